What follows belongs to an exercise in optimizing a design on an open flow for small area; a production flow would make more cautious choices.
In this exercise RTL edits were held to simulation tests only and were not proved equivalent to the original.
Order is by start time. A run may have started before the one above it ended, and the first run may already hold edits.
The series may have gaps, and a smaller design here may also do less where the tests do not look.
No driver is modelled on the clock port, so clocking that relies on it looks cheaper here than on a real chip.

--- design/flow/config.mk ---
export PLATFORM = sky130hd
export DESIGN_NAME = MainClock
export DESIGN_NICKNAME = MainClock
export VERILOG_FILES = /design/flow/design.v
export SDC_FILE = /design/flow/constraint.sdc
export NUM_CORES = 4
export LEC_CHECK = 0
export CAP_MARGIN = 20
export CORE_MARGIN = 2
export CORE_UTILIZATION = 40
export SLEW_MARGIN = 20
--- design/flow/design.v ---
`timescale 1ns / 1ps
module Divider50MHz(
	input CLK_50M,
	input nCLR,
	output reg CLK_1HzOut,
	output Tick
    );
	 parameter N=25;
	 parameter CLK_Freq=50000000; 
	 parameter OUT_Freq=1;
	 reg [N-1:0] CountDiv;
	 assign Tick = ~(CountDiv<(CLK_Freq/(2*OUT_Freq)-1));
	 always@(posedge CLK_50M or negedge nCLR)begin
		if(~nCLR)begin
			CLK_1HzOut<=0;
			CountDiv<=0;
		end
		else begin
			if(CountDiv<(CLK_Freq/(2*OUT_Freq)-1))
				CountDiv<=CountDiv+1'b1;
			else begin
				CountDiv<=0;
				CLK_1HzOut<=~CLK_1HzOut;
			end
		 end
		end
endmodule
`timescale 1ns / 1ps
module Divider1000(
	input CLK_50M,
	input nCLR,
	output reg CLK_1HzOut,
	output Tick
    );
	 parameter N=25;
	 parameter CLK_Freq=50000000; 
	 parameter OUT_Freq=100;
	 reg [N-1:0] CountDiv;
	 assign Tick = ~(CountDiv<(CLK_Freq/(2*OUT_Freq)-1));
	 always@(posedge CLK_50M or negedge nCLR)begin
		if(~nCLR)begin
			CLK_1HzOut<=0;
			CountDiv<=0;
		end
		else begin
			if(CountDiv<(CLK_Freq/(2*OUT_Freq)-1))
				CountDiv<=CountDiv+1'b1;
			else begin
				CountDiv<=0;
				CLK_1HzOut<=~CLK_1HzOut;
			end
		 end
		end
endmodule
`timescale 1ns / 1ps
module Counter10(
	input CP,
	input nCR,
	input EN,
	output reg [3:0] Q
    );
	always@(posedge CP or negedge nCR)begin
		if(~nCR) Q<=4'b0000;
		else if(~EN) Q<=Q;
		else if(Q==4'b1001) Q<=4'b0000;
		else Q<=Q+1'b1;
	end
endmodule
`timescale 1ns / 1ps
module Counter6(
	input CP,
	input nCR,
	input EN,
	output reg [3:0] Q
    );
	always@(posedge CP or negedge nCR)begin
		if(~nCR) Q<=4'b0000;
		else if(~EN) Q<=Q;
		else if(Q==4'b0101) Q<=4'b0000;
		else Q<=Q+1'b1;
	end
endmodule
`timescale 1ns / 1ps
module Counter24(
   output reg [3:0] CntH,CntL,
	input CP,nCR,EN
    );
	always@(posedge CP or negedge nCR)begin
		if(~nCR) {CntH,CntL}<=8'h00;
		else if(~EN) {CntH,CntL}<={CntH,CntL};
		else if((CntH>2)||(CntL>9)||((CntH==2)&&(CntL>=3)))begin  
			{CntH,CntL}<=8'h00;
		end
		else if(CntL==9)begin  
			CntH<=CntH+1'b1;
			CntL<=4'b0000;
		end
		else begin
			CntH<=CntH;
			CntL<=CntL+1'b1;
		end
	end
endmodule
`timescale 1ns / 1ps
module Alarm(
    EN,CP,STEP,nCR,LEDAlarm
    );
	 input CP,STEP,nCR,EN;
    output reg LEDAlarm;
always@(posedge CP or negedge nCR)begin
	 if(~nCR)begin
		LEDAlarm<=0;
	 end else if(STEP)begin
		if(EN==1) LEDAlarm<=~LEDAlarm;
		else LEDAlarm<=0;
	 end
end
endmodule
`timescale 1ns / 1ps
module Zhengdian(
	input EN,CP,STEP,nCR,
	output reg LEDZ
    );
	 always@(posedge CP or negedge nCR)begin
		if(~nCR) LEDZ<=0;
		else if (~STEP) LEDZ<=LEDZ;
		else if (~EN) LEDZ<=0;
		else LEDZ<=~LEDZ;
	end
endmodule
`timescale 1ns / 1ps
module Refresh(
	CP,STEP,HEX,Choose,HEX0,HEX1,HEX2,HEX3,nCR
    );
	 input CP,STEP,nCR;
	 input [6:0] HEX0,HEX1,HEX2,HEX3;
	 output reg [3:0] Choose;
	 output reg [6:0] HEX;
	 always@(posedge CP or negedge nCR)begin
	 if(~nCR) begin Choose<=4'b1110;HEX<=7'b1111111;end
		else if(STEP) begin
		case(Choose)
			4'b1110: begin Choose<=4'b1101;HEX<=HEX1;end
			4'b1101: begin Choose<=4'b1011;HEX<=HEX2;end
			4'b1011: begin Choose<=4'b0111;HEX<=HEX3;end
			default: begin Choose<=4'b1110;HEX<=HEX0;end
		endcase
		end
	 end
endmodule
`timescale 1ns / 1ps
module DisplayControl(
    Hour,Minutes,Second,AHour,AMinutes,
    SwitchMHToS,DisplayA,HEX0,HEX1,HEX2,HEX3
    );
input [7:0] Hour,Minutes,Second,AHour,AMinutes;
input SwitchMHToS,DisplayA;
output reg [6:0] HEX0,HEX1,HEX2,HEX3;
always@(*)begin
    if (DisplayA==1)begin  
        case(AHour[7:4])     
			4'h1:HEX3=7'b1111001; 
			4'h2:HEX3=7'b0100100; 
			4'h3:HEX3=7'b0110000; 
			4'h4:HEX3=7'b0011001; 
			4'h5:HEX3=7'b0010010; 
			4'h6:HEX3=7'b0000010; 
			4'h7:HEX3=7'b1111000; 
			4'h8:HEX3=7'b0000000; 
			4'h9:HEX3=7'b0011000; 
			4'h0:HEX3=7'b1000000; 
			default:HEX3=7'b1111111; 
		endcase
        case(AHour[3:0])     
			4'h1:HEX2=7'b1111001; 
			4'h2:HEX2=7'b0100100; 
			4'h3:HEX2=7'b0110000; 
			4'h4:HEX2=7'b0011001; 
			4'h5:HEX2=7'b0010010; 
			4'h6:HEX2=7'b0000010; 
			4'h7:HEX2=7'b1111000; 
			4'h8:HEX2=7'b0000000; 
			4'h9:HEX2=7'b0011000; 
			4'h0:HEX2=7'b1000000; 
			default:HEX2=7'b1111111; 
		endcase
        case(AMinutes[7:4])     
			4'h1:HEX1=7'b1111001; 
			4'h2:HEX1=7'b0100100; 
			4'h3:HEX1=7'b0110000; 
			4'h4:HEX1=7'b0011001; 
			4'h5:HEX1=7'b0010010; 
			4'h6:HEX1=7'b0000010; 
			4'h7:HEX1=7'b1111000; 
			4'h8:HEX1=7'b0000000; 
			4'h9:HEX1=7'b0011000; 
			4'h0:HEX1=7'b1000000; 
			default:HEX1=7'b1111111; 
		endcase
        case(AMinutes[3:0])     
			4'h1:HEX0=7'b1111001; 
			4'h2:HEX0=7'b0100100; 
			4'h3:HEX0=7'b0110000; 
			4'h4:HEX0=7'b0011001; 
			4'h5:HEX0=7'b0010010; 
			4'h6:HEX0=7'b0000010; 
			4'h7:HEX0=7'b1111000; 
			4'h8:HEX0=7'b0000000; 
			4'h9:HEX0=7'b0011000; 
			4'h0:HEX0=7'b1000000; 
			default:HEX0=7'b1111111; 
		endcase
    end else if(SwitchMHToS==1)begin   
		  case(Minutes[7:4])     
			4'h1:HEX3=7'b1111001; 
			4'h2:HEX3=7'b0100100; 
			4'h3:HEX3=7'b0110000; 
			4'h4:HEX3=7'b0011001; 
			4'h5:HEX3=7'b0010010; 
			4'h6:HEX3=7'b0000010; 
			4'h7:HEX3=7'b1111000; 
			4'h8:HEX3=7'b0000000; 
			4'h9:HEX3=7'b0011000; 
			4'h0:HEX3=7'b1000000; 
			default:HEX3=7'b1111111; 
		  endcase
		  case(Minutes[3:0])     
			4'h1:HEX2=7'b1111001; 
			4'h2:HEX2=7'b0100100; 
			4'h3:HEX2=7'b0110000; 
			4'h4:HEX2=7'b0011001; 
			4'h5:HEX2=7'b0010010; 
			4'h6:HEX2=7'b0000010; 
			4'h7:HEX2=7'b1111000; 
			4'h8:HEX2=7'b0000000; 
			4'h9:HEX2=7'b0011000; 
			4'h0:HEX2=7'b1000000; 
			default:HEX2=7'b1111111; 
		endcase
        case(Second[7:4])     
			4'h1:HEX1=7'b1111001; 
			4'h2:HEX1=7'b0100100; 
			4'h3:HEX1=7'b0110000; 
			4'h4:HEX1=7'b0011001; 
			4'h5:HEX1=7'b0010010; 
			4'h6:HEX1=7'b0000010; 
			4'h7:HEX1=7'b1111000; 
			4'h8:HEX1=7'b0000000; 
			4'h9:HEX1=7'b0011000; 
			4'h0:HEX1=7'b1000000; 
			default:HEX1=7'b1111111; 
		endcase
        case(Second[3:0])     
			4'h1:HEX0=7'b1111001; 
			4'h2:HEX0=7'b0100100; 
			4'h3:HEX0=7'b0110000; 
			4'h4:HEX0=7'b0011001; 
			4'h5:HEX0=7'b0010010; 
			4'h6:HEX0=7'b0000010; 
			4'h7:HEX0=7'b1111000; 
			4'h8:HEX0=7'b0000000; 
			4'h9:HEX0=7'b0011000; 
			4'h0:HEX0=7'b1000000; 
			default:HEX0=7'b1111111; 
		endcase
    end else begin  
        case(Hour[7:4])     
			4'h1:HEX3=7'b1111001; 
			4'h2:HEX3=7'b0100100; 
			4'h3:HEX3=7'b0110000; 
			4'h4:HEX3=7'b0011001; 
			4'h5:HEX3=7'b0010010; 
			4'h6:HEX3=7'b0000010; 
			4'h7:HEX3=7'b1111000; 
			4'h8:HEX3=7'b0000000; 
			4'h9:HEX3=7'b0011000; 
			4'h0:HEX3=7'b1000000; 
			default:HEX3=7'b1111111; 
		endcase
        case(Hour[3:0])     
			4'h1:HEX2=7'b1111001; 
			4'h2:HEX2=7'b0100100; 
			4'h3:HEX2=7'b0110000; 
			4'h4:HEX2=7'b0011001; 
			4'h5:HEX2=7'b0010010; 
			4'h6:HEX2=7'b0000010; 
			4'h7:HEX2=7'b1111000; 
			4'h8:HEX2=7'b0000000; 
			4'h9:HEX2=7'b0011000; 
			4'h0:HEX2=7'b1000000; 
			default:HEX2=7'b1111111; 
		endcase
        case(Minutes[7:4])     
			4'h1:HEX1=7'b1111001; 
			4'h2:HEX1=7'b0100100; 
			4'h3:HEX1=7'b0110000; 
			4'h4:HEX1=7'b0011001; 
			4'h5:HEX1=7'b0010010; 
			4'h6:HEX1=7'b0000010; 
			4'h7:HEX1=7'b1111000; 
			4'h8:HEX1=7'b0000000; 
			4'h9:HEX1=7'b0011000; 
			4'h0:HEX1=7'b1000000; 
			default:HEX1=7'b1111111; 
		endcase
        case(Minutes[3:0])     
			4'h1:HEX0=7'b1111001; 
			4'h2:HEX0=7'b0100100; 
			4'h3:HEX0=7'b0110000; 
			4'h4:HEX0=7'b0011001; 
			4'h5:HEX0=7'b0010010; 
			4'h6:HEX0=7'b0000010; 
			4'h7:HEX0=7'b1111000; 
			4'h8:HEX0=7'b0000000; 
			4'h9:HEX0=7'b0011000; 
			4'h0:HEX0=7'b1000000; 
			default:HEX0=7'b1111111; 
		endcase
    end
	 end
endmodule
`timescale 1ns / 1ps
module Hour12(
	input [7:0] H24,
	input Ctrl,
	output reg [7:0] H
    );
	always@(*)begin
		if(Ctrl==0) H=H24;
		else case(H24)
			8'h00: H=8'h12;
			8'h13: H=8'h01;
			8'h14: H=8'h02;
			8'h15: H=8'h03;
			8'h16: H=8'h04;
			8'h17: H=8'h05;
			8'h18: H=8'h06;
			8'h19: H=8'h07;
			8'h20: H=8'h08;
			8'h21: H=8'h09;
			8'h22: H=8'h10;
			8'h23: H=8'h11;
			default: H=H24;
		endcase
	end
endmodule
`timescale 1ns / 1ps
module MainClock(
	input CP50,  
	input Ctrl24To12,  
	input nCR,EN,  
	input SwitchMHToS,DisplayA,  
	input AdjH,AdjM,  
	output LEDAlarm,LED0,LEDZ,  
	output [3:0] Choose,  
	output [6:0] HEX  
    );
wire [6:0] HEX0,HEX1,HEX2,HEX3;
wire CP1,T1,Tick1;
wire CP1000,T1000;
wire [7:0] Hour,Minutes,Second;
wire [7:0] AHour,AMinutes;
wire [7:0] HourD,AHourD;
wire MinCarry,MinL_EN,MinH_EN,Hour_EN,AMinL_EN,AMinH_EN,AHour_EN;
Divider50MHz #(.N(25),
		 .CLK_Freq(1000), 
		 .OUT_Freq(1))		  
			 U0(.CLK_50M(CP50),
					 .nCLR(nCR),
					 .CLK_1HzOut(CP1),
					 .Tick(T1));
assign Tick1=T1&~CP1;
Counter10 S0(CP50,nCR,Tick1&EN,Second[3:0]);
Counter6  S1(CP50,nCR,Tick1&EN&(Second[3:0]==4'h9),Second[7:4]);
Counter10 M0(CP50,nCR,MinL_EN,Minutes[3:0]);
Counter6  M1(CP50,nCR,MinH_EN,Minutes[7:4]);
assign MinCarry=EN&&(Second==8'h59);
assign MinL_EN=Tick1&&((AdjM&&(DisplayA==0))||MinCarry);
assign MinH_EN=MinL_EN&&(Minutes[3:0]==4'h9);
Counter24 H0(Hour[7:4],Hour[3:0],CP50,nCR,Hour_EN);
assign Hour_EN=Tick1&&((AdjH&&!DisplayA)||(MinCarry&&(Minutes==8'h59)));
Hour12 HC(Hour,Ctrl24To12,HourD);
Hour12 AHC(AHour,Ctrl24To12,AHourD);
assign LED0=Ctrl24To12&&((DisplayA?AHour:Hour)>=8'h12);
Zhengdian Z0((Second<HourD&&Minutes==8'h00),CP50,T1,nCR,LEDZ);
Alarm Al(((AHour==Hour)&&(AMinutes==Minutes)),CP50,T1,nCR,LEDAlarm);
Counter10 AM0(CP50,nCR,AMinL_EN,AMinutes[3:0]);
Counter6  AM1(CP50,nCR,AMinH_EN,AMinutes[7:4]);
assign AMinL_EN=Tick1&&AdjM&&DisplayA;
assign AMinH_EN=AMinL_EN&&(AMinutes[3:0]==4'h9);
Counter24 AH0(AHour[7:4],AHour[3:0],CP50,nCR,AHour_EN);
assign AHour_EN=Tick1&&AdjH&&DisplayA;
DisplayControl D(HourD,Minutes,Second,AHourD,AMinutes,SwitchMHToS,DisplayA,HEX0,HEX1,HEX2,HEX3);
Divider1000 #(.N(25),
		 .CLK_Freq(1000), 
		 .OUT_Freq(100))	 
			 Di0(.CLK_50M(CP50),
					 .nCLR(nCR),
					 .CLK_1HzOut(CP1000),
					 .Tick(T1000));
Refresh R0(CP50,T1000,HEX,Choose,HEX0,HEX1,HEX2,HEX3,nCR);
endmodule
--- design/flow/run.sh ---
#!/bin/bash
# synth_recipe.tcl (not shown) runs the flow's synth.tcl, then flattens the netlist and writes it again
# the make line also repeats each setting of config.mk as NAME=value (left out here)
make -C /OpenROAD-flow-scripts/flow DESIGN_CONFIG=/design/flow/config.mk WORK_HOME=/design/flow/orfs CLKGATE_MAP_FILE= SYNTH_SCRIPT=/design/flow/synth_recipe.tcl finish
--- design/flow/constraint.sdc ---
create_clock -name core_clock -period 10.0 [get_ports {CP50}]
set_input_delay 2.0000 -clock core_clock [delete_from_list [all_inputs] [get_ports {CP50}]]
set_output_delay 2.0000 -clock core_clock [all_outputs]
set_load 0.01 [all_outputs]
==> flow_summary.ini, run 1 <==
[status]
status = complete, no violations

[yosys]
synthTopCellsByArea = dfrtp_1 (31%), ha_1 (11%), o21ai_0 (5.5%)
yosysWarnings = 10
syn_area_per_cell_sq_um = 8.54
ys.flop_type = dfrtp_1
synth_cell_types = 80
netlist_area_sq_um = 7610
synth_edf_count = 0
synthDominantCellAreaShare = 0.309
synth_area_leader_cell = dfrtp_1
ys_ff_latch = 104
netlist_instances = 891
synthArstFlopShare = 1.00
ys_seq_area_frac = 0.344

[critical_path]
worstPathRequired_ns = 8.00
critPathKind = primary input to primary output
rr_startpoint = H0.CntH[1]
reg2reg_depth = 11
endpoint_kind = primary output
crit_arrival_ns = 4.09
start_kind = primary input
crit_fanout = 33
cp-startpoint = DisplayA

[floorplanning]
core-area_sq_um = 18700
start_util = 0.407
fp-row-count = 50
die_y_um = 142
io_pins = 22
dieArea_sq_um = 20100
die_w_um = 142

[cells_and_area]
final_cells = 1152
nNetsFinal = 987
seq_area_sq_um = 2620
multi_input_area_sq_um = 4760
n_antenna_cell = 0
drive_gt1_frac = 0.0741
fill_cells = 1836
area_growth_pct = 9.71

[placement]
dp_hpwl_mm = 14.8
place_congestion = 0.919
dp_cells = 1136
io_buffers = 21

[clock_tree]
clock_sinks = 104
cts_tree = yes
htree_num_levels = 3
cts_buffers = 9
cts_resized = 0
cts-root-buf = clkbuf_16
post_cts_buffers = 0
clock_latency_ns = 0.37
ctsHoldBuffers = 0
clk_pin_slew_ns = 0.08
clockBufferDepth = 2

[min_path]
hold_depth = 1
worstHoldPathType = flip-flop to flip-flop
worstHoldStart = Di0.CountDiv[0]

[sta]
tightest_slew_ns = 0.682
setup_violations = 0
max_slew_margin = 0.545
slew_viol_final = 0
fin_setup_tns_ns = 0
rsz0062_at_grt = no
hold_viol_final = 0
post-route-min-period_ns = 6.09
clock_skew_ns = 0.0171
max_freq_mhz = 164
timing.final.crit_share = 0.609

[grt]
grt_first_pass_wirelength_mm = 33.0
grt_max_degree = 54
first_global_vias = 6054
grt_use_total = 0.210
antenna_found_initial = 0
overflow = 0

[drt]
drtAntennaViolNets = 0
wl_met1_mm = 9.56
drt_pass1_iterations = 6
vias_per_cell = 5.63
met3_length_um = 864
wl_met2_mm = 9.31
drtIter0Drc = 581
vias = 6485
wl_per_cell_um = 17.6
drcViolationCount = 0
top_layer_used = met4
drt_wl_total_mm = 20.2

[job]
cap_violations = 0
sequential cells by signal (all words and copies together) (netlist names), 4 cells and up:
register	flops
AH0.CntH	4
AH0.CntL	4
AM0.Q	4
AM1.Q	4
Di0.CountDiv	25
H0.CntH	4
H0.CntL	4
M0.Q	4
M1.Q	4
R0.Choose	4
R0.HEX	7
S0.Q	4
S1.Q	4
U0.CountDiv	25
final timing paths:
kind | to | slack (ns)
max | LED0 | 3.91
min | Di0.CountDiv[0] | 0.44
max reg2reg | R0.HEX[1] | 6.32
min reg2reg | Di0.CountDiv[0] | 0.44
max in group asynchronous | U0.CountDiv[15] | 7.23
min in group asynchronous | H0.CntL[1] | 1.65
critical path: stages:
cell and delay [ns]:
clkdlybuf4s50_1 0.45, buf_4 0.36, inv_1 0.37, o2111ai_1 0.16
and3_1 0.18, clkdlybuf4s50_1 0.53
metrics by stage:
stage	util	setup slack, ns	hold slack, ns	instance area [sq um]
after detailed placement	0.431	3.93	0.422	8070
after CTS	0.446	3.93	0.442	8350
after floorplan	-	5.11	0.410	7750
final	0.446	3.91	0.441	8350
after global routing	0.446	3.79	0.473	8350
after global placement	0.431	3.93	0.423	8070
final cells by class:
type                            instances  area share
Clock buffer                           10      0.0274
Multi-Input combinational cell        730       0.570
Clock inverter                          6     0.00689
Inverter                               44      0.0198
Timing Repair Buffer                   24      0.0276
Sequential cell                       104       0.313
Tap cell                              234      0.0351
cell families (layout without fill, tap and decap cells):
kind of cell             Yosys count  count (layout)  share of synthesized area
buffers and inverters             94              84                     0.0491
other                              1              38                   0.000493
XOR/XNOR                          30              30                     0.0345
multiplexers                      21              21                     0.0294
adder cells (fa/ha/maj)           66              66                      0.108
AO/OA/AOI/OAI                    277             277                      0.229
AND/OR/NAND/NOR                  298             298                      0.205
flip-flops                       104             104                      0.344
cell usage after synthesis (4+ instances only):
cell and instances:
and2_1 5, o31ai_1 6, a31oi_1 14, a21o_1 7, a21oi_1 80, nor4_1 15
nand2_1 68, inv_1 43, o21ai_0 83, o211ai_1 4, a211o_1 8, or3_1 4
o311a_1 4, o311ai_0 4, a211oi_1 10, or2_2 8, nand3_1 22, nor2_1 76
and3_1 8, o221ai_1 8, nand4b_1 4, nand2b_1 16, clkbuf_1 37, mux2i_1 10
ha_1 66, nand4_1 9, buf_2 8, o2111ai_1 5, o22ai_1 6, nor2b_1 11
xor2_1 20, xnor2_1 10, mux2_2 11, nor3_1 22, nor3b_1 5, nor4b_1 4
dfrtp_1 94, dfstp_2 10
layout by cell type (no fill, tap or decap), types with 5 or more instances in the layout:
cell,count
nand3_1,22
clkbuf_16,9
nor2_1,76
a211oi_1,10
nor2b_1,11
xor2_1,20
a31oi_1,14
and3_1,8
nor3_1,22
ha_1,66
or2_2,8
inv_1,43
o31ai_1,6
nand2b_1,16
and2_1,5
nor4_1,15
nand4_1,9
o22ai_1,6
xnor2_1,10
a21o_1,7
nor3b_1,5
dfstp_2,10
clkdlybuf4s50_1,20
dfrtp_1,94
mux2_2,11
o21ai_0,83
mux2i_1,10
a21oi_1,80
conb_1,38
nand2_1,68
o221ai_1,8
o2111ai_1,5
a211o_1,8
layer usage:
metal,vias to the layer above,GRT usage
met2,141,0.330
met1,3083,0.298
li1,3233,-
met3,28,0.0333
met4,0,0.0637
met5,-,0
Power of run 1 is not shown: the default activity estimate is doubtful for this run.
==> run 2, diff against run 1 <==
==> design/flow/design.v (replaced) <==
`timescale 1ns / 1ps
module MainClock(
	input CP50,  
	input Ctrl24To12,  
	input nCR,EN,  
	input SwitchMHToS,DisplayA,  
	input AdjH,AdjM,  
	output reg LEDAlarm,
	output LED0,
	output reg LEDZ,
	output [3:0] Choose,  
	output reg [6:0] HEX  
    );
reg [2:0] p5;
reg [1:0] sc;       
reg [4:0] q25;
reg hb;
wire stepS = (p5 == 3'd4);
wire round = stepS & (sc == 2'b10);
wire half  = round & (q25 == 5'd24);
wire tick  = half & ~hb;
always @(posedge CP50 or negedge nCR)
	if (~nCR) p5 <= 3'd0;
	else p5 <= stepS ? 3'd0 : p5 + 3'd1;
always @(posedge CP50 or negedge nCR)
	if (~nCR) sc <= 2'b00;
	else if (stepS) sc <= {sc[0], ~sc[1]};
always @(posedge CP50 or negedge nCR)
	if (~nCR) q25 <= 5'd0;
	else if (round) q25 <= (q25 == 5'd24) ? 5'd0 : q25 + 5'd1;
always @(posedge CP50 or negedge nCR)
	if (~nCR) hb <= 1'b0;
	else if (half) hb <= ~hb;
assign Choose = {~(sc == 2'b10), ~(sc == 2'b11), ~(sc == 2'b01), ~(sc == 2'b00)};
reg [3:0] su, mu, hu, amu, ahu;
reg [2:0] st, mt, amt;
reg [1:0] ht, aht;
wire sec59 = (st == 3'd5) & (su == 4'd9);
wire min59 = (mt == 3'd5) & (mu == 4'd9);
wire incS  = tick & EN;
wire incM  = tick & ((AdjM & ~DisplayA) | (EN & sec59));
wire incH  = tick & ((AdjH & ~DisplayA) | (EN & sec59 & min59));
wire incAM = tick & AdjM & DisplayA;
wire incAH = tick & AdjH & DisplayA;
always @(posedge CP50 or negedge nCR)
	if (~nCR) begin su <= 0; st <= 0; end
	else if (incS) begin
		su <= (su == 4'd9) ? 4'd0 : su + 4'd1;
		if (su == 4'd9) st <= (st == 3'd5) ? 3'd0 : st + 3'd1;
	end
always @(posedge CP50 or negedge nCR)
	if (~nCR) begin mu <= 0; mt <= 0; end
	else if (incM) begin
		mu <= (mu == 4'd9) ? 4'd0 : mu + 4'd1;
		if (mu == 4'd9) mt <= (mt == 3'd5) ? 3'd0 : mt + 3'd1;
	end
always @(posedge CP50 or negedge nCR)
	if (~nCR) begin amu <= 0; amt <= 0; end
	else if (incAM) begin
		amu <= (amu == 4'd9) ? 4'd0 : amu + 4'd1;
		if (amu == 4'd9) amt <= (amt == 3'd5) ? 3'd0 : amt + 3'd1;
	end
always @(posedge CP50 or negedge nCR)
	if (~nCR) begin hu <= 0; ht <= 0; end
	else if (incH) begin
		if (ht == 2'd2 && hu == 4'd3) begin hu <= 0; ht <= 0; end
		else if (hu == 4'd9) begin hu <= 0; ht <= ht + 2'd1; end
		else hu <= hu + 4'd1;
	end
always @(posedge CP50 or negedge nCR)
	if (~nCR) begin ahu <= 0; aht <= 0; end
	else if (incAH) begin
		if (aht == 2'd2 && ahu == 4'd3) begin ahu <= 0; aht <= 0; end
		else if (ahu == 4'd9) begin ahu <= 0; aht <= aht + 2'd1; end
		else ahu <= ahu + 4'd1;
	end
function [5:0] h12;
	input [5:0] h;
	input c;
	begin
		if (~c) h12 = h;
		else case (h)
			6'h00: h12 = 6'h12;
			6'h13: h12 = 6'h01;
			6'h14: h12 = 6'h02;
			6'h15: h12 = 6'h03;
			6'h16: h12 = 6'h04;
			6'h17: h12 = 6'h05;
			6'h18: h12 = 6'h06;
			6'h19: h12 = 6'h07;
			6'h20: h12 = 6'h08;
			6'h21: h12 = 6'h09;
			6'h22: h12 = 6'h10;
			6'h23: h12 = 6'h11;
			default: h12 = h;
		endcase
	end
endfunction
wire hz = (sc == 2'b10);
wire [5:0] hsel = (DisplayA & ~hz) ? {aht, ahu} : {ht, hu};
wire [5:0] hshow = h12(hsel, Ctrl24To12);
wire pmH = ht[1] | (ht[0] & (hu[3] | hu[2] | hu[1]));
wire pmA = aht[1] | (aht[0] & (ahu[3] | ahu[2] | ahu[1]));
assign LED0 = Ctrl24To12 & (DisplayA ? pmA : pmH);
always @(posedge CP50 or negedge nCR)
	if (~nCR) LEDZ <= 1'b0;
	else if (half) LEDZ <= ({mt, mu} == 7'h00) & ({1'b0, st, su} < {2'b00, hshow}) & ~LEDZ;
always @(posedge CP50 or negedge nCR)
	if (~nCR) LEDAlarm <= 1'b0;
	else if (half) LEDAlarm <= ({aht, ahu, amt, amu} == {ht, hu, mt, mu}) & ~LEDAlarm;
wire [6:0] msel = DisplayA ? {amt, amu} : {mt, mu};
wire left_ms = ~DisplayA & SwitchMHToS;   
wire [3:0] d3 = left_ms ? {1'b0, mt} : {2'b00, hshow[5:4]};
wire [3:0] d2 = left_ms ? mu : hshow[3:0];
wire [3:0] d1 = left_ms ? {1'b0, st} : {1'b0, msel[6:4]};
wire [3:0] d0 = left_ms ? su : msel[3:0];
reg [3:0] dg;
always @(posedge CP50 or negedge nCR)
	if (~nCR) dg <= 4'hF;
	else if (stepS) case (sc)
		2'b00: dg <= d1;
		2'b01: dg <= d2;
		2'b11: dg <= d3;
		default: dg <= d0;
	endcase
always @(*)
	case (dg)
		4'h0: HEX = 7'b1000000;
		4'h1: HEX = 7'b1111001;
		4'h2: HEX = 7'b0100100;
		4'h3: HEX = 7'b0110000;
		4'h4: HEX = 7'b0011001;
		4'h5: HEX = 7'b0010010;
		4'h6: HEX = 7'b0000010;
		4'h7: HEX = 7'b1111000;
		4'h8: HEX = 7'b0000000;
		4'h9: HEX = 7'b0011000;
		default: HEX = 7'b1111111;
	endcase
endmodule
--- a/design/flow/config.mk
+++ b/design/flow/config.mk
@@ -5,6 +5,7 @@
 export SDC_FILE = /design/flow/constraint.sdc
 export NUM_CORES = 4
 export LEC_CHECK = 0
+export ABC_AREA = 1
 export CAP_MARGIN = 20
 export CORE_MARGIN = 2
 export CORE_UTILIZATION = 40
==> flow_summary.ini, run 2 <==
[status]
status = complete, no violations

[grt]
use_met3 = 0.0288
grt_use_met2 = 0.298
grt-busiest-layer = met2
overflow = 0
grt_use_total = 0.190
grt_use_met1 = 0.279
grt_max_degree = 51
first_global_vias = 3106
antenna_found_initial = 0
grt_first_pass_wirelength_mm = 15.2

[clock_tree]
clk_pin_slew_ns = 0.09
ctsHoldBuffers = 0
post_cts_buffers = 0
clockBufferDepth = 2
clock_sinks = 50
cts_resized = 0
clock_latency_ns = 0.31
cts-root-buf = clkbuf_8
cts_buffers = 5
htree_num_levels = 2
cts_tree = yes

[min_path]
worstHoldPathType = flip-flop to flip-flop
hold_path_end = p5[0]
hold_depth = 1
worstHoldStart = p5[0]

[yosys]
ys_ff_latch = 50
netlist_area_sq_um = 3620
ys_seq_area_frac = 0.347
ys.flop_type = dfrtp_1
yosysWarnings = 1
synthTopCellsByArea = dfrtp_1 (32%), nand2_1 (9.6%), inv_1 (7.3%)
synth_edf_count = 0
synth_area_leader_cell = dfrtp_1
synthDominantCellAreaShare = 0.318
synth_most_common_cell = nand2_1
syn_area_per_cell_sq_um = 7.40
netlist_top_cells_count = nand2_1 (93), inv_1 (70), nor2_1 (48), dfrtp_1 (46), o21ai_0 (38)
netlist_instances = 489
synthArstFlopShare = 1.00
synth_cell_types = 47

[sta]
clock_skew_ns = 0.0139
fin_setup_tns_ns = 0
setup_violations = 0
hold_ws_ns = 0.469
post-route-min-period_ns = 6.25
tightest_slew_ns = 1.05
slew_viol_final = 0
hold_viol_final = 0
max_slew_margin = 0.297
rsz0062_at_grt = no
timing.final.crit_share = 0.625
max_freq_mhz = 160

[drt]
wl_per_cell_um = 14.3
drt_pass1_iterations = 5
drtAntennaViolNets = 0
drtIter0Drc = 260
drcViolationCount = 0
vias_per_cell = 5.22
drt_wl_total_mm = 8.82
vias = 3227

[critical_path]
reg2reg_depth = 17
worstPathRequired_ns = 8.00
worstPathCellList = clkdlybuf4s50_1 > inv_1 > o31ai_1 > nor2_1 > clkdlybuf4s50_1
rrSetupSlack_ns = 7.26
crit_arrival_ns = 4.25
cp-startpoint = DisplayA
path_buf_inv = 3
r2r-end = LEDZ
path_delay_family = buffers and inverters
crit_fanout = 26
critPathKind = primary input to primary output
rr_startpoint = sc[1]
cpPeakStageDelay_ns = 1.16
timing.critical_path.mode_cell = clkdlybuf4s50_1
crit_slowest_cell = clkdlybuf4s50_1
start_kind = primary input
endpoint_kind = primary output

[placement]
io_buffers = 21
place_congestion = 0.892
place_area_sq_um = 3910
dp_hpwl_mm = 6.67

[cells_and_area]
layout_commonest_cell = nand2_1
top_register = q25
area_growth_pct = 10.5
largest_reg_flops = 5
nNetsFinal = 531
fin_area_sq_um = 4000
drive_gt1_frac = 0.106
n_antenna_cell = 0
layout_common_cells = nand2_1 (93), inv_1 (70), nor2_1 (48)

[floorplanning]
dieArea_sq_um = 9830
die_y_um = 99.1
start_util = 0.413
core-area_sq_um = 8760
io_pins = 22
die_w_um = 99.1
fp-row-count = 34

[job]
cap_violations = 0
run 2: cell count changes after synthesis, moves of 28 or more:
cell	before	now
a21oi_1	80	30
clkbuf_1	37	3
dfrtp_1	94	46
ha_1	66	14
nor2_1	76	48
o21ai_0	83	38
run 2: layout make-up:
| cell class | instances | area, sq um |
|---|---|---|
| Clock buffer | 6 | 82.6 |
| Clock inverter | 2 | 12.5 |
| Fill cell | 890 | 4760 |
| Inverter | 76 | 288 |
| Multi-Input combinational cell | 354 | 2010 |
| Sequential cell | 50 | 1260 |
| Tap cell | 108 | 135 |
| Timing Repair Buffer | 22 | 213 |
run 2: stage by stage:
stage | setup slack [ns] | utilization | std cells
after floorplan | 5.15 | - | 489
after global placement | 3.83 | 0.446 | 610
after detailed placement | 3.79 | 0.446 | 610
after CTS | 3.79 | 0.456 | 618
after global routing | 3.59 | 0.456 | 618
final | 3.75 | 0.456 | 618
run 2: worst register-to-register path: stages (launching register included):
cell,delay (ns)
dfrtp_1,0.62
nand2_8,0.19
nand2_8,0.15
nand2_1,0.08
nand2_1,0.14
nor2_1,0.06
nand3_1,0.08
nand2_1,0.07
nor2_2,0.12
nand2_4,0.08
nand2_4,0.09
nand2_1,0.07
ha_1,0.17
nor2_1,0.11
nand3_1,0.08
nor4_1,0.28
o211ai_1,0.13
o21ai_0,0.16
run 2: kinds of logic (layout without fill, tap and decap cells):
family                   Yosys count  after routing  share of synthesized area
AO/OA/AOI/OAI                     99             99                      0.158
XOR/XNOR                          11             11                     0.0266
adder cells (fa/ha/maj)           14             14                     0.0484
buffers and inverters             85            106                     0.0971
flip-flops                        50             50                      0.347
multiplexers                       1              1                    0.00276
AND/OR/NAND/NOR                  229            229                      0.320
run 2: worst max path at each step:
stage	to	cells after the start
final	LED0	5
after global routing	LED0	5
after CTS	LED0	5
after detailed placement	LED0	5
after global placement	LED0	5
after floorplan	LED0	5
run 2: metal layers:
metal	wire, um	up-vias
met2	3920	98
met5	0	-
li1	-	1663
met1	4330	1460
met3	516	6
met4	54	0
Power of run 2 is not shown: the default activity estimate is doubtful for this run.
==> run 3, diff against run 2 <==
==> design/flow/flow/run.sh (new file) <==
#!/bin/bash
# Own layout flow: the standard ORFS flow, except
#  - synthesis maps the combinational logic with flow/abc.script (area) and no adder cells,
#  - ports are buffered with the smallest buffer.
set -euo pipefail
W=$(pwd)
export MY_ABC_SCRIPT=$W/flow/abc.script
{ head -n 1 synth_recipe.tcl; cat flow/abc_override.tcl; tail -n +2 synth_recipe.tcl; } > my_synth.tcl
sed -e "s#SYNTH_SCRIPT=$W/synth_recipe.tcl#SYNTH_SCRIPT=$W/my_synth.tcl#" \
    -e 's#"\${@:-finish}"#ADDER_MAP_FILE= "BUFFER_PORTS_ARGS=-buffer_cell sky130_fd_sc_hd__buf_1" "${@:-finish}"#' \
    standard.sh > my_standard.sh
grep -q my_synth.tcl my_standard.sh
grep -q ADDER_MAP_FILE= my_standard.sh
bash my_standard.sh > flow.log 2>&1
==> design/flow/flow/abc.script (new file) <==
strash
&get -n
&deepsyn -T 30
&put
dch -f
map -a
topo
==> design/flow/flow/abc_override.tcl (new file) <==
# use this flow's own ABC script for the combinational mapping; registers are untouched
proc abc {args} {
  set i [lsearch -exact $args -script]
  if { $i >= 0 } { lset args [expr {$i + 1}] $::env(MY_ABC_SCRIPT) }
  yosys abc {*}$args
}
==> design/flow/standard.sh (new file) <==
#!/bin/bash
# synth_recipe.tcl (not shown) runs the flow's synth.tcl, then flattens the netlist and writes it again
# the make line also repeats each setting of config.mk as NAME=value (left out here)
make -C /OpenROAD-flow-scripts/flow DESIGN_CONFIG=/design/flow/config.mk WORK_HOME=/design/flow/orfs CLKGATE_MAP_FILE= SYNTH_SCRIPT=/design/flow/synth_recipe.tcl "${@:-finish}"
removed: design/flow/run.sh
==> flow_summary.ini, run 3 <==
[yosys]
synth_edf_count = 0
synth_cell_types = 33
syn_area_per_cell_sq_um = 7.27
ys_seq_area_frac = 0.437
synthDominantCellAreaShare = 0.401
netlist_area_sq_um = 2870
netlist_top_cells_count = clkinv_1 (76), nor2_1 (75), nand2_1 (56), dfrtp_1 (46), o21ai_0 (34)
synth_area_leader_cell = dfrtp_1
ys_ff_latch = 50
yosysWarnings = 1
synthTopCellsByArea = dfrtp_1 (40%), clkinv_1 (9.9%), nor2_1 (9.8%)
synth_most_common_cell = clkinv_1
ys.flop_type = dfrtp_1
netlist_instances = 395
synthArstFlopShare = 1.00

[grt]
overflow = 0
grt_first_pass_wirelength_mm = 12.2
grt_max_degree = 51
first_global_vias = 2626
grt_use_total = 0.200
antenna_found_initial = 0

[sta]
hold_viol_final = 0
fin_setup_tns_ns = 0
finalWorstSetupSlack_ns = 5.08
clock_skew_ns = 0.0110
tightest_slew_ns = 0.640
max_freq_mhz = 203
max_slew_margin = 0.574
post-route-min-period_ns = 4.92
rsz0062_at_grt = no
setup_violations = 0
slew_viol_final = 0
timing.final.crit_share = 0.492

[critical_path]
crit_slowest_cell = nor2_1
path_buf_inv = 4
crit_arrival_ns = 5.11
start_kind = primary input
critPathKind = primary input to flip-flop
cpPeakStageDelay_ns = 0.47
worstPathCellList = buf_1 > clkinv_1 > nor2_1 > o21ai_0 > a211oi_1 > nor2_1 > a32o_1 > nand2_1 > nor2_1 > clkinv_1 > nor2_1 > a21oi_1 > clkinv_1 > nand3_1 > o21a_1 > a22oi_1 > a21oi_1 > o21ai_0
worstPathRequired_ns = 10.19
crit_fanout = 12
timing.critical_path.mode_cell = nor2_1
path_delay_family = compound AO/OA/AOI/OAI gates
endpoint_kind = flip-flop

[floorplanning]
dieArea_sq_um = 7880
core-area_sq_um = 6870
start_util = 0.418
die_y_um = 88.7
die_w_um = 88.7
fp-row-count = 30
io_pins = 22

[cells_and_area]
layout_commonest_cell = clkinv_1
top_register = q25
nNetsFinal = 432
area_growth_pct = 12.2
largest_reg_flops = 5
layout_common_cells = clkinv_1 (76), nor2_1 (75), nand2_1 (56)
drive_gt1_frac = 0.0400
n_antenna_cell = 0
fin_area_sq_um = 3220

[drt]
vias_per_cell = 5.31
wl_per_cell_um = 14.0
drcViolationCount = 0
drt_wl_total_mm = 7.29
vias = 2768
drtIter0Drc = 263
drt_pass1_iterations = 4
drtAntennaViolNets = 0

[clock_tree]
post_cts_buffers = 0
htree_num_levels = 2
clockBufferDepth = 2
cts_buffers = 5
clock_latency_ns = 0.31
clk_pin_slew_ns = 0.10
cts-root-buf = clkbuf_8
cts_resized = 0
ctsHoldBuffers = 0
clock_sinks = 50
cts_tree = yes

[placement]
dp_slack_ns = 4.81
place_area_sq_um = 3080
dp_hpwl_mm = 5.59
place_congestion = 0.961
io_buffers = 21

[min_path]
worstHoldPathType = flip-flop to flip-flop

[job]
cap_violations = 0

[status]
status = complete, no violations
[run 3: cell types whose count changed in the layout (fill, tap and decap cells not counted), sizes merged, moves of 6 or more]
cell | before | now
inv | 76 | 0
clkinv | 1 | 76
nand2 | 110 | 56
nand3 | 36 | 5
clkdlybuf4s50 | 20 | 0
buf | 2 | 21
nor2 | 58 | 75
ha | 14 | 0
a21oi | 30 | 24
a22oi | 2 | 8
nor3 | 10 | 16
xor2 | 9 | 3
[run 3: cell type report]
cell class,count,area [sq um]
clock inverters,2,60.1
well taps,96,120
multi-input cells,269,1330
flip-flops and latches,50,1260
inverters,76,285
repair buffers,22,87.6
clock buffers,6,82.6
fillers,703,3650
[run 3: worst register-to-register path, delay by kind of cell, from the launching register on]
family        cells  cell delay, ns
simple gates     15            2.48
buf+inv           7            0.90
flops             1            0.44
[run 3: final timing paths]
check                      cells after the start      to  slack, ns      from
max in group asynchronous                      2    LEDZ       7.78       nCR
setup / recovery                              18    LEDZ       5.08  DisplayA
hold / removal                                 1   p5[0]       0.45     p5[0]
hold reg to reg                                1   p5[0]       0.45     p5[0]
min in group asynchronous                      2   hu[1]       1.78       nCR
setup reg to reg                              22  amt[2]       6.14     sc[1]
[run 3: cells by family after synthesis]
| group | share of synthesized area |
|---|---|
| compound gates | 0.220 |
| flops | 0.437 |
| xor+xnor | 0.00915 |
| buf+inv | 0.0993 |
| simple gates | 0.230 |
| mux | 0.00348 |
[run 3: through the flow]
step | util | instances | hold WS [ns]
after floorplan | - | 395 | 0.426
after global placement | 0.448 | 513 | 0.442
final | 0.469 | 521 | 0.454
after detailed placement | 0.448 | 513 | 0.445
after global routing | 0.469 | 521 | 0.477
after CTS | 0.469 | 521 | 0.459
[run 3: metal layers]
metal | global-route usage | vias up | share of wire
li1 | - | 1400 | -
met3 | 0.0420 | 9 | 0.060
met5 | 0 | - | 0
met4 | 0.0592 | 0 | 0.014
met2 | 0.313 | 72 | 0.44
met1 | 0.280 | 1287 | 0.49
Power of run 3 is not shown: the default activity estimate is doubtful for this run.
==> run 4, diff against run 3 <==
==> design/flow/flow/run.sh (replaced) <==
#!/bin/bash
# Own layout flow: the standard ORFS flow (standard.sh's make call), except
#  - synthesis maps the combinational logic with flow/abc.script and no adder cells
#    (registers come out of the standard synthesis steps unchanged),
#  - ports are buffered with the smallest buffer,
#  - the clock tree is built without dummy loads (flow/cts_args.txt).
set -euo pipefail
W=$(pwd)
export MY_ABC_SCRIPT=$W/flow/abc.script
{ head -n 1 synth_recipe.tcl; cat flow/abc_override.tcl; tail -n +2 synth_recipe.tcl; } > my_synth.tcl
MAKE_LINE=$(grep '^make -C' standard.sh | sed 's/ "\${@:-finish}"$//')
MAKE_LINE=${MAKE_LINE//synth_recipe.tcl/my_synth.tcl}
grep -q my_synth.tcl <<< "$MAKE_LINE"
CTS="$(cat flow/cts_args.txt)"
eval "$MAKE_LINE" ADDER_MAP_FILE= \
  "'BUFFER_PORTS_ARGS=-buffer_cell sky130_fd_sc_hd__buf_1'" \
  "'CTS_ARGS=$CTS'" finish > flow.log 2>&1
F=$W/orfs/results/sky130hd/MainClock/base
: # left out here: write the final layout as DEF
==> design/flow/flow/abc.script (replaced) <==
strash
&get -n
&deepsyn -T 30
&dch
&nf -R 1000
&put
topo
==> design/flow/flow/cts_args.txt (new file) <==
-sink_clustering_enable -repair_clock_nets -dont_use_dummy_load
==> flow_summary.ini, run 4 <==
[floorplanning]
start_util = 0.409
dieArea_sq_um = 7600
io_pins = 22
fp-row-count = 30
core-area_sq_um = 6760
die_w_um = 87.2
die_y_um = 87.2

[drt]
vias_per_cell = 5.98
drcViolationCount = 0
wl_per_cell_um = 16.0
vias = 2542
drt_wl_total_mm = 6.79
drtIter0Drc = 234
drt_pass1_iterations = 7
drtAntennaViolNets = 0

[sta]
fin_setup_tns_ns = 0
max_slew_margin = 0.570
slew_viol_final = 0
rsz0062_at_grt = no
setup_violations = 0
max_freq_mhz = 194
hold_viol_final = 0
post-route-min-period_ns = 5.16
timing.final.crit_share = 0.516
clock_skew_ns = 0.0145
tightest_slew_ns = 0.645

[critical_path]
r2r-end = LEDZ
endpoint_kind = primary output
rr_startpoint = sc[0]
rrSetupSlack_ns = 6.28
worstPathRequired_ns = 8.00
crit_arrival_ns = 3.16
reg2reg_depth = 13
crit_fanout = 10
start_kind = primary input
critPathKind = primary input to primary output

[cells_and_area]
fill_cells = 674
layout_commonest_cell = dfrtp_1
largest_reg_flops = 5
nNetsFinal = 355
area_growth_pct = 9.27
n_antenna_cell = 0
layout_common_cells = dfrtp_1 (46), nor2_1 (40), nand2_1 (31)
top_register = q25
final_core_utilization = 0.447
drive_gt1_frac = 0.0319

[grt]
overflow = 0
grt_max_degree = 51
antenna_found_initial = 0
first_global_vias = 2253
grt_first_pass_wirelength_mm = 11.4
grt_use_total = 0.193

[clock_tree]
clockBufferDepth = 2
cts_tree = yes
cts_buffers = 5
post_cts_buffers = 0
ctsHoldBuffers = 0
htree_num_levels = 2
clk_pin_slew_ns = 0.09
clock_latency_ns = 0.30
clock_sinks = 50
cts-root-buf = clkbuf_8
cts_resized = 0

[yosys]
ys.flop_type = dfrtp_1
synth_cell_types = 41
netlist_area_sq_um = 2770
ys_seq_area_frac = 0.454
syn_area_per_cell_sq_um = 8.70
synthArstFlopShare = 1.00
synth_area_leader_cell = dfrtp_1
ys_ff_latch = 50
synth_most_common_cell = dfrtp_1
yosysWarnings = 1
netlist_instances = 318
synth_edf_count = 0
synthTopCellsByArea = dfrtp_1 (42%), a21oi_1 (5.4%), nor2_1 (5.4%)
netlist_top_cells_count = dfrtp_1 (46), nor2_1 (40), nand2_1 (31), a21oi_1 (30), clkinv_1 (21)
synthDominantCellAreaShare = 0.416

[min_path]
hold_depth = 1
worstHoldStart = q25[4]
hold_path_end = q25[4]
worstHoldPathType = flip-flop to flip-flop

[placement]
place_congestion = 0.887
io_buffers = 21
dp_hpwl_mm = 5.06

[status]
status = complete, no violations

[job]
cap_violations = 0
run 4: final cells by class:
type                       instances  area (sq um)  area share
timing repair buffer              22          87.6      0.0290
multi-input combinational        247          1430       0.474
sequential                        50          1260       0.416
tap                               80           100      0.0331
clock buffer                       5          68.8      0.0228
inverter                          21          78.8      0.0261
run 4: per-stage QoR:
stage	hold WS, ns	worst slack [ns]	cells	cell area [sq um]
2_1_floorplan	0.427	5.47	318	2770
3_3_place_gp	0.451	4.88	420	2950
3_5_place_dp	0.458	4.74	420	2950
4_1_cts	0.468	4.85	425	3020
5_1_grt	0.511	4.58	425	3020
6_report	0.468	4.84	425	3020
run 4: worst max path at each step:
stage / end / slack, ns / start
2_1_floorplan: LED0 / 5.47 / DisplayA
3_3_place_gp: LED0 / 4.88 / DisplayA
3_5_place_dp: LEDZ / 4.74 / DisplayA
4_1_cts: LED0 / 4.85 / DisplayA
5_1_grt: LEDZ / 4.58 / DisplayA
6_report: LED0 / 4.84 / DisplayA
run 4: metal layers:
| metal | GRT usage | vias to the layer above | routed length [um] |
|---|---|---|---|
| met5 | 0 | - | 0 |
| met4 | 0.0755 | 0 | 163 |
| met3 | 0.0436 | 16 | 441 |
| met2 | 0.283 | 100 | 3020 |
| met1 | 0.277 | 1188 | 3170 |
| li1 | - | 1238 | - |
run 4: cells by family after synthesis:
kind of cell / after synthesis / share of synthesized area
xor+xnor: 13 / 0.0412
flops: 50 / 0.454
buf+inv: 21 / 0.0285
mux: 7 / 0.0258
simple gates: 130 / 0.226
compound gates: 96 / 0.221
fa+ha+maj: 1 / 0.00362
run 4: worst max-delay path: stages:
cell and delay [ns]:
buf_1 0.32, clkinv_1 0.29, o311a_1 0.42, buf_1 0.13
Power of run 4 is not shown: the default activity estimate is doubtful for this run.
==> run 5, diff against run 4 <==
==> design/flow/flow/cts_args.txt (replaced) <==
-sink_clustering_enable -repair_clock_nets -dont_use_dummy_load -buf_list sky130_fd_sc_hd__clkbuf_16 -sink_clustering_size 50 -sink_clustering_max_diameter 200
==> flow_summary.ini, run 5 <==
[sta]
clock_skew_ns = 0.0109
max_slew_margin = 0.575
post-route-min-period_ns = 5.16
fin_setup_tns_ns = 0
max_freq_mhz = 194
slew_viol_final = 0
rsz0062_at_grt = no
tightest_slew_ns = 0.637
hold_ws_ns = 0.463
setup_violations = 0
timing.final.crit_share = 0.516
hold_viol_final = 0

[yosys]
muxShareOfSynthArea = 0.0258
yosys.area_share.simple = 0.226
synthArstFlopShare = 1.00
yosys.area_share.xor_xnor = 0.0412
synth_top_family_by_area = simple AND/OR/NAND/NOR gates
synth_most_common_cell = dfrtp_1
synth-compound-area-share = 0.221
ys_seq_area_frac = 0.454
synthDominantCellAreaShare = 0.416
yosys.area_share.adder = 0.00362
synth_cell_types = 41
ys_ff_latch = 50
netlist_top_cells_count = dfrtp_1 (46), nor2_1 (40), nand2_1 (31), a21oi_1 (30), clkinv_1 (21)
ys.flop_type = dfrtp_1
netlist_instances = 318
synthTopCellsByArea = dfrtp_1 (42%), a21oi_1 (5.4%), nor2_1 (5.4%)
synth_area_leader_cell = dfrtp_1
netlist_area_sq_um = 2770
synth_edf_count = 0
yosysWarnings = 1
syn_area_per_cell_sq_um = 8.70

[min_path]
worstHoldStart = q25[4]
worstHoldPathType = flip-flop to flip-flop
hold_depth = 1

[clock_tree]
cts-root-buf = clkbuf_16
htree_num_levels = 2
cts_buffers = 5
clockBufferDepth = 2
post_cts_buffers = 0
cts_resized = 0
ctsHoldBuffers = 0
clock_latency_ns = 0.29
clock_sinks = 50
cts_tree = yes
clk_pin_slew_ns = 0.07

[critical_path]
cp-startpoint = DisplayA
worstPathRequired_ns = 8.00
path_buf_inv = 3
cpPeakStageDelay_ns = 0.42
reg2reg_depth = 13
timing.critical_path.mode_cell = buf_1
rr_startpoint = sc[0]
path_depth = 4
crit_slowest_cell = o311a_1
endpoint_kind = primary output
critPathKind = primary input to primary output
crit_arrival_ns = 3.16
path_delay_family = buffers and inverters
start_kind = primary input
crit_fanout = 10
worstPathCellList = buf_1 > clkinv_1 > o311a_1 > buf_1

[drt]
top_layer_used = met4
vias = 2500
drtAntennaViolNets = 0
drt_wl_total_mm = 6.78
wl_per_cell_um = 16.0
drcViolationCount = 0
drt_pass1_iterations = 5
wl_met2_mm = 3.08
wl_met1_mm = 3.14
met3_length_um = 445
drtIter0Drc = 240
vias_per_cell = 5.88

[floorplanning]
core-area_sq_um = 6760
dieArea_sq_um = 7600
die_w_um = 87.2
io_pins = 22
die_y_um = 87.2
fp-row-count = 30
start_util = 0.409

[cells_and_area]
nNetsFinal = 355
drive_gt1_frac = 0.0319
top_register = q25
area_growth_pct = 11.3
layout_common_cells = dfrtp_1 (46), nor2_1 (40), nand2_1 (31)
fill_cells = 664
layout_commonest_cell = dfrtp_1
n_antenna_cell = 0
largest_reg_flops = 5

[grt]
grt_use_total = 0.191
grt_max_degree = 51
antenna_found_initial = 0
overflow = 0
first_global_vias = 2259
grt_first_pass_wirelength_mm = 11.2

[status]
status = complete, no violations

[job]
cap_violations = 0

[placement]
place_congestion = 0.887
dp_hpwl_mm = 5.06
io_buffers = 21
[run 5: cell counts after synthesis]
No cell type changed its count.
[run 5: worst paths after layout]
| kind | end | slack [ns] |
|---|---|---|
| min in group asynchronous | hu[0] | 1.81 |
| max reg2reg | LEDZ | 6.28 |
| min reg2reg | q25[4] | 0.46 |
| max | LED0 | 4.84 |
| min | q25[4] | 0.46 |
| max in group asynchronous | ahu[3] | 7.74 |
[run 5: kinds of logic (layout without fill, tap and decap cells)]
logic type | after synthesis | in the layout
multiplexers | 7 | 7
AND/OR/NAND/NOR | 130 | 130
XOR/XNOR | 13 | 13
adder cells (fa/ha/maj) | 1 | 1
buffers and inverters | 21 | 48
AO/OA/AOI/OAI | 96 | 96
flip-flops | 50 | 50
[run 5: stage by stage]
stage / setup slack, ns / instance area [sq um] / util / std cells
after floorplan: 5.47 / 2770 / - / 318
after global placement: 4.88 / 2950 / 0.437 / 420
after detailed placement: 4.74 / 2950 / 0.437 / 420
after CTS: 4.85 / 3080 / 0.456 / 425
after global routing: 4.56 / 3080 / 0.456 / 425
final: 4.84 / 3080 / 0.456 / 425
[run 5: per-layer routing]
| metal | vias to the layer above | global-route usage |
|---|---|---|
| li1 | 1234 | - |
| met1 | 1170 | 0.269 |
| met2 | 83 | 0.291 |
| met3 | 13 | 0.0389 |
| met4 | 0 | 0.0741 |
| met5 | - | 0 |
[run 5: final cells by class]
cell class                      count  area [sq um]  share of cell area
Multi-Input combinational cell    247          1430               0.465
Sequential cell                    50          1260               0.408
Clock buffer                        5           125              0.0406
Tap cell                           80           100              0.0325
Timing Repair Buffer               22          87.6              0.0284
Inverter                           21          78.8              0.0256
Power of run 5 is not shown: the default activity estimate is doubtful for this run.
==> run 6, diff against run 5 <==
==> design/flow/design.v (replaced) <==
`timescale 1ns / 1ps
module MainClock(
	input CP50,  
	input Ctrl24To12,  
	input nCR,EN,  
	input SwitchMHToS,DisplayA,  
	input AdjH,AdjM,  
	output reg LEDAlarm,
	output LED0,
	output reg LEDZ,
	output [3:0] Choose,  
	output reg [6:0] HEX  
    );
reg [2:0] p5;
reg [1:0] sc;       
reg [4:0] q25;
reg hb;
wire stepS = p5[2] & ~p5[1];
wire round = stepS & sc[1] & ~sc[0];
wire q24   = q25[4] & q25[3];
wire half  = round & q24;
wire tick  = half & ~hb;
always @(posedge CP50 or negedge nCR)
	if (~nCR) p5 <= 3'b000;
	else p5 <= {p5[1:0], ~(p5[2] | p5[1])};
always @(posedge CP50 or negedge nCR)
	if (~nCR) sc <= 2'b00;
	else if (stepS) sc <= {sc[0], ~sc[1]};
always @(posedge CP50 or negedge nCR)
	if (~nCR) q25 <= 5'd0;
	else if (round) q25 <= q24 ? 5'd0 : q25 + 5'd1;
always @(posedge CP50 or negedge nCR)
	if (~nCR) hb <= 1'b0;
	else if (half) hb <= ~hb;
assign Choose = {~(sc == 2'b10), ~(sc == 2'b11), ~(sc == 2'b01), ~(sc == 2'b00)};
reg [3:0] su, mu, amu;
reg [2:0] st, mt, amt;
reg [4:0] hr, ahr;     
wire su9 = su[3] & su[0];
wire mu9 = mu[3] & mu[0];
wire amu9 = amu[3] & amu[0];
wire st5 = st[2] & st[0];
wire mt5 = mt[2] & mt[0];
wire amt5 = amt[2] & amt[0];
wire sec59 = st5 & su9;
wire min59 = mt5 & mu9;
wire incS  = tick & EN;
wire incM  = tick & ((AdjM & ~DisplayA) | (EN & sec59));
wire incH  = tick & ((AdjH & ~DisplayA) | (EN & sec59 & min59));
wire incAM = tick & AdjM & DisplayA;
wire incAH = tick & AdjH & DisplayA;
always @(posedge CP50 or negedge nCR)
	if (~nCR) begin su <= 0; st <= 0; end
	else if (incS) begin
		su <= su9 ? 4'd0 : su + 4'd1;
		if (su9) st <= st5 ? 3'd0 : st + 3'd1;
	end
always @(posedge CP50 or negedge nCR)
	if (~nCR) begin mu <= 0; mt <= 0; end
	else if (incM) begin
		mu <= mu9 ? 4'd0 : mu + 4'd1;
		if (mu9) mt <= mt5 ? 3'd0 : mt + 3'd1;
	end
always @(posedge CP50 or negedge nCR)
	if (~nCR) begin amu <= 0; amt <= 0; end
	else if (incAM) begin
		amu <= amu9 ? 4'd0 : amu + 4'd1;
		if (amu9) amt <= amt5 ? 3'd0 : amt + 3'd1;
	end
always @(posedge CP50 or negedge nCR)
	if (~nCR) hr <= 0;
	else if (incH) hr <= (hr[4] & hr[2] & hr[1] & hr[0]) ? 5'd0 : hr + 5'd1;
always @(posedge CP50 or negedge nCR)
	if (~nCR) ahr <= 0;
	else if (incAH) ahr <= (ahr[4] & ahr[2] & ahr[1] & ahr[0]) ? 5'd0 : ahr + 5'd1;
function [5:0] hbcd;    
	input [4:0] h;
	input c;
	reg [4:0] s;
	begin
		if (c & (h == 5'd0)) s = 5'd12;
		else if (c & (h > 5'd12)) s = h - 5'd12;
		else s = h;
		if (s >= 5'd20) hbcd = {2'd2, s[3:0] - 4'd4};
		else if (s >= 5'd10) hbcd = {2'd1, s[3:0] - 4'd10};
		else hbcd = {2'd0, s[3:0]};
	end
endfunction
wire hz = sc[1] & ~sc[0];
wire [4:0] hsel = (DisplayA & ~hz) ? ahr : hr;
wire [5:0] hshow = hbcd(hsel, Ctrl24To12);
wire pmH = hr[4] | (hr[3] & hr[2]);
wire pmA = ahr[4] | (ahr[3] & ahr[2]);
assign LED0 = Ctrl24To12 & (DisplayA ? pmA : pmH);
always @(posedge CP50 or negedge nCR)
	if (~nCR) LEDZ <= 1'b0;
	else if (half) LEDZ <= ({mt, mu} == 7'h00) & ({1'b0, st, su} < {2'b00, hshow}) & ~LEDZ;
always @(posedge CP50 or negedge nCR)
	if (~nCR) LEDAlarm <= 1'b0;
	else if (half) LEDAlarm <= ({ahr, amt, amu} == {hr, mt, mu}) & ~LEDAlarm;
wire [6:0] msel = DisplayA ? {amt, amu} : {mt, mu};
wire left_ms = ~DisplayA & SwitchMHToS;   
wire [3:0] d3 = left_ms ? {1'b0, mt} : {2'b00, hshow[5:4]};
wire [3:0] d2 = left_ms ? mu : hshow[3:0];
wire [3:0] d1 = left_ms ? {1'b0, st} : {1'b0, msel[6:4]};
wire [3:0] d0 = left_ms ? su : msel[3:0];
reg [3:0] dg;    
always @(posedge CP50 or negedge nCR)
	if (~nCR) dg <= 4'hF;
	else if (stepS) case (sc)
		2'b00: dg <= d1;
		2'b01: dg <= d2;
		2'b11: dg <= d3;
		default: dg <= d0;
	endcase
always @(*)
	case (dg)
		4'h0: HEX = 7'b1000000;
		4'h1: HEX = 7'b1111001;
		4'h2: HEX = 7'b0100100;
		4'h3: HEX = 7'b0110000;
		4'h4: HEX = 7'b0011001;
		4'h5: HEX = 7'b0010010;
		4'h6: HEX = 7'b0000010;
		4'h7: HEX = 7'b1111000;
		4'h8: HEX = 7'b0000000;
		4'h9: HEX = 7'b0011000;
		default: HEX = 7'b1111111;
	endcase
endmodule
==> design/flow/flow/cts_args.txt (replaced) <==
-sink_clustering_enable -repair_clock_nets -dont_use_dummy_load
==> flow_summary.ini, run 6 <==
[drt]
vias = 2300
wl_per_cell_um = 15.5
drtIter0Drc = 172
vias_per_cell = 5.74
drt_wl_total_mm = 6.22
drt_pass1_iterations = 4
drcViolationCount = 0
drtAntennaViolNets = 0

[floorplanning]
dieArea_sq_um = 7190
die_y_um = 84.8
io_pins = 22
fp-row-count = 29
start_util = 0.414
core-area_sq_um = 6310
die_w_um = 84.8

[status]
status = complete, no violations

[critical_path]
rrSetupSlack_ns = 6.34
cpPeakStageDelay_ns = 0.50
path_delay_family = buffers and inverters
critPathKind = primary input to primary output
start_kind = primary input
rr_startpoint = sc[0]
path_depth = 6
crit_fanout = 17
crit_arrival_ns = 3.10
r2r-end = hr[4]
worstPathRequired_ns = 8.00
cp-endpoint = LED0
timing.critical_path.mode_cell = buf_1
worstPathCellList = buf_1 > nand2b_1 > a21o_1 > nand2_1 > nor2_1 > buf_1
cp-startpoint = DisplayA
path_buf_inv = 2
crit_slowest_cell = buf_1
endpoint_kind = primary output
reg2reg_depth = 11

[placement]
place_congestion = 0.915
dp_cells = 396
io_buffers = 21
dp_hpwl_mm = 4.53

[sta]
max_slew_margin = 0.550
post-route-min-period_ns = 5.10
clock_skew_ns = 0.0150
fin_setup_tns_ns = 0
timing.final.crit_share = 0.510
hold_viol_final = 0
tightest_slew_ns = 0.675
max_freq_mhz = 196
rsz0062_at_grt = no
setup_violations = 0
slew_viol_final = 0

[yosys]
synthTopCellsByArea = dfrtp_1 (42%), a21oi_1 (5.9%), nor2_1 (5.0%)
ys_ff_latch = 48
synth_edf_count = 0
synthDominantCellAreaShare = 0.422
syn_area_per_cell_sq_um = 8.85
netlist_area_sq_um = 2610
synth_most_common_cell = dfrtp_1
netlist_top_cells_count = dfrtp_1 (44), nor2_1 (35), a21oi_1 (31), nand2_1 (25), o21ai_0 (21)
synthArstFlopShare = 1.00
synth_cell_types = 41
synth_area_leader_cell = dfrtp_1
ys.flop_type = dfrtp_1
netlist_instances = 295
ys_seq_area_frac = 0.462
yosysWarnings = 1

[grt]
antenna_found_initial = 0
first_global_vias = 2165
overflow = 0
grt_first_pass_wirelength_mm = 10.5
grt_max_degree = 49
grt_use_total = 0.185

[cells_and_area]
n_antenna_cell = 0
nNetsFinal = 334
area_growth_pct = 10.3
final_cells = 401
drive_gt1_frac = 0.0401
layout_common_cells = dfrtp_1 (44), nor2_1 (35), a21oi_1 (31)
layout_commonest_cell = dfrtp_1
largestRegisters = ahr (5), hr (5), q25 (5)

[clock_tree]
clockBufferDepth = 2
cts_buffers = 5
ctsHoldBuffers = 0
cts_tree = yes
cts_resized = 0
post_cts_buffers = 0
htree_num_levels = 2
clock_latency_ns = 0.31
clock_sinks = 48
clk_pin_slew_ns = 0.09
cts-root-buf = clkbuf_8

[min_path]
worstHoldStart = p5[0]
worstHoldPathType = flip-flop to flip-flop
hold_depth = 0

[job]
cap_violations = 0
[run 6: cell count changes in the layout (fill, tap and decap cells not counted), sizes merged, moves of 4 or more]
cell	previous run	this run
a22o	1	7
nand2	31	25
clkinv	21	16
a222oi	4	0
nand3	11	7
nor2	40	35
a22oi	0	5
[run 6: worst min path at each step]
stage,endpoint
floorplan,p5[1]
finish,p5[1]
global placement,p5[1]
global route,p5[1]
CTS,p5[1]
detailed placement,p5[1]
[run 6: worst reg2reg max path, cell delays in order, from the launching register on]
cell     delay (ns)
dfrtp_1        0.45
nor2b_1        0.13
buf_4          0.18
nand4_1        0.39
nor2_1         0.49
and3_1         0.28
and2_0         0.43
nand3_1        0.17
o21ai_0        0.45
and3_1         0.35
a31oi_1        0.11
a31oi_1        0.16
[run 6: stage by stage]
stage,hold slack (ns),worst slack (ns),cell area [sq um],utilization
CTS,0.360,4.90,2880,0.456
finish,0.355,4.90,2880,0.456
detailed placement,0.347,4.89,2810,0.445
global placement,0.335,4.94,2810,0.445
global route,0.378,4.68,2880,0.456
floorplan,0.331,5.61,2610,-
[run 6: kinds of logic (layout without fill, tap and decap cells)]
kind of cell | Yosys count | in the layout | synth area share
compound gates | 104 | 104 | 0.253
mux | 5 | 5 | 0.0196
xor+xnor | 13 | 13 | 0.0436
simple gates | 109 | 109 | 0.199
buf+inv | 16 | 45 | 0.0230
flops | 48 | 48 | 0.462
[run 6: layer usage]
metal  GRT usage  vias up  routed length [um]
met2       0.288       39                2920
met1       0.260     1106                2960
met4      0.0577        0                  74
li1            -     1149                   -
met5           0        -                   0
met3      0.0364        6                 263
[run 6: area by class of cell]
type / instances / area (sq um)
clock buffers: 5 / 68.8
fillers: 657 / 3430
inverters: 16 / 60.1
multi-input cells: 231 / 1350
flip-flops and latches: 48 / 1210
well taps: 77 / 96.3
repair buffers: 24 / 103
Power of run 6 is not shown: the default activity estimate is doubtful for this run.
==> run 7, diff against run 6 <==
==> design/flow/design.v (replaced) <==
`timescale 1ns / 1ps
module MainClock(
	input CP50,  
	input Ctrl24To12,  
	input nCR,EN,  
	input SwitchMHToS,DisplayA,  
	input AdjH,AdjM,  
	output reg LEDAlarm,
	output LED0,
	output reg LEDZ,
	output [3:0] Choose,  
	output reg [6:0] HEX  
    );
reg [2:0] p5;
reg [1:0] sc;       
reg [4:0] q25;
reg hb;
wire stepS = p5[2] & ~p5[1];
wire round = stepS & sc[1] & ~sc[0];
wire q24   = q25[4] & q25[3];
wire half  = round & q24;
wire tick  = half & ~hb;
always @(posedge CP50 or negedge nCR)
	if (~nCR) p5 <= 3'b000;
	else p5 <= {p5[1:0], ~(p5[2] | p5[1])};
always @(posedge CP50 or negedge nCR)
	if (~nCR) sc <= 2'b00;
	else if (stepS) sc <= {sc[0], ~sc[1]};
always @(posedge CP50 or negedge nCR)
	if (~nCR) q25 <= 5'd0;
	else if (round) q25 <= q24 ? 5'd0 : q25 + 5'd1;
always @(posedge CP50 or negedge nCR)
	if (~nCR) hb <= 1'b0;
	else if (half) hb <= ~hb;
assign Choose = {~(sc == 2'b10), ~(sc == 2'b11), ~(sc == 2'b01), ~(sc == 2'b00)};
reg [5:0] sec, mn, amn;    
reg [4:0] hr, ahr;         
wire sec59 = sec[5] & sec[4] & sec[3] & sec[1] & sec[0];
wire min59 = mn[5] & mn[4] & mn[3] & mn[1] & mn[0];
wire amn59 = amn[5] & amn[4] & amn[3] & amn[1] & amn[0];
wire incS  = tick & EN;
wire incM  = tick & ((AdjM & ~DisplayA) | (EN & sec59));
wire incH  = tick & ((AdjH & ~DisplayA) | (EN & sec59 & min59));
wire incAM = tick & AdjM & DisplayA;
wire incAH = tick & AdjH & DisplayA;
always @(posedge CP50 or negedge nCR)
	if (~nCR) sec <= 0;
	else if (incS) sec <= sec59 ? 6'd0 : sec + 6'd1;
always @(posedge CP50 or negedge nCR)
	if (~nCR) mn <= 0;
	else if (incM) mn <= min59 ? 6'd0 : mn + 6'd1;
always @(posedge CP50 or negedge nCR)
	if (~nCR) amn <= 0;
	else if (incAM) amn <= amn59 ? 6'd0 : amn + 6'd1;
always @(posedge CP50 or negedge nCR)
	if (~nCR) hr <= 0;
	else if (incH) hr <= (hr[4] & hr[2] & hr[1] & hr[0]) ? 5'd0 : hr + 5'd1;
always @(posedge CP50 or negedge nCR)
	if (~nCR) ahr <= 0;
	else if (incAH) ahr <= (ahr[4] & ahr[2] & ahr[1] & ahr[0]) ? 5'd0 : ahr + 5'd1;
wire hz = sc[1] & ~sc[0];
wire [4:0] hsel = (DisplayA & ~hz) ? ahr : hr;
wire [4:0] hshow = ~Ctrl24To12 ? hsel :
                   (hsel == 5'd0) ? 5'd12 :
                   (hsel > 5'd12) ? hsel - 5'd12 : hsel;
wire pmH = hr[4] | (hr[3] & hr[2]);
wire pmA = ahr[4] | (ahr[3] & ahr[2]);
assign LED0 = Ctrl24To12 & (DisplayA ? pmA : pmH);
always @(posedge CP50 or negedge nCR)
	if (~nCR) LEDZ <= 1'b0;
	else if (half) LEDZ <= (mn == 6'd0) & (sec < {1'b0, hshow}) & ~LEDZ;
always @(posedge CP50 or negedge nCR)
	if (~nCR) LEDAlarm <= 1'b0;
	else if (half) LEDAlarm <= ({ahr, amn} == {hr, mn}) & ~LEDAlarm;
wire right = ~sc[0];       
wire units = sc[1] ^ sc[0];   
wire [5:0] pv = right ? (DisplayA ? amn : SwitchMHToS ? sec : mn)
                      : ((SwitchMHToS & ~DisplayA) ? mn : {1'b0, hshow});
reg [3:0] pt, pu;
always @(*) begin
	if (pv >= 6'd50) begin pt = 4'd5; pu = pv - 6'd50; end
	else if (pv >= 6'd40) begin pt = 4'd4; pu = pv - 6'd40; end
	else if (pv >= 6'd30) begin pt = 4'd3; pu = pv - 6'd30; end
	else if (pv >= 6'd20) begin pt = 4'd2; pu = pv - 6'd20; end
	else if (pv >= 6'd10) begin pt = 4'd1; pu = pv - 6'd10; end
	else begin pt = 4'd0; pu = pv[3:0]; end
end
reg [3:0] dg;    
always @(posedge CP50 or negedge nCR)
	if (~nCR) dg <= 4'hF;
	else if (stepS) dg <= units ? pu : pt;
always @(*)
	case (dg)
		4'h0: HEX = 7'b1000000;
		4'h1: HEX = 7'b1111001;
		4'h2: HEX = 7'b0100100;
		4'h3: HEX = 7'b0110000;
		4'h4: HEX = 7'b0011001;
		4'h5: HEX = 7'b0010010;
		4'h6: HEX = 7'b0000010;
		4'h7: HEX = 7'b1111000;
		4'h8: HEX = 7'b0000000;
		4'h9: HEX = 7'b0011000;
		4'hA: HEX = 7'b0000101;
		4'hB: HEX = 7'b0110101;
		4'hC: HEX = 7'b0011000;
		4'hD: HEX = 7'b0010011;
		4'hE: HEX = 7'b0000111;
		default: HEX = 7'b1111111;
	endcase
endmodule
==> flow_summary.ini, run 7 <==
[floorplanning]
start_util = 0.419
core-area_sq_um = 5990
dieArea_sq_um = 6920
die_w_um = 83.2
fp-row-count = 28
die_y_um = 83.2
io_pins = 22

[grt]
first_global_vias = 2093
overflow = 0
grt_use_total = 0.172
antenna_found_initial = 0
grt_first_pass_wirelength_mm = 9.76
grt_max_degree = 46

[drt]
drt_pass1_iterations = 5
drtAntennaViolNets = 0
drcViolationCount = 0
vias_per_cell = 5.60
drtIter0Drc = 154
drt_wl_total_mm = 5.71
wl_per_cell_um = 14.4
vias = 2230

[sta]
clock_skew_ns = 0.0262
post-route-min-period_ns = 5.02
fin_setup_tns_ns = 0
setup_violations = 0
tightest_slew_ns = 0.624
slew_viol_final = 0
hold_ws_ns = 0.359
max_freq_mhz = 199
timing.final.crit_share = 0.502
rsz0062_at_grt = no
max_slew_margin = 0.580
hold_viol_final = 0

[cells_and_area]
area_growth_pct = 9.98
fin_area_sq_um = 2760
drive_gt1_frac = 0.0341
largestRegisters = amn (6), mn (6), sec (6)
layout_commonest_cell = nor2_1
nNetsFinal = 333
n_antenna_cell = 0
layout_common_cells = nor2_1 (46), dfrtp_1 (41), nand2_1 (35)

[critical_path]
crit_fanout = 12
crit_arrival_ns = 5.24
start_kind = primary input
critPathKind = primary input to flip-flop
worstPathRequired_ns = 10.21
cpPeakStageDelay_ns = 0.46
crit_slowest_cell = o21ai_0
worstPathCellList = buf_1 > nand2_1 > mux2i_1 > a21o_1 > nand2b_1 > o21ai_0 > and2_0 > clkinv_1 > nand2_1 > nand2b_1 > o32ai_1 > clkinv_1 > nand3_1 > o21ai_0 > a221o_1
endpoint_kind = flip-flop

[placement]
place_congestion = 0.878
place_area_sq_um = 2690
dp_hpwl_mm = 4.27
io_buffers = 21

[clock_tree]
clock_sinks = 45
post_cts_buffers = 0
cts_buffers = 5
ctsHoldBuffers = 0
clockBufferDepth = 2
clk_pin_slew_ns = 0.09
clock_latency_ns = 0.30
cts_resized = 0
cts-root-buf = clkbuf_8
htree_num_levels = 2
cts_tree = yes

[yosys]
netlist_instances = 296
synth_edf_count = 0
netlist_area_sq_um = 2510
synthTopCellsByArea = dfrtp_1 (41%), nor2_1 (6.9%), nand2_1 (5.2%)
syn_area_per_cell_sq_um = 8.47
netlist_top_cells_count = nor2_1 (46), dfrtp_1 (41), nand2_1 (35), a21oi_1 (25), clkinv_1 (18)
ys.flop_type = dfrtp_1
synthDominantCellAreaShare = 0.409
synthArstFlopShare = 1.00
synth_cell_types = 38
synth_area_leader_cell = dfrtp_1
ys_seq_area_frac = 0.451
synth_most_common_cell = nor2_1
ys_ff_latch = 45
yosysWarnings = 1

[job]
cap_violations = 0

[min_path]
worstHoldPathType = flip-flop to flip-flop

[status]
status = complete, no violations
## run 7: cell types whose count changed after synthesis, moves of 3 or more
cell,before,now
nor4_1,2,5
a222oi_1,0,4
nor2_1,35,46
a21oi_1,31,25
nand3_1,7,10
o21ai_0,21,12
a221oi_1,5,1
a22o_1,7,2
nand2b_1,4,8
nand2_1,25,35
dfrtp_1,44,41
xnor2_1,7,10
## run 7: per-layer routing
metal / routed length [um] / global-route usage / up-vias
met4: 53 / 0.0402 / 0
met2: 2590 / 0.280 / 53
met3: 253 / 0.0348 / 8
met1: 2820 / 0.236 / 1039
li1: - / - / 1130
met5: 0 / 0 / -
## run 7: layout make-up
type                       count  area [sq um]
timing repair buffer          22          87.6
clock buffer                   5          68.8
fill                         583          3230
tap                           75          93.8
inverter                      18          67.6
sequential                    45          1130
multi-input combinational    233          1310
## run 7: path summary, 6_finish.rpt
check | from | end | slack (ns) | cells past startpoint
max in group asynchronous | nCR | sec[3] | 7.82 | 2
max | DisplayA | dg[2] | 4.98 | 15
min reg2reg | p5[0] | p5[1] | 0.36 | 0
max reg2reg | sc[0] | hr[3] | 5.70 | 12
min in group asynchronous | nCR | amn[4] | 1.77 | 2
min | p5[0] | p5[1] | 0.36 | 0
## run 7: stage by stage
step | setup WS (ns) | cells | utilization
global route | 4.68 | 398 | 0.460
finish | 4.98 | 398 | 0.460
global placement | 4.91 | 393 | 0.449
floorplan | 5.53 | 296 | -
CTS | 5.07 | 398 | 0.460
detailed placement | 4.78 | 393 | 0.449
## run 7: logic make-up (layout without fill, tap and decap cells)
family	after synthesis	count (layout)	share of synthesized area
fa+ha+maj	1	1	0.00399
compound gates	77	77	0.197
simple gates	133	133	0.241
flops	45	45	0.451
mux	6	6	0.0240
xor+xnor	16	16	0.0559
buf+inv	18	45	0.0269
## run 7: critical path, delay by kind of cell
family,cells,cell delay (ns)
buffers and inverters,3,0.62
AO/OA/AOI/OAI,5,1.30
AND/OR/NAND/NOR,6,1.05
multiplexers,1,0.27
Power of run 7 is not shown: the default activity estimate is doubtful for this run.
==> run 8, diff against run 7 <==
--- a/design/flow/flow/run.sh
+++ b/design/flow/flow/run.sh
@@ -3,7 +3,8 @@
 #  - synthesis maps the combinational logic with flow/abc.script and no adder cells
 #    (registers come out of the standard synthesis steps unchanged),
 #  - ports are buffered with the smallest buffer,
-#  - the clock tree is built without dummy loads (flow/cts_args.txt).
+#  - the clock tree is built without dummy loads (flow/cts_args.txt), and its root
+#    buffer, which drives only the leaf buffers, is a small one (flow/post_cts.tcl).
 set -euo pipefail
 W=$(pwd)
 export MY_ABC_SCRIPT=$W/flow/abc.script
@@ -14,6 +15,6 @@
 CTS="$(cat flow/cts_args.txt)"
 eval "$MAKE_LINE" ADDER_MAP_FILE= \
   "'BUFFER_PORTS_ARGS=-buffer_cell sky130_fd_sc_hd__buf_1'" \
-  "'CTS_ARGS=$CTS'" finish > flow.log 2>&1
+  "'CTS_ARGS=$CTS'" POST_CTS_TCL=$W/flow/post_cts.tcl finish > flow.log 2>&1
 F=$W/orfs/results/sky130hd/MainClock/base
 : # left out here: write the final layout as DEF
==> design/flow/flow/post_cts.tcl (new file) <==
# The clock tree root only drives the four leaf buffers: use a small buffer for it.
set root [[ord::get_db_block] findInst clkbuf_0_CP50]
if { $root != "NULL" } {
  replace_cell $root sky130_fd_sc_hd__clkbuf_2
  puts "post_cts: root clock buffer resized to clkbuf_2"
}
==> flow_summary.ini, run 8 <==
[clock_tree]
clock_sinks = 45

[yosys]
synthArstFlopShare = 1.00
yosys.area_share.simple = 0.241
synth_most_common_cell = nor2_1
synthTopCellsByArea = dfrtp_1 (41%), nor2_1 (6.9%), nand2_1 (5.2%)
synth_top_family_by_area = simple AND/OR/NAND/NOR gates
netlist_area_sq_um = 2510
ys.flop_type = dfrtp_1
yosysWarnings = 1
netlist_top_cells_count = nor2_1 (46), dfrtp_1 (41), nand2_1 (35), a21oi_1 (25), clkinv_1 (18)
synth_edf_count = 0
ys_ff_latch = 45
syn_area_per_cell_sq_um = 8.47
ys_seq_area_frac = 0.451
netlist_instances = 296
synth_cell_types = 38
yosys.area_share.xor_xnor = 0.0559
yosys.area_share.adder = 0.00399
synthDominantCellAreaShare = 0.409
muxShareOfSynthArea = 0.0240
synth-compound-area-share = 0.197
synth_area_leader_cell = dfrtp_1

[status]
lastStage = clock tree synthesis
stop_error = [ERROR STA-0124] instance type 'odb__dbInst' is not an instance.
status = did not finish

[floorplanning]
die_w_um = 83.2
io_pins = 22
start_util = 0.419
fp-row-count = 28
die_y_um = 83.2

[placement]
place_congestion = 0.878
dp_hpwl_mm = 4.27
io_buffers = 21
## run 8: cell counts after synthesis
No cell type changed its count.
## run 8: cell families after synthesis
group                    Yosys count
XOR/XNOR                          16
AO/OA/AOI/OAI                     77
flip-flops                        45
AND/OR/NAND/NOR                  133
buffers and inverters             18
multiplexers                       6
adder cells (fa/ha/maj)            1
## run 8: metrics by stage
stage                     std cells  hold WS (ns)  cell area (sq um)  setup WS, ns
after floorplan                 296         0.331               2510          5.53
after global placement          393         0.333               2690          4.91
after detailed placement        393         0.336               2690          4.78
## run 8: worst max-delay path by stage
stage               cells past startpoint     to     start  slack [ns]
floorplan                              14  dg[2]  DisplayA        5.53
global placement                       15  dg[2]  DisplayA        4.91
detailed placement                     15  dg[2]  DisplayA        4.78
==> run 9, diff against run 8 <==
==> design/flow/flow/post_cts.tcl (replaced) <==
# The clock tree root only drives the four leaf buffers: use a small buffer for it.
set root [get_cells -quiet clkbuf_0_CP50]
if { [llength $root] == 1 } {
  replace_cell $root sky130_fd_sc_hd__clkbuf_2
  puts "post_cts: root clock buffer resized to clkbuf_2"
}
==> flow_summary.ini, run 9 <==
[sta]
timing.final.crit_share = 0.490
hold_viol_final = 0
tightest_slew_ns = 0.607
slew_viol_final = 0
post-route-min-period_ns = 4.90
max_slew_margin = 0.591
fin_setup_tns_ns = 0
rsz0062_at_grt = no
clock_skew_ns = 0.0258
setup_violations = 0
max_freq_mhz = 204

[drt]
drt_pass1_iterations = 6
wl_per_cell_um = 14.4
wl_met1_mm = 2.79
drtAntennaViolNets = 0
top_layer_used = met4
wl_met2_mm = 2.55
met3_length_um = 315
vias_per_cell = 5.63
vias = 2242
drtIter0Drc = 222
drt_wl_total_mm = 5.73
drcViolationCount = 0

[floorplanning]
io_pins = 22
die_w_um = 83.2
die_y_um = 83.2
start_util = 0.419
dieArea_sq_um = 6920
fp-row-count = 28
core-area_sq_um = 5990

[yosys]
netlist_instances = 296
synth_most_common_cell = nor2_1
synthDominantCellAreaShare = 0.409
yosysWarnings = 1
ys_ff_latch = 45
synthArstFlopShare = 1.00
netlist_top_cells_count = nor2_1 (46), dfrtp_1 (41), nand2_1 (35), a21oi_1 (25), clkinv_1 (18)
synth_edf_count = 0
ys.flop_type = dfrtp_1
synth_area_leader_cell = dfrtp_1
synth_cell_types = 38
synthTopCellsByArea = dfrtp_1 (41%), nor2_1 (6.9%), nand2_1 (5.2%)
syn_area_per_cell_sq_um = 8.47
netlist_area_sq_um = 2510
ys_seq_area_frac = 0.451

[grt]
antenna_found_initial = 0
grt_first_pass_wirelength_mm = 9.76
overflow = 0
grt_use_total = 0.172
first_global_vias = 2093
grt_max_degree = 46

[cells_and_area]
nNetsFinal = 333
area_growth_pct = 9.63
layout_common_cells = nor2_1 (46), dfrtp_1 (41), nand2_1 (35)
drive_gt1_frac = 0.0341
layout_commonest_cell = nor2_1
largestRegisters = amn (6), mn (6), sec (6)
fill_cells = 586
n_antenna_cell = 0

[min_path]
worstHoldPathType = flip-flop to flip-flop

[clock_tree]
clk_pin_slew_ns = 0.09
cts_tree = yes
clock_latency_ns = 0.39
clock_sinks = 45

[critical_path]
crit_fanout = 12
crit_arrival_ns = 5.20
endpoint_kind = flip-flop
crit_slowest_cell = o21ai_0
worstPathCellList = buf_1 > nand2_1 > mux2i_1 > a21o_1 > nand2b_1 > o21ai_0 > and2_0 > clkinv_1 > nand2_1 > nand2b_1 > o32ai_1 > clkinv_1 > nand3_1 > o21ai_0 > a221o_1
cpPeakStageDelay_ns = 0.45
worstPathRequired_ns = 10.30
critPathKind = primary input to flip-flop
start_kind = primary input

[placement]
place_congestion = 0.878
io_buffers = 21
dp_hpwl_mm = 4.27

[status]
status = complete, no violations

[job]
cap_violations = 0
==> run 9: area by class of cell <==
type                    count  area (sq um)  area share
inverters                  18          67.6      0.0246
well taps                  75          93.8      0.0341
multi-input cells         233          1310       0.476
flip-flops and latches     45          1130       0.411
clock buffers               5          60.1      0.0218
repair buffers             22          87.6      0.0319
==> run 9: cell families (layout without fill, tap and decap cells) <==
family | count (synthesis) | in the layout | share of synthesized area
AOI/OAI and AO/OA | 77 | 77 | 0.197
xor gates and xnor gates | 16 | 16 | 0.0559
adders and majority gates | 1 | 1 | 0.00399
buffers and inverters | 18 | 45 | 0.0269
DFF | 45 | 45 | 0.451
muxes | 6 | 6 | 0.0240
and+or+nand+nor | 133 | 133 | 0.241
==> run 9: stage by stage <==
stage | std cells | hold WS (ns) | worst slack (ns) | util | cell area [sq um]
after floorplan | 296 | 0.331 | 5.53 | - | 2510
after global placement | 393 | 0.333 | 4.91 | 0.449 | 2690
after detailed placement | 393 | 0.336 | 4.78 | 0.449 | 2690
after global routing | 398 | 0.376 | 4.77 | 0.459 | 2750
final | 398 | 0.359 | 5.10 | 0.459 | 2750
==> run 9: layer usage <==
| layer | vias to the layer above | track usage |
|---|---|---|
| met1 | 1039 | 0.236 |
| met3 | 10 | 0.0348 |
| met2 | 65 | 0.280 |
| li1 | 1128 | - |
| met4 | 0 | 0.0402 |
| met5 | - | 0 |
==> run 9: worst paths after layout <==
kind / from / end / slack (ns) / cells after the start
worst min register to register: p5[0] / p5[1] / 0.36 / 0
worst max-delay path: DisplayA / dg[2] / 5.10 / 15
max in group asynchronous: nCR / sec[3] / 7.91 / 2
min in group asynchronous: nCR / amn[4] / 1.68 / 2
worst max register to register: sc[0] / hr[3] / 5.71 / 12
worst min-delay path: p5[0] / p5[1] / 0.36 / 0
==> run 9: worst max-delay path, delay by kind of cell <==
kind	cells	cell delay, ns
AOI/OAI and AO/OA	5	1.29
and+or+nand+nor	6	1.04
buffers and inverters	3	0.61
muxes	1	0.26
Power of run 9 is not shown: the default activity estimate is doubtful for this run.
==> run 10, diff against run 9 <==
--- a/design/flow/flow/run.sh
+++ b/design/flow/flow/run.sh
@@ -4,7 +4,8 @@
 #    (registers come out of the standard synthesis steps unchanged),
 #  - ports are buffered with the smallest buffer,
 #  - the clock tree is built without dummy loads (flow/cts_args.txt), and its root
-#    buffer, which drives only the leaf buffers, is a small one (flow/post_cts.tcl).
+#    buffer, which drives only the leaf buffers, is a small one, and the leaves are
+#    buf_6 (flow/post_cts.tcl).
 set -euo pipefail
 W=$(pwd)
 export MY_ABC_SCRIPT=$W/flow/abc.script
--- a/design/flow/flow/post_cts.tcl
+++ b/design/flow/flow/post_cts.tcl
@@ -4,3 +4,8 @@
   replace_cell $root sky130_fd_sc_hd__clkbuf_2
   puts "post_cts: root clock buffer resized to clkbuf_2"
 }
+# The leaf buffers: buf_6 drives about as strongly as clkbuf_8 and is smaller.
+foreach leaf [get_cells -quiet clkbuf_*_*__f_CP50] {
+  replace_cell $leaf sky130_fd_sc_hd__buf_6
+  puts "post_cts: [get_full_name $leaf] resized to buf_6"
+}
==> flow_summary.ini, run 10 <==
[critical_path]
r2r-end = hr[3]
cp-endpoint = dg[2]
crit_fanout = 12
reg2reg_depth = 12
worstPathRequired_ns = 10.28
crit_arrival_ns = 5.22
critPathKind = primary input to flip-flop
cp-startpoint = DisplayA
rr_startpoint = sc[0]
start_kind = primary input
endpoint_kind = flip-flop
rrSetupSlack_ns = 5.69

[yosys]
yosysWarnings = 1
netlist_instances = 296
ys.flop_type = dfrtp_1
netlist_top_cells_count = nor2_1 (46), dfrtp_1 (41), nand2_1 (35), a21oi_1 (25), clkinv_1 (18)
netlist_area_sq_um = 2510
syn_area_per_cell_sq_um = 8.47
synth_area_leader_cell = dfrtp_1
synth_most_common_cell = nor2_1
synth_edf_count = 0
synthTopCellsByArea = dfrtp_1 (41%), nor2_1 (6.9%), nand2_1 (5.2%)
synth_cell_types = 38
synthArstFlopShare = 1.00
synthDominantCellAreaShare = 0.409
ys_seq_area_frac = 0.451
ys_ff_latch = 45

[grt]
grt_use_total = 0.172
grt_max_degree = 46
antenna_found_initial = 0
overflow = 0
grt_first_pass_wirelength_mm = 9.76
first_global_vias = 2097

[placement]
dp_slack_ns = 4.78
place_area_sq_um = 2690
place_congestion = 0.878
dp_hpwl_mm = 4.27
io_buffers = 21

[cells_and_area]
final_core_utilization = 0.457
largestRegisters = amn (6), mn (6), sec (6)
area_growth_pct = 9.23
layout_commonest_cell = nor2_1
nNetsFinal = 333
n_antenna_cell = 0
layout_common_cells = nor2_1 (46), dfrtp_1 (41), nand2_1 (35)
fin_area_sq_um = 2740
drive_gt1_frac = 0.0341

[sta]
max_slew_margin = 0.585
finalWorstSetupSlack_ns = 5.06
hold_viol_final = 0
clock_skew_ns = 0.0263
max_freq_mhz = 202
fin_setup_tns_ns = 0
timing.final.crit_share = 0.494
setup_violations = 0
rsz0062_at_grt = no
post-route-min-period_ns = 4.94
tightest_slew_ns = 0.615
slew_viol_final = 0

[floorplanning]
die_w_um = 83.2
start_util = 0.419
die_y_um = 83.2
io_pins = 22
dieArea_sq_um = 6920
fp-row-count = 28
core-area_sq_um = 5990

[clock_tree]
clock_sinks = 45
clock_latency_ns = 0.36
clk_pin_slew_ns = 0.10
cts_tree = yes

[drt]
wl_per_cell_um = 14.4
drcViolationCount = 0
drtIter0Drc = 193
vias_per_cell = 5.62
vias = 2238
drt_wl_total_mm = 5.73
drt_pass1_iterations = 4
drtAntennaViolNets = 0

[min_path]
worstHoldPathType = flip-flop to flip-flop

[job]
cap_violations = 0

[status]
status = complete, no violations
[run 10: worst max-delay path, stage by stage]
cell and delay (ns):
buf_1 0.35, nand2_1 0.29, mux2i_1 0.27, a21o_1 0.26, nand2b_1 0.17, o21ai_0 0.45, and2_0 0.31, clkinv_1 0.12
nand2_1 0.10, nand2b_1 0.08, o32ai_1 0.19, clkinv_1 0.15, nand3_1 0.10, o21ai_0 0.08, a221o_1 0.32
[run 10: per-stage QoR]
step	hold slack (ns)	cells
3_3_place_gp	0.333	393
2_1_floorplan	0.331	296
6_report	0.361	398
5_1_grt	0.379	398
3_5_place_dp	0.336	393
[run 10: final cells by class]
cell class,instances,area (sq um)
clock buffers,5,50.0
fillers,589,3250
inverters,18,67.6
multi-input cells,233,1310
flip-flops and latches,45,1130
well taps,75,93.8
repair buffers,22,87.6
[run 10: how the worst min path moves through the flow]
stage	depth (start not counted)	start	to
final	0	p5[0]	p5[1]
after global routing	0	p5[0]	p5[1]
after detailed placement	0	p5[0]	p5[1]
after global placement	0	p5[0]	p5[1]
after floorplan	0	p5[0]	p5[1]
[run 10: cell families after synthesis]
logic type	after synthesis	synth area share
buf+inv	18	0.0269
flops	45	0.451
compound gates	77	0.197
simple gates	133	0.241
mux	6	0.0240
fa+ha+maj	1	0.00399
xor+xnor	16	0.0559
[run 10: metal layers]
metal / vias up / part of all wire / track usage
met5: - / 0 / 0
met4: 0 / 0.0092 / 0.0402
met3: 8 / 0.054 / 0.0348
met2: 63 / 0.45 / 0.282
met1: 1038 / 0.48 / 0.235
li1: 1129 / - / -
Power of run 10 is not shown: the default activity estimate is doubtful for this run.
==> run 11, diff against run 10 <==
--- a/design/flow/flow/run.sh
+++ b/design/flow/flow/run.sh
@@ -5,7 +5,8 @@
 #  - ports are buffered with the smallest buffer,
 #  - the clock tree is built without dummy loads (flow/cts_args.txt), and its root
 #    buffer, which drives only the leaf buffers, is a small one, and the leaves are
-#    buf_6 (flow/post_cts.tcl).
+#    buf_6 (flow/post_cts.tcl),
+#  - the reset port buffer drives the resets itself (flow/post_resize.tcl).
 set -euo pipefail
 W=$(pwd)
 export MY_ABC_SCRIPT=$W/flow/abc.script
@@ -16,6 +17,6 @@
 CTS="$(cat flow/cts_args.txt)"
 eval "$MAKE_LINE" ADDER_MAP_FILE= \
   "'BUFFER_PORTS_ARGS=-buffer_cell sky130_fd_sc_hd__buf_1'" \
-  "'CTS_ARGS=$CTS'" POST_CTS_TCL=$W/flow/post_cts.tcl finish > flow.log 2>&1
+  "'CTS_ARGS=$CTS'" POST_CTS_TCL=$W/flow/post_cts.tcl POST_RESIZE_TCL=$W/flow/post_resize.tcl finish > flow.log 2>&1
 F=$W/orfs/results/sky130hd/MainClock/base
 : # left out here: write the final layout as DEF
==> design/flow/flow/post_resize.tcl (new file) <==
# The reset port's buffer drives only one more buffer, which drives the registers'
# resets: drop that second buffer and give the port buffer its size instead.
set block [ord::get_db_block]
set pnet [$block findNet nCR]
set pbs {}
foreach it [$pnet getITerms] { lappend pbs [$it getInst] }
if { [llength $pbs] == 1 } {
  set pb [lindex $pbs 0]
  set onet ""
  foreach it [$pb getITerms] { if { [$it isOutputSignal] } { set onet [$it getNet] } }
  if { $onet != "" && $onet != "NULL" } {
    set loads {}
    foreach it [$onet getITerms] { if { [$it getInst] != $pb } { lappend loads [$it getInst] } }
    if { [llength $loads] == 1 } {
      set b [lindex $loads 0]
      set m [[$b getMaster] getName]
      if { [regexp {^sky130_fd_sc_hd__(clk)?buf_[0-9]+$} $m] } {
        set bname [$b getName]
        set pbname [$pb getName]
        remove_buffers [get_cells $bname]
        replace_cell [get_cells $pbname] $m
        puts "post_resize: removed $bname, reset port buffer $pbname is now $m"
      }
    }
  }
}
==> flow_summary.ini, run 11 <==
[status]
status = complete, no violations

[sta]
max_freq_mhz = 202
max_slew_margin = 0.601
rsz0062_at_grt = no
finalWorstSetupSlack_ns = 5.05
slew_viol_final = 0
timing.final.crit_share = 0.495
post-route-min-period_ns = 4.95
setup_violations = 0
hold_viol_final = 0
clock_skew_ns = 0.0265
tightest_slew_ns = 0.593
fin_setup_tns_ns = 0

[drt]
drtAntennaViolNets = 0
drtIter0Drc = 192
wl_per_cell_um = 14.2
vias = 2231
drt_wl_total_mm = 5.65
drcViolationCount = 0
vias_per_cell = 5.62
drt_pass1_iterations = 5

[critical_path]
worstPathRequired_ns = 10.27
crit_fanout = 12
endpoint_kind = flip-flop
start_kind = primary input
critPathKind = primary input to flip-flop
crit_arrival_ns = 5.23

[floorplanning]
die_w_um = 83.2
io_pins = 22
die_y_um = 83.2
core-area_sq_um = 5990
start_util = 0.419
dieArea_sq_um = 6920
fp-row-count = 28

[yosys]
netlist_instances = 296
synthDominantCellAreaShare = 0.409
synth_area_leader_cell = dfrtp_1
ys.flop_type = dfrtp_1
synthTopCellsByArea = dfrtp_1 (41%), nor2_1 (6.9%), nand2_1 (5.2%)
ys_seq_area_frac = 0.451
synth_most_common_cell = nor2_1
synthArstFlopShare = 1.00
yosysWarnings = 1
synth_cell_types = 38
syn_area_per_cell_sq_um = 8.47
synth_edf_count = 0
netlist_area_sq_um = 2510
ys_ff_latch = 45
netlist_top_cells_count = nor2_1 (46), dfrtp_1 (41), nand2_1 (35), a21oi_1 (25), clkinv_1 (18)

[min_path]
worstHoldPathType = flip-flop to flip-flop

[clock_tree]
clock_sinks = 45
clock_latency_ns = 0.37
clk_pin_slew_ns = 0.10
cts_tree = yes

[grt]
grt_first_pass_wirelength_mm = 9.61
antenna_found_initial = 0
overflow = 0
grt_max_degree = 46
grt_use_total = 0.170
first_global_vias = 2042

[placement]
dp_hpwl_mm = 4.24
dp_slack_ns = 4.78
io_buffers = 21
place_congestion = 0.878

[cells_and_area]
nNetsFinal = 332
drive_gt1_frac = 0.0311
n_antenna_cell = 0
layout_commonest_cell = nor2_1
seq_area_sq_um = 1130
largestRegisters = amn (6), mn (6), sec (6)
layout_common_cells = nor2_1 (46), dfrtp_1 (41), nand2_1 (35)
area_growth_pct = 9.03
fill_cells = 584
multi_input_area_sq_um = 1310

[job]
cap_violations = 0
-- run 11: cell counts after synthesis --
No cell type changed its count.
-- run 11: cells by family after synthesis --
kind of cell / share of synthesized area
AOI/OAI and AO/OA: 0.197
xor gates and xnor gates: 0.0559
adders and majority gates: 0.00399
buffers and inverters: 0.0269
DFF: 0.451
muxes: 0.0240
and+or+nand+nor: 0.241
-- run 11: metal layers --
metal,track usage,share of wire,up-vias
met2,0.262,0.44,58
met4,0.0551,0.024,0
met5,0,0,-
met3,0.0308,0.042,13
li1,-,-,1121
met1,0.243,0.50,1039
-- run 11: area by class of cell --
cell class / count / share of cell area
Clock buffer: 5 / 0.0183
Sequential cell: 45 / 0.414
Multi-Input combinational cell: 233 / 0.479
Timing Repair Buffer: 21 / 0.0302
Inverter: 18 / 0.0247
Tap cell: 75 / 0.0343
-- run 11: stage by stage --
step           hold WS, ns  std cells   util  instance area [sq um]
2_1_floorplan        0.331        296      -                   2510
3_3_place_gp         0.333        393  0.449                   2690
3_5_place_dp         0.336        392  0.448                   2680
5_1_grt              0.379        397  0.456                   2730
6_report             0.361        397  0.456                   2730
-- run 11: worst paths after layout --
check / startpoint / endpoint / slack (ns) / cells past startpoint
min: p5[0] / p5[1] / 0.36 / 0
min in group asynchronous: nCR / mn[4] / 1.62 / 1
min reg2reg: p5[0] / p5[1] / 0.36 / 0
max reg2reg: sc[0] / hr[3] / 5.70 / 12
max in group asynchronous: nCR / dg[0] / 7.96 / 1
max: DisplayA / dg[2] / 5.05 / 15
-- run 11: critical path: stages --
cell and delay, ns:
buf_1 0.35, nand2_1 0.29, mux2i_1 0.40, nand3_1 0.20, nand2_1 0.11, nor2_1 0.04
o22ai_1 0.18, a31oi_1 0.10, o211ai_1 0.42, nand2_1 0.17, o32ai_1 0.34, clkinv_1 0.14
nand3_1 0.09, o21ai_0 0.08, a221o_1 0.32
Power of run 11 is not shown: the default activity estimate is doubtful for this run.
==> run 12, diff against run 11 <==
==> design/flow/flow/abc.script (replaced) <==
strash
&get -n
&deepsyn -T 30
&dch -f
&nf -R 1000 -a
&put
topo
==> flow_summary.ini, run 12 <==
[critical_path]
worstPathRequired_ns = 8.00
endpoint_kind = primary output
crit_fanout = 9
rr_startpoint = sc[0]
reg2reg_depth = 12
rrSetupSlack_ns = 6.14
r2r-end = hr[3]
crit_arrival_ns = 2.99
critPathKind = primary input to primary output
start_kind = primary input

[floorplanning]
die_w_um = 83.2
core-area_sq_um = 5990
fp-row-count = 28
start_util = 0.419
dieArea_sq_um = 6920
die_y_um = 83.2
io_pins = 22

[drt]
drt_wl_total_mm = 5.79
vias = 2265
drtIter0Drc = 152
wl_per_cell_um = 14.7
drtAntennaViolNets = 0
drt_pass1_iterations = 4
drcViolationCount = 0
vias_per_cell = 5.73

[cells_and_area]
seq_area_sq_um = 1130
layout_common_cells = nor2_1 (47), dfrtp_1 (41), a21oi_1 (31)
multi_input_area_sq_um = 1330
fill_cells = 595
nNetsFinal = 330
n_antenna_cell = 0
largestRegisters = amn (6), mn (6), sec (6)
final_cells = 395
drive_gt1_frac = 0.0313
area_growth_pct = 9.02
layout_commonest_cell = nor2_1

[min_path]
hold_depth = 0
hold_path_end = p5[1]
worstHoldStart = p5[0]
worstHoldPathType = flip-flop to flip-flop

[yosys]
netlist_top_cells_count = nor2_1 (47), dfrtp_1 (41), a21oi_1 (31), nand2_1 (29), o21ai_0 (14)
synthTopCellsByArea = dfrtp_1 (41%), nor2_1 (7.0%), a21oi_1 (6.2%)
yosysWarnings = 1
synth_area_leader_cell = dfrtp_1
syn_area_per_cell_sq_um = 8.54
ys.flop_type = dfrtp_1
synth_most_common_cell = nor2_1
ys_ff_latch = 45
netlist_instances = 294
netlist_area_sq_um = 2510
synth_cell_types = 39
synth_edf_count = 0
ys_seq_area_frac = 0.451
synthArstFlopShare = 1.00
synthDominantCellAreaShare = 0.409

[placement]
io_buffers = 21
place_congestion = 0.886
dp_cells = 390
dp_hpwl_mm = 4.28

[sta]
tightest_slew_ns = 0.654
fin_setup_tns_ns = 0
max_freq_mhz = 201
slew_viol_final = 0
post-route-min-period_ns = 4.99
hold_viol_final = 0
rsz0062_at_grt = no
clock_skew_ns = 0.0145
max_slew_margin = 0.559
setup_violations = 0
timing.final.crit_share = 0.499
hold_ws_ns = 0.354

[clock_tree]
clock_latency_ns = 0.36
clk_pin_slew_ns = 0.08
clock_sinks = 45
cts_tree = yes

[grt]
grt_max_degree = 46
antenna_found_initial = 0
overflow = 0
first_global_vias = 2049
grt_first_pass_wirelength_mm = 9.98
grt_use_total = 0.175

[job]
cap_violations = 0

[status]
status = complete, no violations
run 12: changes by cell type after synthesis, moves of 2 or more:
cell,delta
a21oi_1,+6
nand2_1,-6
clkinv_1,-5
a221oi_1,+2
a222oi_1,-2
a31oi_1,-2
a32oi_1,-2
and3_1,+2
nand3_1,-2
o21ai_0,+2
run 12: how the worst max path moves through the flow:
stage                     slack (ns)    end      from
after global routing            4.84   LED0  DisplayA
after floorplan                 5.57   LED0  DisplayA
after detailed placement        4.99  dg[2]  DisplayA
after global placement          5.06   LED0  DisplayA
final                           5.01   LED0  DisplayA
run 12: area by class of cell:
cell class,instances,area share
Clock buffer,5,0.0183
Inverter,13,0.0178
Multi-Input combinational cell,236,0.486
Sequential cell,45,0.413
Tap cell,75,0.0343
Timing Repair Buffer,21,0.0302
run 12: metrics by stage:
step | area, sq um | setup slack (ns) | util
6_report | 2740 | 5.01 | 0.457
5_1_grt | 2740 | 4.84 | 0.457
3_5_place_dp | 2690 | 4.99 | 0.448
3_3_place_gp | 2690 | 5.06 | 0.449
2_1_floorplan | 2510 | 5.57 | -
run 12: cells by family after synthesis:
kind of cell	count (synthesis)	synth area share
fa+ha+maj	2	0.00798
buf+inv	13	0.0194
simple gates	131	0.242
compound gates	82	0.203
flops	45	0.451
mux	6	0.0239
xor+xnor	15	0.0523
run 12: critical path, cell delays in order:
cell,delay [ns]
buf_1,0.29
clkinv_1,0.24
nand2_1,0.11
nand2_1,0.05
a31oi_1,0.14
buf_1,0.17
run 12: metal layers:
metal  wire, um  global-route usage  up-vias
met3        259              0.0378        9
met4         89              0.0402        0
met2       2590               0.272       52
met5          0                   0        -
li1           -                   -     1126
met1       2860               0.250     1078
Power of run 12 is not shown: the default activity estimate is doubtful for this run.
==> run 13, diff against run 12 <==
--- a/design/flow/flow/run.sh
+++ b/design/flow/flow/run.sh
@@ -1,6 +1,7 @@
 #!/bin/bash
 # Own layout flow: the standard ORFS flow (standard.sh's make call), except
-#  - synthesis maps the combinational logic with flow/abc.script and no adder cells
+#  - synthesis maps the combinational logic with each of flow/abc*.script, keeps the
+#    smallest result, and uses no adder cells
 #    (registers come out of the standard synthesis steps unchanged),
 #  - ports are buffered with the smallest buffer,
 #  - the clock tree is built without dummy loads (flow/cts_args.txt), and its root
@@ -9,7 +10,7 @@
 #  - the reset port buffer drives the resets itself (flow/post_resize.tcl).
 set -euo pipefail
 W=$(pwd)
-export MY_ABC_SCRIPT=$W/flow/abc.script
+export MY_ABC_SCRIPTS="$W/flow/abc1.script $W/flow/abc2.script $W/flow/abc3.script $W/flow/abc4.script"
 { head -n 1 synth_recipe.tcl; cat flow/abc_override.tcl; tail -n +2 synth_recipe.tcl; } > my_synth.tcl
 MAKE_LINE=$(grep '^make -C' standard.sh | sed 's/ "\${@:-finish}"$//')
 MAKE_LINE=${MAKE_LINE//synth_recipe.tcl/my_synth.tcl}
==> design/flow/flow/abc1.script (new file) <==
strash
&get -n
&deepsyn -T 30
&dch
&nf -R 1000
&put
topo
==> design/flow/flow/abc2.script (new file) <==
strash
&get -n
&deepsyn -T 30
&dch -f
&nf -R 1000 -a
&put
topo
==> design/flow/flow/abc3.script (new file) <==
strash
&get -n
&deepsyn -T 30
&put
dch -f
amap
topo
==> design/flow/flow/abc4.script (new file) <==
strash
&get -n
&deepsyn -T 30
&dch -f
&nf -R 1000
&put
topo
==> design/flow/flow/abc_override.tcl (replaced) <==
# Map the combinational logic with each of this flow's ABC scripts (MY_ABC_SCRIPTS) in
# turn and keep the smallest result. ABC never touches the registers.
proc my_abc_area { } {
  set f $::env(OBJECTS_DIR)/my_abc_stat.txt
  set libs {}
  foreach lib $::env(LIB_FILES) { lappend libs -liberty $lib }
  yosys tee -q -o $f stat {*}$libs
  set fh [open $f r]; set txt [read $fh]; close $fh
  if { [regexp {Chip area for module[^:]*:\s*([0-9.]+)} $txt -> a] } { return $a }
  return 1e12
}
proc abc {args} {
  set i [lsearch -exact $args -script]
  if { $i < 0 } { yosys abc {*}$args; return }
  yosys design -save my_pre_abc
  set best ""
  set best_area 1e12
  foreach script $::env(MY_ABC_SCRIPTS) {
    yosys design -load my_pre_abc
    lset args [expr {$i + 1}] $script
    yosys abc {*}$args
    set a [my_abc_area]
    puts "my_abc: $script area $a"
    if { $a < $best_area } { set best_area $a; set best $script }
  }
  yosys design -load my_pre_abc
  lset args [expr {$i + 1}] $best
  yosys abc {*}$args
  puts "my_abc: kept $best area [my_abc_area]"
}
removed: design/flow/flow/abc.script
==> flow_summary.ini, run 13 <==
[grt]
antenna_found_initial = 0
overflow = 0
grt_first_pass_wirelength_mm = 9.61
grt_max_degree = 46
first_global_vias = 2042
grt_use_total = 0.170

[floorplanning]
core-area_sq_um = 5990
die_y_um = 83.2
die_w_um = 83.2
fp-row-count = 28
io_pins = 22
start_util = 0.419
dieArea_sq_um = 6920

[yosys]
syn_area_per_cell_sq_um = 8.47
yosys.area_share.xor_xnor = 0.0559
synth_top_family_by_area = simple AND/OR/NAND/NOR gates
yosysWarnings = 1
netlist_top_cells_count = nor2_1 (46), dfrtp_1 (41), nand2_1 (35), a21oi_1 (25), clkinv_1 (18)
ys_ff_latch = 45
synth_most_common_cell = nor2_1
synth_area_leader_cell = dfrtp_1
muxShareOfSynthArea = 0.0240
ys.flop_type = dfrtp_1
netlist_area_sq_um = 2510
netlist_instances = 296
synthDominantCellAreaShare = 0.409
yosys.area_share.simple = 0.241
yosys.area_share.adder = 0.00399
synthTopCellsByArea = dfrtp_1 (41%), nor2_1 (6.9%), nand2_1 (5.2%)
ys_seq_area_frac = 0.451
synth-compound-area-share = 0.197
synthArstFlopShare = 1.00
synth_edf_count = 0
synth_cell_types = 38

[sta]
max_freq_mhz = 202
rsz0062_at_grt = no
hold_viol_final = 0
max_slew_margin = 0.601
clock_skew_ns = 0.0265
tightest_slew_ns = 0.593
setup_violations = 0
fin_setup_tns_ns = 0
timing.final.crit_share = 0.495
slew_viol_final = 0
post-route-min-period_ns = 4.95

[job]
cap_violations = 0

[placement]
io_buffers = 21
place_congestion = 0.878
dp_hpwl_mm = 4.24

[critical_path]
crit_fanout = 12
start_kind = primary input
rrSetupSlack_ns = 5.70
timing.critical_path.mode_cell = nand2_1
path_buf_inv = 2
critPathKind = primary input to flip-flop
endpoint_kind = flip-flop
crit_slowest_cell = o211ai_1
crit_arrival_ns = 5.23
cpPeakStageDelay_ns = 0.42
worstPathRequired_ns = 10.27
worstPathCellList = buf_1 > nand2_1 > mux2i_1 > nand3_1 > nand2_1 > nor2_1 > o22ai_1 > a31oi_1 > o211ai_1 > nand2_1 > o32ai_1 > clkinv_1 > nand3_1 > o21ai_0 > a221o_1
path_delay_family = compound AO/OA/AOI/OAI gates

[drt]
wl_per_cell_um = 14.2
drtIter0Drc = 192
drt_pass1_iterations = 5
vias_per_cell = 5.62
drcViolationCount = 0
drtAntennaViolNets = 0
drt_wl_total_mm = 5.65
vias = 2231

[cells_and_area]
layout_common_cells = nor2_1 (46), dfrtp_1 (41), nand2_1 (35)
fill_cells = 584
nNetsFinal = 332
drive_gt1_frac = 0.0311
area_growth_pct = 9.03
n_antenna_cell = 0
layout_commonest_cell = nor2_1
largestRegisters = amn (6), mn (6), sec (6)

[clock_tree]
cts_tree = yes
clock_latency_ns = 0.37
clock_sinks = 45
clk_pin_slew_ns = 0.10

[status]
status = complete, no violations

[min_path]
worstHoldPathType = flip-flop to flip-flop
[run 13: changes by cell type after synthesis, sizes merged, moves of 2 or more]
cell,previous run,this run
a21oi,31,25
nand2,29,35
clkinv,13,18
a221oi,3,1
a222oi,2,4
a31oi,9,11
a32oi,0,2
and3,7,5
nand3,8,10
o21ai,14,12
[run 13: area by class of cell]
| class | count | area (sq um) | share of cell area |
|---|---|---|---|
| inverter | 18 | 67.6 | 0.0247 |
| multi-input combinational | 233 | 1310 | 0.479 |
| tap | 75 | 93.8 | 0.0343 |
| sequential | 45 | 1130 | 0.414 |
| timing repair buffer | 21 | 82.6 | 0.0302 |
| clock buffer | 5 | 50.0 | 0.0183 |
[run 13: routing by layer]
metal / up-vias / part of all wire / GRT usage
li1: 1121 / - / -
met1: 1039 / 0.50 / 0.243
met2: 58 / 0.44 / 0.262
met3: 13 / 0.042 / 0.0308
met4: 0 / 0.024 / 0.0551
met5: - / 0 / 0
[run 13: worst paths after layout]
check	startpoint	to	cells after the start
max reg2reg	sc[0]	hr[3]	12
min in group asynchronous	nCR	mn[4]	1
min reg2reg	p5[0]	p5[1]	0
min	p5[0]	p5[1]	0
max in group asynchronous	nCR	dg[0]	1
max	DisplayA	dg[2]	15
[run 13: per-stage QoR]
step	hold slack [ns]	instance area (sq um)	cells	setup slack, ns	utilization
floorplan	0.331	2510	296	5.53	-
global placement	0.333	2690	393	4.91	0.449
detailed placement	0.336	2680	392	4.78	0.448
global route	0.379	2730	397	4.74	0.456
finish	0.361	2730	397	5.05	0.456
[run 13: cell families (layout without fill, tap and decap cells)]
kind of cell,count (synthesis),after routing
AOI/OAI and AO/OA,77,77
xor gates and xnor gates,16,16
adders and majority gates,1,1
buffers and inverters,18,44
DFF,45,45
muxes,6,6
and+or+nand+nor,133,133
Power of run 13 is not shown: the default activity estimate is doubtful for this run.

[static timing again, ports no longer ideal]
The flow's constraints put no driver on any port. The routed layouts listed below were extracted and timed again, unchanged, in two steps. Step 1 (the two cells are an assumption about what drives the block):
set clk [get_ports {CP50}]
set_driving_cell -lib_cell sky130_fd_sc_hd__clkbuf_16 $clk
set_driving_cell -lib_cell sky130_fd_sc_hd__buf_2 [delete_from_list [all_inputs] $clk]
Step 2, shift: input delay + t, output delay - t, t = (earliest + latest rising clock arrival at the registers) / 2. This alone moves slack from input paths to output paths. Slacks: ideal ports / drivers / drivers and shift; pairs: ideal ports / drivers.
| run | t, ns | setup WS [ns] | hold slack, ns | slew at the worst register clock pin (ns) |
|---|---|---|---|---|
| run 1 | 0.409 | 3.913 / 3.891 / 3.891 | 0.441 / 0.441 / 0.441 | 0.08 / 0.08 |
| run 2 | 0.338 | 3.752 / 3.731 / 3.731 | 0.469 / 0.469 / 0.469 | 0.10 / 0.10 |
| run 3 | 0.335 | 5.079 / 5.083 / 4.748 | 0.454 / 0.454 / 0.454 | 0.10 / 0.10 |
| run 4 | 0.326 | 4.837 / 4.812 / 4.703 | 0.468 / 0.468 / 0.468 | 0.09 / 0.09 |
| run 5 | 0.320 | 4.839 / 4.815 / 4.701 | 0.463 / 0.463 / 0.463 | 0.07 / 0.07 |
| run 6 | 0.329 | 4.898 / 4.873 / 4.835 | 0.355 / 0.355 / 0.355 | 0.09 / 0.09 |
| run 7 | 0.318 | 4.977 / 4.978 / 4.660 | 0.359 / 0.359 / 0.359 | 0.09 / 0.09 |
| run 9 | 0.401 | 5.098 / 5.097 / 4.695 | 0.359 / 0.359 / 0.359 | 0.09 / 0.09 |
| run 10 | 0.377 | 5.058 / 5.057 / 4.680 | 0.361 / 0.361 / 0.361 | 0.10 / 0.10 |
| run 11 | 0.380 | 5.048 / 5.048 / 4.668 | 0.361 / 0.361 / 0.361 | 0.10 / 0.10 |
| run 12 | 0.380 | 5.013 / 4.985 / 4.890 | 0.354 / 0.354 / 0.354 | 0.09 / 0.09 |
| run 13 | 0.380 | 5.048 / 5.048 / 4.668 | 0.361 / 0.361 / 0.361 | 0.10 / 0.10 |
After both steps setup and hold are still met in every run listed. For run 9, which loses most, drivers alone change the setup slack by -0.001 ns; drivers and shift together by -0.403 ns.
